Source: an optimization exercise on an open RTL-to-GDS flow (aim: small area). Production flows keep margins and buffers that such runs may drop.
RTL that was checked went through simulation tests only; none was proved equivalent to the original.
Order is by start time. A run may have started before the one above it ended, and the first run may already hold edits.
The series may have gaps, and a smaller design here may also do less where the tests do not look.
Only the layout flow was run in runs 3 and 4; the RTL was not checked for function there.
In runs 6 to 16 the design's own scripts or RTL, not TritonCTS, make the clock network.
The flow treats the clock pin as an ideal source. Dropping or thinning the clock tree relies on that and would not hold on a real chip.

## design/flow/design.v

```verilog
module Circuit (
    input clk,
    input entry_sensor,
    input exit_sensor,
    input [1:0] switch,
    input reset,
    output [3:0] parking_slots,
    output door_open_light,
    output full_light,
    output [2:0] capacity,
    output [2:0] best_place,
    output [7:0] sev_data,
    output [4:0] sev_sel
);
  reg [4:0] c;
  reg [6:0] l;
  wire lt = (l[5:0] == 6'h2a);
  wire lfb = (l[0] ^ l[6]) & ~lt;
  always @(posedge clk or posedge reset) begin
    if (reset) begin
      c <= 5'd0;
      l <= 7'h54;
    end else begin
      c <= c + 5'd1;
      l <= {l[5:0], lfb};
    end
  end
  wire en_fast = ~c[0];
  wire lt7 = lt & (c[2:0] == 3'b111);
  wire en_2Hz = lt7 & ~c[3];
  wire en_1Hz = lt7 & c[3] & ~c[4];
  reg [1:0] ze, zx;
  reg de, dx;
  always @(posedge clk or posedge reset) begin
    if (reset) begin
      ze <= 2'd0; de <= 1'b0;
      zx <= 2'd0; dx <= 1'b0;
    end else begin
      ze <= {~entry_sensor & (ze[1] ^ ze[0]), ~entry_sensor & ~ze[0]};
      de <= &ze;
      zx <= {~exit_sensor & (zx[1] ^ zx[0]), ~exit_sensor & ~zx[0]};
      dx <= &zx;
    end
  end
  reg [3:0] state;
  reg pulse;
  wire full = &state;
  wire ent = en_fast & de & ~dx;
  wire ext = en_fast & dx & ~de;
  wire [3:0] fill = {state[3] | (&state[2:0]), state[2] | (&state[1:0]), state[1] | state[0], 1'b1};
  wire [3:0] sw_dec = 4'b0001 << switch;
  wire do_ent = ent & ~full;
  wire do_ext = ext & |(state & sw_dec);
  always @(posedge clk or posedge reset) begin
    if (reset) begin
      state <= 4'd0;
      pulse <= 1'b0;
    end else begin
      if (do_ent) state <= fill;
      else if (do_ext) state <= state & ~sw_dec;
      pulse <= do_ent | do_ext;
    end
  end
  assign parking_slots = state;
  reg [2:0] cap_v;
  assign capacity = cap_v;
  always @(*) begin
    case (state)
      4'b0000: cap_v = 3'd4;
      4'b0001, 4'b0010, 4'b0100, 4'b1000: cap_v = 3'd3;
      4'b0111, 4'b1011, 4'b1101, 4'b1110: cap_v = 3'd1;
      4'b1111: cap_v = 3'd0;
      default: cap_v = 3'd2;
    endcase
  end
  assign best_place = full ? 3'd5 :
                      ~state[0] ? 3'd0 :
                      ~state[1] ? 3'd1 :
                      ~state[2] ? 3'd2 : 3'd3;
  reg dtl, dled;
  reg [1:0] dp;
  wire didle = ~(dp[1] | dp[0]);
  always @(posedge clk or posedge reset) begin
    if (reset) begin
      dtl <= 1'b0; dled <= 1'b0; dp <= 2'b00;
    end else begin
      if (pulse) dtl <= 1'b1;
      else if (en_2Hz & didle) dtl <= 1'b0;
      if (en_2Hz) begin
        if (didle) begin
          dled <= dtl;
          dp <= {dtl, 1'b0};
        end else begin
          dled <= ~dled & ~dp[0];
          if (~dled) dp <= {1'b0, dp[1]};
        end
      end
    end
  end
  assign door_open_light = dled;
  reg ftl, fled;
  reg [1:0] fp;
  wire fidle = ~(fp[1] | fp[0]);
  always @(posedge clk or posedge reset) begin
    if (reset) begin
      ftl <= 1'b0; fled <= 1'b0; fp <= 2'b00;
    end else begin
      if (ent & full) ftl <= 1'b1;
      else if (en_1Hz & fidle) ftl <= 1'b0;
      if (en_1Hz) begin
        if (fidle) begin
          fled <= ftl;
          fp <= {ftl, ftl};
        end else begin
          fled <= ~fled & ~(fp == 2'b01);
          if (~fled) fp <= fp - 2'd1;
        end
      end
    end
  end
  assign full_light = fled;
  reg [9:0] r;
  wire tick = ((r & 10'h0ef) == 10'h026);
  wire rfb = (r[8] ^ r[9]) & ~tick;
  reg sx, sy, sz;
  reg [2:0] val;
  always @(posedge clk or posedge reset) begin
    if (reset) begin
      r <= 10'h04c;
      sx <= 1'b0; sy <= 1'b0; sz <= 1'b0;
      val <= 3'd0;
    end else begin
      r <= {r[8:0], rfb};
      if (tick) begin
        sx <= (sy & sz) | ~(sx | sy | sz);
        sy <= sx | (~sy & sz);
        sz <= sy ^ sz;
        val <= sx ? capacity : best_place;
      end
    end
  end
  assign sev_sel = {1'b0, sx, sy & ~sz, ~sy & sz, sy & sz};
  reg [7:0] seg;
  always @(*) begin
    case (val)
      3'd0: seg = 8'b00111111;
      3'd1: seg = 8'b00000110;
      3'd2: seg = 8'b01011011;
      3'd3: seg = 8'b01001111;
      3'd4: seg = 8'b01100110;
      3'd5: seg = 8'b01101101;
      default: seg = 8'b00000000;
    endcase
  end
  assign sev_data = sy ? seg : 8'b0;
endmodule
```

## design/flow/run.sh

```bash
#!/bin/bash
# synth_recipe.tcl (not shown) runs the flow's synth.tcl, then flattens the netlist and writes it again
# the make line also repeats each setting of config.mk as NAME=value (left out here)
make -C /OpenROAD-flow-scripts/flow DESIGN_CONFIG=/design/flow/config.mk WORK_HOME=/design/flow/orfs CLKGATE_MAP_FILE= SYNTH_SCRIPT=/design/flow/synth_recipe.tcl finish
```

## design/flow/config.mk

```make
export PLATFORM = sky130hd
export DESIGN_NAME = Circuit
export DESIGN_NICKNAME = Circuit
export VERILOG_FILES = /design/flow/design.v
export SDC_FILE = /design/flow/constraint.sdc
export NUM_CORES = 4
export LEC_CHECK = 0
export CAP_MARGIN = 20
export CORE_MARGIN = 2
export CORE_UTILIZATION = 40
export SLEW_MARGIN = 20
```

## design/flow/constraint.sdc

```tcl
create_clock -name core_clock -period 10.0 [get_ports {clk}]
set_input_delay 2.0000 -clock core_clock [delete_from_list [all_inputs] [get_ports {clk}]]
set_output_delay 2.0000 -clock core_clock [all_outputs]
set_load 0.01 [all_outputs]
```

==> results.yml, run 1 <==
clock_network:
  cts-root-buf: "clkbuf_8"
  worstSkewPairLatency_ns: 0.29
  cts_setup_buffers: 0
  ctsResizeCount: 0
  htreeDepth: 2
  path_clk_slew_ns: 0.08
  postCtsHoldBufs: 0
  cts_tree: "built"
  clock-sinks: 47
  cts_inserted_buffers: 5
  clockBufferDepth: 2
setup_path:
  crit_slowest_cell: "clkdlybuf4s50_1"
  arrival_ns: 2.19
  crit_required_ns: 8.00
  criticalPathCategory: "flip-flop to primary output"
  worstPathCellList: "inv_1, ha_1, nor2b_1, a211oi_1, a21o_1, clkdlybuf4s50_1"
  max_stage_delay_ns: 0.53
  worst_setup_path_end_kind: "primary output"
  cp-start-kind: "flip-flop"
  rr_startpoint: "c[0]"
  crit_start: "state[0]"
  path_buf_inv: 2
  cp_top_family: "buffers and inverters"
  critPathMaxFanout: 7
logic_synthesis:
  ys_warn_count: 1
  synth_top_area_share: 0.4913
  synthCells: 180
  yosysMostFrequentCell: "dfrtp_1"
  ys_top_cells_by_area: "dfrtp_1 49%, dfstp_2 7.5%, ha_1 6.6%"
  synth_cell_type_count: 42
  synth_area_per_cell_sq_um: 11.60
  netlist.top_cell.by_area: "dfrtp_1"
  synthArstFlopShare: 1.000
  synth_edf_count: 0
  synthTopCellsByCount: "41 x dfrtp_1, 12 x nor2_1, 11 x a21oi_1, 11 x ha_1, 11 x inv_1"
  netlist_area_sq_um: 2088
  ys_ff_latch: 47
  ys.flop_type: "dfrtp_1"
  synth_seq_area_share: 0.5668
final_layout:
  drive_gt1_frac: 0.1000
  area_delta_synth_final_pct: 19.83
  nets: 226
  num-fill-cells: 489
  antennaDiodeCount: 0
floorplan:
  dieWidth_microns: 76.26
  start_util: 0.4115
  core-area_sq_um: 5075
  die_h_microns: 76.26
  dieArea_sq_um: 5815
  row_count: 26
  pin_count: 31
global_route:
  grt_pass1_vias: 1347
  grt_usage: 0.1359
  antenna_found_initial: 0
  gr-usage-met2: 0.2177
  grt_max_degree: 48
  grt_util_met1: 0.1829
  grt_pass1_wl_microns: 6361
  grt_overflow: 0
  use_met3: 0.03673
  grt-busiest-layer: "met2"
min_path:
  min_path_type: "flip-flop to flip-flop"
  hold_path.startpoint: "r[4]"
detailed_routing:
  antenna_left: 0
  wl_microns: 3599
  vias: 1393
  viasPerCell: 4.975
  drt_iter0_drc: 147
  drt_pre_antenna_iters: 4
  drc: 0
  routedWlPerCell_microns: 12.85
placement:
  port_buffers: 28
  hpwl_microns: 2643
  gp_congestion: 0.7317
sta:
  hold_viol_final: 0
  rsz0062_at_grt: "false"
  worstMarginPinSlew_ns: 0.6005
  finalCritPeriodShare: 0.4187
  min_period_ns: 4.187
  fin_tns_setup_ns: 0
  slew_headroom: 0.5988
  setup_viol: 0
  fmax_mhz: 238.8
  maxSlewViolCount: 0
  skew_ns: 0.006115
flow_run:
  cap_viol_max_count: 0
status:
  status: "finished clean"
[metal layers]
layer  share of wire  vias to the layer above
li1                -                      675
met1            0.47                      683
met2            0.48                       31
met3           0.044                        4
met4          0.0081                        0
met5               0                        -
[sequential cells by signal, summed over array words and instances (netlist names), 2 cells and up]
signal and count:
r 10, l 7, c 5, state 4, val 3, dp 2
fp 2, ze 2, zx 2
[layout by cell type (no fill, tap or decap), types with 3 or more instances in the layout]
master	synthesis	routed
a21oi_1	11	11
inv_1	11	10
xnor2_1	6	6
clkdlybuf4s50_1	0	28
a211oi_1	3	3
nor3b_1	5	5
nand3_1	3	3
ha_1	11	11
o21ai_0	7	7
clkbuf_8	0	5
nor3_1	6	6
dfstp_2	6	6
dfrtp_1	41	41
nor2_1	12	12
a31oi_1	3	3
nand2_1	10	10
nand2b_1	4	4
nor2b_1	5	5
[cell type report]
class / instances / area, sq um / share of cell area
Tap cell: 70 / 87.58 / 0.03500
Clock inverter: 2 / 12.51 / 0.005000
Clock buffer: 6 / 72.57 / 0.02900
Timing Repair Buffer: 29 / 287.8 / 0.1150
Sequential cell: 47 / 1184 / 0.4730
Inverter: 12 / 45.04 / 0.01800
Multi-Input combinational cell: 114 / 813.3 / 0.3250
[cells by family (layout without fill, tap and decap cells)]
logic type               count (synthesis)  count (layout)  synth area share
XOR/XNOR                                 7               7           0.03655
buffers and inverters                   20              49           0.04554
AO/OA/AOI/OAI                           37              37            0.1114
other                                    1               2          0.001796
multiplexers                             3               3           0.02157
adder cells (fa/ha/maj)                 11              11           0.06591
flip-flops                              47              47            0.5668
AND/OR/NAND/NOR                         54              54            0.1504
[stage by stage]
stage	hold slack (ns)	setup WS [ns]	cells	instance area, sq um	util
final	0.3553	5.813	280	2502	0.4931
after global routing	0.3721	5.707	280	2502	0.4931
after CTS	0.3585	5.794	280	2502	0.4931
after detailed placement	0.3393	6.125	272	2417	0.4763
after global placement	0.3400	6.218	272	2417	0.4763
after floorplan	0.3312	6.735	181	2092	-
[path summary, 6_finish.rpt]
kind                                to  slack, ns  depth (start not counted)
max in group asynchronous         r[2]       7.46                          3
setup reg to reg                  fled       8.15                          5
hold reg to reg                   r[5]       0.36                          0
hold / removal                    r[5]       0.36                          0
setup / recovery           capacity[1]       5.81                          6
min in group asynchronous         r[4]       2.16                          3
Power of run 1 is not shown: the default activity estimate is doubtful for this run.
==> inputs of run 2 (changes only) <==
--- a/design/flow/config.mk
+++ b/design/flow/config.mk
@@ -10,2 +10,5 @@
 export CORE_UTILIZATION = 40
+export CTS_BUF_LIST = sky130_fd_sc_hd__clkbuf_8
+export CTS_CLUSTER_DIAMETER = 200
+export CTS_CLUSTER_SIZE = 50
 export SLEW_MARGIN = 20
==> run 2 against run 1 <==
- still clean
- cell count stayed put
- clock skew stayed put
- fmax hardly changed
- clock-buffer cell count is 1 lower
- sequential share of layout area stayed put
- die area stayed put
- utilization stayed put
- critical path type unchanged
==> results.yml, run 2 <==
status:
  status: "finished clean"
sta:
  hold_viol_final: 0
  fmax_mhz: 238.8
  min_period_ns: 4.187
  worstMarginPinSlew_ns: 0.6005
  hold_ws_ns: 0.3553
  maxSlewViolCount: 0
  fin_tns_setup_ns: 0
  setup_ws_ns: 5.813
  slew_headroom: 0.5988
  rsz0062_at_grt: "false"
  setup_viol: 0
  finalCritPeriodShare: 0.4187
  skew_ns: 0.006115
final_layout:
  area_delta_synth_final_pct: 19.83
  largest_reg_flops: 10
  final_cell_mix: "41 x dfrtp_1, 28 x clkdlybuf4s50_1, 12 x nor2_1"
  multiInputGateArea_sq_um: 813.3
  regMostFlops: "r"
  regArea_sq_um: 1184
  drive_gt1_frac: 0.1000
  final_common_cell: "dfrtp_1"
  num-fill-cells: 489
  antennaDiodeCount: 0
  finish.utilization: 0.4931
  top_regs: "r x10, l x7, c x5"
  nets: 226
clock_network:
  ctsResizeCount: 0
  path_clk_slew_ns: 0.08
  clockBufferDepth: 2
  cts_setup_buffers: 0
  cts_inserted_buffers: 5
  cts-root-buf: "clkbuf_8"
  clock-sinks: 47
  cts_tree: "built"
  worstSkewPairLatency_ns: 0.29
  htreeDepth: 2
  postCtsHoldBufs: 0
detailed_routing:
  vias: 1395
  antenna_left: 0
  drc: 0
  routedWlPerCell_microns: 12.84
  drt_pre_antenna_iters: 4
  drt_iter0_drc: 147
  wl_microns: 3596
  viasPerCell: 4.982
logic_synthesis:
  synthArstFlopShare: 1.000
  ys.flop_type: "dfrtp_1"
  synth_area_per_cell_sq_um: 11.60
  synth_seq_area_share: 0.5668
  synth_edf_count: 0
  synth_cell_type_count: 42
  synthCells: 180
  netlist.top_cell.by_area: "dfrtp_1"
  netlist_area_sq_um: 2088
  ys_ff_latch: 47
  synthTopCellsByCount: "41 x dfrtp_1, 12 x nor2_1, 11 x a21oi_1, 11 x ha_1, 11 x inv_1"
  synth_top_area_share: 0.4913
  ys_top_cells_by_area: "dfrtp_1 49%, dfstp_2 7.5%, ha_1 6.6%"
  ys_warn_count: 1
  yosysMostFrequentCell: "dfrtp_1"
setup_path:
  critPathMaxFanout: 7
  cp-start-kind: "flip-flop"
  regToRegEndpoint: "fled"
  rr_startpoint: "c[0]"
  reg2reg_slack_ns: 8.15
  crit_required_ns: 8.00
  criticalPathCategory: "flip-flop to primary output"
  worst_setup_path_end_kind: "primary output"
  r2r_cells: 5
  arrival_ns: 2.19
global_route:
  grt_pass1_wl_microns: 6361
  grt_usage: 0.1359
  grt_max_degree: 48
  grt_overflow: 0
  antenna_found_initial: 0
  grt_pass1_vias: 1347
placement:
  dpl_worst_slack_ns: 6.125
  hpwl_microns: 2643
  port_buffers: 28
  gp_congestion: 0.7317
min_path:
  min_path_cells: 0
  min_path_type: "flip-flop to flip-flop"
  holdPathEnd: "r[5]"
  hold_path.startpoint: "r[4]"
floorplan:
  row_count: 26
  dieArea_sq_um: 5815
  start_util: 0.4115
  pin_count: 31
  core-area_sq_um: 5075
  dieWidth_microns: 76.26
  die_h_microns: 76.26
flow_run:
  cap_viol_max_count: 0
run 2: cell type report:
type	instances	share of cell area
multi-input cells	114	0.3250
well taps	70	0.03500
clock inverters	3	0.006500
clock buffers	5	0.02750
flip-flops and latches	47	0.4730
repair buffers	29	0.1150
inverters	12	0.01800
run 2: cells by family after synthesis:
group	count (synthesis)	synth area share
AO/OA/AOI/OAI	37	0.1114
XOR/XNOR	7	0.03655
adder cells (fa/ha/maj)	11	0.06591
buffers and inverters	20	0.04554
flip-flops	47	0.5668
multiplexers	3	0.02157
other	1	0.001796
AND/OR/NAND/NOR	54	0.1504
run 2: routing by layer:
| metal | up-vias | part of all wire | global-route usage |
|---|---|---|---|
| met5 | - | 0 | 0 |
| li1 | 675 | - | - |
| met4 | 0 | 0.0081 | 0.03818 |
| met2 | 31 | 0.48 | 0.2177 |
| met3 | 4 | 0.044 | 0.03673 |
| met1 | 685 | 0.46 | 0.1829 |
run 2: worst max path at each step:
stage,from,end,slack [ns]
after floorplan,state[0],capacity[1],6.74
after global placement,state[0],capacity[1],6.22
after detailed placement,state[0],capacity[1],6.13
after CTS,state[0],capacity[1],5.79
after global routing,state[0],capacity[1],5.71
final,state[0],capacity[1],5.81
run 2: critical path: stages, from the launching register on:
cell,delay (ns)
dfrtp_1,0.48
inv_1,0.12
ha_1,0.20
nor2b_1,0.12
a211oi_1,0.32
a21o_1,0.12
clkdlybuf4s50_1,0.53
run 2: stage by stage:
step                      instance area [sq um]  instances
final                                      2502        280
after global routing                       2502        280
after CTS                                  2502        280
after detailed placement                   2417        272
after global placement                     2417        272
after floorplan                            2092        181
Power of run 2 is not shown: the default activity estimate is doubtful for this run.
==> inputs of run 3 (changes only) <==
==> design/flow/design.v (replaced) <==
module Circuit (
    input clk,
    input entry_sensor,
    input exit_sensor,
    input [1:0] switch,
    input reset,
    output [3:0] parking_slots,
    output door_open_light,
    output full_light,
    output [2:0] capacity,
    output [2:0] best_place,
    output [7:0] sev_data,
    output [4:0] sev_sel
);
  wire en_fast, en_2Hz, en_1Hz, de, dx, pulse, fullent, tick;
  wire [3:0] state;
  PkDiv u_div (.clk(clk), .reset(reset), .en_fast(en_fast), .en_2Hz(en_2Hz), .en_1Hz(en_1Hz));
  PkDeb u_de (.clk(clk), .reset(reset), .b(entry_sensor), .d(de));
  PkDeb u_dx (.clk(clk), .reset(reset), .b(exit_sensor), .d(dx));
  PkFsm u_fsm (.clk(clk), .reset(reset), .en_fast(en_fast), .de(de), .dx(dx), .switch(switch),
               .state(state), .pulse(pulse), .fullent(fullent));
  assign parking_slots = state;
  PkCap u_cap (.state(state), .capacity(capacity), .best_place(best_place));
  PkDoor u_door (.clk(clk), .reset(reset), .en(en_2Hz), .trig(pulse), .led(door_open_light));
  PkFull u_full (.clk(clk), .reset(reset), .en(en_1Hz), .trig(fullent), .led(full_light));
  PkDisp u_disp (.clk(clk), .reset(reset), .capacity(capacity), .best_place(best_place),
                 .sev_data(sev_data), .sev_sel(sev_sel));
endmodule
module PkDiv (input clk, input reset, output en_fast, output en_2Hz, output en_1Hz);
  reg [4:0] c;
  reg [6:0] l;
  wire lt = (l[5:0] == 6'h2a);
  wire lfb = (l[0] ^ l[6]) & ~lt;
  always @(posedge clk or posedge reset) begin
    if (reset) begin
      c <= 5'd0;
      l <= 7'h54;
    end else begin
      c <= c + 5'd1;
      l <= {l[5:0], lfb};
    end
  end
  assign en_fast = ~c[0];
  wire lt7 = lt & (c[2:0] == 3'b111);
  assign en_2Hz = lt7 & ~c[3];
  assign en_1Hz = lt7 & c[3] & ~c[4];
endmodule
module PkDeb (input clk, input reset, input b, output reg d);
  reg [1:0] z;
  always @(posedge clk or posedge reset) begin
    if (reset) begin
      z <= 2'd0; d <= 1'b0;
    end else begin
      z <= {~b & (z[1] ^ z[0]), ~b & ~z[0]};
      d <= &z;
    end
  end
endmodule
module PkFsm (input clk, input reset, input en_fast, input de, input dx, input [1:0] switch,
              output reg [3:0] state, output reg pulse, output fullent);
  wire full = &state;
  wire ent = en_fast & de & ~dx;
  wire ext = en_fast & dx & ~de;
  wire [3:0] clr = {4{ext}} & (4'b0001 << switch);
  wire [3:0] set = {ent & (&state[2:0]), ent & (&state[1:0]), ent & state[0], ent};
  assign fullent = ent & full;
  always @(posedge clk or posedge reset) begin
    if (reset) begin
      state <= 4'd0;
      pulse <= 1'b0;
    end else begin
      state <= (state | set) & ~clr;
      pulse <= (ent & ~full) | |(state & clr);
    end
  end
endmodule
module PkCap (input [3:0] state, output [2:0] capacity, output [2:0] best_place);
  assign capacity[0] = ^state;
  assign capacity[1] = ((state[0] ^ state[1]) & (state[2] ^ state[3])) |
                       ((state[0] | state[1]) ^ (state[2] | state[3]));
  assign capacity[2] = ~(|state);
  assign best_place[2] = &state;
  assign best_place[1] = state[0] & state[1] & ~(state[2] & state[3]);
  assign best_place[0] = state[0] & (~state[1] | state[2]);
endmodule
module PkDoor (input clk, input reset, input en, input trig, output reg led);
  reg tl;
  reg [1:0] p;
  wire idle = ~(p[1] | p[0]);
  always @(posedge clk or posedge reset) begin
    if (reset) begin
      tl <= 1'b0; led <= 1'b0; p <= 2'b00;
    end else begin
      if (trig) tl <= 1'b1;
      else if (en & idle) tl <= 1'b0;
      if (en) begin
        if (idle) begin
          led <= tl;
          p <= {tl, 1'b0};
        end else begin
          led <= ~led & ~p[0];
          if (~led) p <= {1'b0, p[1]};
        end
      end
    end
  end
endmodule
module PkFull (input clk, input reset, input en, input trig, output reg led);
  reg tl;
  reg [1:0] p;
  wire idle = ~(p[1] | p[0]);
  always @(posedge clk or posedge reset) begin
    if (reset) begin
      tl <= 1'b0; led <= 1'b0; p <= 2'b00;
    end else begin
      if (trig) tl <= 1'b1;
      else if (en & idle) tl <= 1'b0;
      if (en) begin
        if (idle) begin
          led <= tl;
          p <= {tl, tl};
        end else begin
          led <= ~led & ~(p == 2'b01);
          if (~led) p <= p - 2'd1;
        end
      end
    end
  end
endmodule
module PkDisp (input clk, input reset, input [2:0] capacity, input [2:0] best_place,
               output reg [7:0] sev_data, output [4:0] sev_sel);
  reg [9:0] r;
  wire tick = ((r & 10'h0ef) == 10'h026);
  wire rfb = (r[8] ^ r[9]) & ~tick;
  reg [3:0] q;
  wire blank = &q[2:0];
  always @(posedge clk or posedge reset) begin
    if (reset) begin
      r <= 10'h04c;
      q <= 4'b1110;
    end else begin
      r <= {r[8:0], rfb};
      if (tick) begin
        if (blank) q[2:0] <= q[3] ? best_place : capacity;
        else begin
          q[3] <= ~q[3];
          q[2:0] <= 3'b111;
        end
      end
    end
  end
  wire ab = q[2] & q[1];
  assign sev_sel = {1'b0, ~q[3] & ab & q[0], ~q[3] & ~ab, q[3] & ab & q[0], q[3] & ~ab};
  always @(*) begin
    case (q[2:0])
      3'd0: sev_data = 8'b00111111;
      3'd1: sev_data = 8'b00000110;
      3'd2: sev_data = 8'b01011011;
      3'd3: sev_data = 8'b01001111;
      3'd4: sev_data = 8'b01100110;
      3'd5: sev_data = 8'b01101101;
      default: sev_data = 8'b00000000;
    endcase
  end
endmodule
==> design/flow/flow/run.sh (new file) <==
#!/bin/bash
set -euo pipefail
export BUFFER_PORTS_ARGS="-buffer_cell sky130_fd_sc_hd__buf_1"
export RECOVER_POWER=100
bash standard.sh MATCH_CELL_FOOTPRINT=0 finish > standard_flow.log 2>&1
==> design/flow/standard.sh (new file) <==
#!/bin/bash
# synth_recipe.tcl (not shown) runs the flow's synth.tcl, then flattens the netlist and writes it again
# the make line also repeats each setting of config.mk as NAME=value (left out here)
make -C /OpenROAD-flow-scripts/flow DESIGN_CONFIG=/design/flow/config.mk WORK_HOME=/design/flow/orfs CLKGATE_MAP_FILE= SYNTH_SCRIPT=/design/flow/synth_recipe.tcl "${@:-finish}"
--- a/design/flow/config.mk
+++ b/design/flow/config.mk
@@ -10,5 +10,2 @@
 export CORE_UTILIZATION = 40
-export CTS_BUF_LIST = sky130_fd_sc_hd__clkbuf_8
-export CTS_CLUSTER_DIAMETER = 200
-export CTS_CLUSTER_SIZE = 50
 export SLEW_MARGIN = 20
removed: design/flow/run.sh
==> run 3 against run 2 <==
- the layout now fails its checks (capacitance limit, slew limit)
- worst setup slack improved by 0.45 ns
- via count decreased by 8.0%
- final area decreased by 13%
- fmax increased by 12%
- clock-buffer cell count increased by 2
- register-to-register slack got worse by 0.23 ns
- hold slack improved by 0.0080 ns
- first-iteration DRC count decreased by 32%
- global-route usage increased by 0.80 points
- critical path type unchanged
- highest routed layer unchanged
==> results.yml, run 3 <==
setup_path:
  worst_setup_path_end_kind: "primary output"
  regToRegEndpoint: "u_disp.q[3]"
  r2r_cells: 4
  crit_required_ns: 8.00
  cp-start-kind: "flip-flop"
  criticalPathCategory: "flip-flop to primary output"
  arrival_ns: 1.74
  rr_startpoint: "u_disp.r[2]"
  reg2reg_slack_ns: 7.92
  critPathMaxFanout: 6
min_path:
  holdPathEnd: "u_disp.r[5]"
  min_path_cells: 0
  hold_path.startpoint: "u_disp.r[4]"
  min_path_type: "flip-flop to flip-flop"
clock_network:
  path_clk_slew_ns: 0.08
  cts_tree: "built"
  ctsResizeCount: 0
  clockBufferDepth: 2
  cts-root-buf: "clkbuf_8"
  cts_inserted_buffers: 5
  worstSkewPairLatency_ns: 0.29
  clock-sinks: 45
  cts_setup_buffers: 0
  htreeDepth: 2
  postCtsHoldBufs: 0
global_route:
  grt_usage: 0.1438
  grt_overflow: 0
  antenna_found_initial: 0
  grt_pass1_wl_microns: 5906
  grt_pass1_vias: 1294
  grt_max_degree: 33
final_layout:
  drive_gt1_frac: 0.05612
  area_delta_synth_final_pct: 11.66
  final_cell_mix: "36 x dfrtp_1, 28 x buf_1, 13 x nor2_1"
  num-fill-cells: 460
  antennaDiodeCount: 0
  nets: 211
  largest_reg_flops: 10
  regMostFlops: "u_disp.r"
  final_common_cell: "dfrtp_1"
  final_cell_area_sq_um: 2181
  top_regs: "u_disp.r x10, u_div.l x7, u_div.c x5"
floorplan:
  core-area_sq_um: 4723
  pin_count: 31
  die_h_microns: 73.88
  dieWidth_microns: 73.88
  start_util: 0.4135
  row_count: 25
  dieArea_sq_um: 5458
logic_synthesis:
  synth_seq_area_share: 0.5823
  ys_top_cells_by_area: "dfrtp_1 46%, dfstp_2 12%, ha_1 6.4%"
  ys.flop_type: "dfrtp_1"
  synth_cell_type_count: 44
  netlist.top_cell.by_area: "dfrtp_1"
  synth_top_area_share: 0.4612
  synthArstFlopShare: 1.000
  ys_warn_count: 6
  synth_edf_count: 0
  netlist_area_sq_um: 1953
  yosysMostFrequentCell: "dfrtp_1"
  synthTopCellsByCount: "36 x dfrtp_1, 13 x nor2_1, 12 x inv_1"
  ys_ff_latch: 45
  synth_area_per_cell_sq_um: 11.77
  synthCells: 166
sta:
  skew_ns: 0.006016
  slew_headroom: -0.09870
  setup_viol: 0
  fmax_mhz: 267.4
  fin_tns_setup_ns: 0
  worstMarginPinSlew_ns: 1.648
  hold_viol_final: 0
  hold_ws_ns: 0.3634
  finalCritPeriodShare: 0.3740
  rsz0062_at_grt: "false"
  min_period_ns: 3.740
  maxSlewViolCount: 33
detailed_routing:
  drc: 0
  wl_microns: 3354
  drt_pre_antenna_iters: 4
  viasPerCell: 4.878
  vias: 1283
  antenna_left: 0
  drt_iter0_drc: 100
  routedWlPerCell_microns: 12.75
placement:
  place_area_sq_um: 2107
  gp_congestion: 0.8131
  port_buffers: 28
  hpwl_microns: 2480
status:
  status: "finished with violations"
  failed_checks: "capacitance limit, slew limit"
flow_run:
  cap_viol_max_count: 1
## run 3: cell types whose count changed in the layout (fill, tap and decap cells not counted), sizes merged, moves of 3 or more
| cell | delta |
|---|---|
| nor3 | -5 |
| nand2 | -3 |
| clkinv | -3 |
| nor3b | -3 |
| clkdlybuf4s50 | -28 |
| clkbuf | +3 |
| dfrtp | -5 |
| dfstp | +3 |
| a31oi | +4 |
| buf | +27 |
| a21oi | -4 |
## run 3: layout make-up
| cell class | count | area, sq um | share of cell area |
|---|---|---|---|
| clock buffers | 7 | 76.32 | 0.03500 |
| flip-flops and latches | 45 | 1137 | 0.5215 |
| clock inverters | 1 | 7.507 | 0.003442 |
| repair buffers | 29 | 108.9 | 0.04991 |
| well taps | 67 | 83.83 | 0.03844 |
| inverters | 12 | 45.04 | 0.02065 |
| multi-input cells | 102 | 721.9 | 0.3310 |
## run 3: cells by family (layout without fill, tap and decap cells)
family	count (synthesis)	count (layout)	synth area share
simple gates	49	49	0.1499
buf+inv	20	49	0.04676
mux	4	4	0.02755
other cells	1	2	0.001920
flops	45	45	0.5823
xor+xnor	7	7	0.03139
fa+ha+maj	10	10	0.06406
compound gates	30	30	0.09609
## run 3: routing by layer
| metal | global-route usage | wire (microns) | vias up |
|---|---|---|---|
| met5 | 0 | 0 | - |
| met4 | 0.06667 | 75 | 0 |
| met3 | 0.04664 | 134 | 7 |
| met2 | 0.2371 | 1692 | 21 |
| met1 | 0.1698 | 1451 | 630 |
| li1 | - | - | 625 |
## run 3: worst max-delay path, stage by stage (launching register included)
cell	delay [ns]
dfrtp_1	0.43
inv_1	0.11
ha_1	0.21
ha_1	0.28
or2_2	0.30
buf_1	0.13
## run 3: stage by stage
step | std cells | worst slack (ns) | utilization
after global routing | 263 | 5.906 | 0.4617
after global placement | 255 | 6.614 | 0.4461
after CTS | 263 | 6.241 | 0.4638
final | 263 | 6.260 | 0.4617
after floorplan | 167 | 6.686 | -
after detailed placement | 255 | 6.560 | 0.4461
## run 3: how the worst max path moves through the flow
stage	startpoint	end
floorplan	u_fsm.state[0]	capacity[1]
global placement	u_fsm.state[0]	capacity[1]
detailed placement	u_fsm.state[0]	capacity[1]
CTS	u_fsm.state[0]	capacity[1]
global route	reset	u_door.led
finish	u_fsm.state[0]	capacity[1]
Power of run 3 is not shown: the default activity estimate is doubtful for this run.
==> inputs of run 4 (changes only) <==
--- a/design/flow/flow/run.sh
+++ b/design/flow/flow/run.sh
@@ -4,2 +4,3 @@
 export RECOVER_POWER=100
+export CTS_ARGS="-sink_clustering_enable -repair_clock_nets -dont_use_dummy_load -buf_list sky130_fd_sc_hd__clkbuf_4 -sink_clustering_size 12 -sink_clustering_max_diameter 60"
 bash standard.sh MATCH_CELL_FOOTPRINT=0 finish > standard_flow.log 2>&1
==> run 4 against run 3 <==
- final area shrank 2.1%
- fmax shrank 1.7%
- cell count decreased by 1.1%
- wire length up 0.24%
- non-clock buffer count did not move
- clock-buffer cell count down 2
- the layout still fails its checks (capacitance limit, slew limit)
- global-route usage shrank 0.087 points
- utilization fell by 0.98 points
- critical path type unchanged
- die area did not move
- worst setup slack got worse by 0.066 ns
==> results.yml, run 4 <==
sta:
  slew_headroom: -0.1066
  fin_tns_setup_ns: 0
  fmax_mhz: 262.7
  setup_viol: 0
  maxSlewViolCount: 33
  hold_viol_final: 0
  min_period_ns: 3.806
  worstMarginPinSlew_ns: 1.660
  rsz0062_at_grt: "false"
  skew_ns: 0.02729
  finalCritPeriodShare: 0.3806
logic_synthesis:
  synth_edf_count: 0
  synthArstFlopShare: 1.000
  yosysMostFrequentCell: "dfrtp_1"
  ys_top_cells_by_area: "dfrtp_1 46%, dfstp_2 12%, ha_1 6.4%"
  ys_ff_latch: 45
  netlist_area_sq_um: 1953
  netlist.top_cell.by_area: "dfrtp_1"
  ys_warn_count: 6
  synthCells: 166
  synth_top_area_share: 0.4612
  synth_cell_type_count: 44
  synthTopCellsByCount: "36 x dfrtp_1, 13 x nor2_1, 12 x inv_1"
  ys.flop_type: "dfrtp_1"
  synth_seq_area_share: 0.5823
  synth_area_per_cell_sq_um: 11.77
setup_path:
  criticalPathCategory: "flip-flop to primary output"
  cpMostUsedCell: "ha_1"
  cp_top_family: "adder cells"
  max_stage_delay_ns: 0.44
  crit_required_ns: 8.00
  critPathMaxFanout: 6
  cp-start-kind: "flip-flop"
  worst_setup_path_end_kind: "primary output"
  arrival_ns: 1.81
  path_buf_inv: 2
  crit_slowest_cell: "dfrtp_1"
  worstPathCellList: "inv_1, ha_1, ha_1, or2_2, buf_1"
final_layout:
  antennaDiodeCount: 0
  regMostFlops: "u_disp.r"
  final_cell_mix: "36 x dfrtp_1, 28 x buf_1, 13 x nor2_1"
  top_regs: "u_disp.r x10, u_div.l x7, u_div.c x5"
  largest_reg_flops: 10
  nets: 211
  drive_gt1_frac: 0.05181
  final_common_cell: "dfrtp_1"
  area_delta_synth_final_pct: 9.289
status:
  status: "finished with violations"
  failed_checks: "capacitance limit, slew limit"
clock_network:
  clockBufferDepth: 2
  worstSkewPairLatency_ns: 0.35
  cts_inserted_buffers: 5
  ctsResizeCount: 0
  clock-sinks: 45
  cts-root-buf: "clkbuf_4"
  cts_setup_buffers: 0
  htreeDepth: 2
  path_clk_slew_ns: 0.12
  postCtsHoldBufs: 0
  cts_tree: "built"
detailed_routing:
  routedWlPerCell_microns: 12.93
  drt_pre_antenna_iters: 5
  viasPerCell: 4.935
  wl_microns: 3362
  drc: 0
  drt_iter0_drc: 96
  vias: 1283
  antenna_left: 0
floorplan:
  die_h_microns: 73.88
  row_count: 25
  start_util: 0.4135
  dieArea_sq_um: 5458
  dieWidth_microns: 73.88
  pin_count: 31
  core-area_sq_um: 4723
placement:
  hpwl_microns: 2480
  gp_congestion: 0.8131
  port_buffers: 28
global_route:
  grt_usage: 0.1430
  antenna_found_initial: 0
  grt_pass1_vias: 1290
  grt_pass1_wl_microns: 5851
  grt_max_degree: 33
  grt_overflow: 0
flow_run:
  cap_viol_max_count: 1
min_path:
  min_path_type: "flip-flop to flip-flop"
-- run 4: cells by family (layout without fill, tap and decap cells) --
logic type	Yosys count	in the layout	synth area share
flops	45	45	0.5823
mux	4	4	0.02755
fa+ha+maj	10	10	0.06406
other cells	1	2	0.001920
xor+xnor	7	7	0.03139
simple gates	49	49	0.1499
buf+inv	20	46	0.04676
compound gates	30	30	0.09609
-- run 4: cell type report --
cell class	instances	area, sq um
flip-flops and latches	45	1137
multi-input cells	102	721.9
clock buffers	5	37.54
repair buffers	29	108.9
well taps	67	83.83
fillers	468	2589
inverters	12	45.04
-- run 4: per-layer routing --
metal / GRT usage / up-vias / wire, microns
met5: 0 / - / 0
met4: 0.07677 / 0 / 86
met3: 0.04390 / 9 / 127
met2: 0.2321 / 25 / 1648
met1: 0.1689 / 628 / 1500
li1: - / 621 / -
-- run 4: path summary, 6_finish.rpt --
check	startpoint	end	slack [ns]	cells past startpoint
setup / recovery	u_fsm.state[0]	capacity[1]	6.19	5
hold / removal	u_disp.r[4]	u_disp.r[5]	0.34	0
hold reg to reg	u_disp.r[4]	u_disp.r[5]	0.34	0
min in group asynchronous	reset	u_disp.r[8]	1.62	2
setup reg to reg	u_disp.r[2]	u_disp.q[3]	7.91	4
max in group asynchronous	reset	u_door.led	6.45	3
-- run 4: per-stage QoR --
step / util / setup WS [ns] / instances / hold slack (ns) / instance area, sq um
after floorplan: - / 6.686 / 167 / 0.3312 / 1957
final: 0.4519 / 6.194 / 260 / 0.3371 / 2135
after global routing: 0.4519 / 5.963 / 260 / 0.3385 / 2135
after detailed placement: 0.4461 / 6.560 / 255 / 0.3490 / 2107
after global placement: 0.4461 / 6.614 / 255 / 0.3419 / 2107
after CTS: 0.4540 / 6.165 / 260 / 0.3415 / 2145
Power of run 4 is not shown: the default activity estimate is doubtful for this run.
==> inputs of run 5 (changes only) <==
--- a/design/flow/design.v
+++ b/design/flow/design.v
@@ -48,9 +48,9 @@
 module PkDeb (input clk, input reset, input b, output reg d);
-  reg [1:0] z;
+  reg [1:0] g;
   always @(posedge clk or posedge reset) begin
     if (reset) begin
-      z <= 2'd0; d <= 1'b0;
+      g <= 2'b00; d <= 1'b0;
     end else begin
-      z <= {~b & (z[1] ^ z[0]), ~b & ~z[0]};
-      d <= &z;
+      g <= {~b & g[0], ~b & ~g[1]};
+      d <= g[1] & ~g[0];
     end
@@ -139,3 +139,3 @@
       r <= 10'h04c;
-      q <= 4'b1110;
+      q <= 4'b0110;
     end else begin
@@ -143,3 +143,3 @@
       if (tick) begin
-        if (blank) q[2:0] <= q[3] ? best_place : capacity;
+        if (blank) q[2:0] <= q[3] ? capacity : best_place;
         else begin
@@ -152,3 +152,3 @@
   wire ab = q[2] & q[1];
-  assign sev_sel = {1'b0, ~q[3] & ab & q[0], ~q[3] & ~ab, q[3] & ab & q[0], q[3] & ~ab};
+  assign sev_sel = {1'b0, q[3] & ab & q[0], q[3] & ~ab, ~q[3] & ab & q[0], ~q[3] & ~ab};
   always @(*) begin
==> design/flow/flow/run.sh (replaced) <==
#!/bin/bash
# The standard layout, with three changes that only make it smaller:
#  - port buffers are buf_1 instead of the 10 um2 delay buffer buffer_ports picks;
#  - after the placement resize, every combinational cell is put at its smallest
#    drive strength and repair_design fixes any slew/cap violation (flow/downsize.tcl);
#  - the clock tree uses clkbuf_8 without dummy loads.
set -euo pipefail
export BUFFER_PORTS_ARGS="-buffer_cell sky130_fd_sc_hd__buf_1"
export POST_RESIZE_TCL="$(pwd)/flow/downsize.tcl"
export CTS_ARGS="-sink_clustering_enable -repair_clock_nets -dont_use_dummy_load -buf_list sky130_fd_sc_hd__clkbuf_8"
bash standard.sh finish > standard_flow.log 2>&1
==> design/flow/flow/downsize.tcl (new file) <==
# Post-resize hook: put every combinational cell at its smallest drive strength,
# then let repair_design fix any slew/cap violation this leaves.
set block [ord::get_db_block]
set db [ord::get_db]
set masters {}
foreach lib [$db getLibs] {
  foreach m [$lib getMasters] { dict set masters [$m getName] $m }
}
set dont_use [split $::env(DONT_USE_CELLS)]
set n 0
foreach inst [$block getInsts] {
  set name [[$inst getMaster] getName]
  if {![regexp {^(sky130_fd_sc_hd__[a-z0-9]+)_([0-9]+)$} $name -> base drv]} { continue }
  if {[regexp {__(df|dl|sdf|edf|tap|fill|decap|conb|clk|dly|buf|probe|lpflow)} $base]} { continue }
  set best $name
  set bestA [expr {[[$inst getMaster] getWidth]}]
  foreach cand [dict keys $masters ${base}_*] {
    if {![regexp "^${base}_\[0-9\]+\$" $cand]} { continue }
    if {[lsearch -exact $dont_use $cand] >= 0} { continue }
    set w [[dict get $masters $cand] getWidth]
    if {$w < $bestA || ($w == $bestA && $cand eq "${base}_1")} { set best $cand; set bestA $w }
  }
  if {$best ne $name} {
    replace_cell [$inst getName] $best
    incr n
  }
}
puts "downsize: replaced $n cells"
estimate_parasitics -placement
repair_design
==> run 5 against run 4 <==
- now clean on timing, DRC and antenna
- die area is the same
- register-to-register slack lost 0.08 ns
- sequential share of layout area up 0.16 points
- clock skew fell by 0.016 ns
- wire length decreased by 4.1%
- critical endpoint unchanged
==> results.yml, run 5 <==
final_layout:
  num-fill-cells: 474
  top_regs: "u_disp.r x10, u_div.l x7, u_div.c x5"
  nets: 208
  largest_reg_flops: 10
  final_cell_mix: "37 x dfrtp_1, 28 x buf_1, 16 x nor2_1"
  area_delta_synth_final_pct: 8.841
  antennaDiodeCount: 0
  final_common_cell: "dfrtp_1"
  finish.utilization: 0.4501
  regMostFlops: "u_disp.r"
  regArea_sq_um: 1136
  multiInputGateArea_sq_um: 671.9
  drive_gt1_frac: 0.08333
floorplan:
  dieWidth_microns: 73.88
  die_h_microns: 73.88
  start_util: 0.4135
  dieArea_sq_um: 5458
  core-area_sq_um: 4723
  pin_count: 31
  row_count: 25
clock_network:
  cts_inserted_buffers: 5
  path_clk_slew_ns: 0.08
  clockBufferDepth: 2
  postCtsHoldBufs: 0
  cts-root-buf: "clkbuf_8"
  clock-sinks: 45
  ctsResizeCount: 0
  worstSkewPairLatency_ns: 0.29
  cts_tree: "built"
  cts_setup_buffers: 0
  htreeDepth: 2
detailed_routing:
  drt_iter0_drc: 45
  wl_microns: 3223
  drc: 0
  viasPerCell: 4.792
  routedWlPerCell_microns: 12.44
  drt_pre_antenna_iters: 4
  antenna_left: 0
  vias: 1241
logic_synthesis:
  synth_seq_area_share: 0.5817
  netlist.top_cell.by_area: "dfrtp_1"
  ys_warn_count: 6
  synth_top_area_share: 0.4741
  synth_area_per_cell_sq_um: 11.84
  synth_edf_count: 0
  synthTopCellsByCount: "37 x dfrtp_1, 15 x nor2_1, 14 x inv_1"
  ys_ff_latch: 45
  synth_cell_type_count: 40
  ys_top_cells_by_area: "dfrtp_1 47%, dfstp_2 11%, ha_1 5.1%"
  ys.flop_type: "dfrtp_1"
  synthCells: 165
  yosysMostFrequentCell: "dfrtp_1"
  netlist_area_sq_um: 1953
  synthArstFlopShare: 1.000
min_path:
  min_path_type: "flip-flop to flip-flop"
sta:
  slew_headroom: 0.3438
  finalCritPeriodShare: 0.3667
  worstMarginPinSlew_ns: 0.9707
  setup_viol: 0
  skew_ns: 0.01122
  rsz0062_at_grt: "false"
  min_period_ns: 3.667
  fmax_mhz: 272.7
  fin_tns_setup_ns: 0
  hold_viol_final: 0
  maxSlewViolCount: 0
placement:
  gp_congestion: 0.8625
  hpwl_microns: 2397
  port_buffers: 28
setup_path:
  arrival_ns: 1.67
  critPathMaxFanout: 6
  criticalPathCategory: "flip-flop to primary output"
  cp-start-kind: "flip-flop"
  worst_setup_path_end_kind: "primary output"
  crit_required_ns: 8.00
global_route:
  grt_usage: 0.1330
  grt_pass1_vias: 1225
  grt_overflow: 0
  grt_max_degree: 46
  grt_pass1_wl_microns: 5437
  antenna_found_initial: 0
flow_run:
  cap_viol_max_count: 0
status:
  status: "finished clean"
-- run 5: cell types whose count changed after synthesis, sizes merged, moves of 2 or more --
| cell | delta |
|---|---|
| nor3 | +2 |
| ha | -2 |
| o41ai | +2 |
| a31oi | -2 |
| nor2 | +3 |
| o31ai | -2 |
| nand2b | -3 |
| a21oi | +3 |
| inv | +2 |
-- run 5: area by class of cell --
cell class	instances	area share
timing repair buffer	29	0.05297
sequential	45	0.5344
clock buffer	5	0.03237
multi-input combinational	99	0.3161
tap	67	0.03943
inverter	14	0.02472
-- run 5: per-layer routing --
layer / wire length [microns] / share of wire / up-vias / global-route usage
met4: 69 / 0.021 / 0 / 0.05455
met5: 0 / 0 / - / 0
met1: 1454 / 0.45 / 596 / 0.1718
li1: - / - / 613 / -
met3: 141 / 0.044 / 9 / 0.04252
met2: 1559 / 0.48 / 23 / 0.2063
-- run 5: stage by stage --
| step | hold WS [ns] | worst slack (ns) | cells | instance area [sq um] |
|---|---|---|---|---|
| detailed placement | 0.3347 | 6.640 | 254 | 2051 |
| finish | 0.3517 | 6.333 | 259 | 2126 |
| floorplan | 0.3312 | 6.685 | 166 | 1957 |
| global route | 0.3747 | 6.199 | 259 | 2126 |
| global placement | 0.3321 | 6.614 | 254 | 2107 |
| CTS | 0.3535 | 6.311 | 259 | 2120 |
-- run 5: path summary, 6_finish.rpt --
check,start,cells after the start,slack [ns],endpoint
worst min-delay path,u_disp.r[4],0,0.35,u_disp.r[5]
worst max register to register,u_div.c[0],5,7.83,u_full.led
max in group asynchronous,reset,3,7.80,u_div.l[6]
min in group asynchronous,reset,3,1.81,u_disp.r[5]
worst max-delay path,u_fsm.state[0],5,6.33,capacity[1]
worst min register to register,u_disp.r[4],0,0.35,u_disp.r[5]
-- run 5: critical path: stages (launching register included) --
cell and delay [ns]:
dfrtp_1 0.43, inv_1 0.10, ha_1 0.20, ha_1 0.27
or2_1 0.24, buf_1 0.13
-- run 5: logic make-up (layout without fill, tap and decap cells) --
logic type	after synthesis	count (layout)	synth area share
buf+inv	22	48	0.05061
xor+xnor	7	7	0.03139
fa+ha+maj	8	8	0.05125
compound gates	32	32	0.1051
other cells	1	2	0.001920
mux	4	4	0.02819
simple gates	46	46	0.1499
flops	45	45	0.5817
Power of run 5 is not shown: the default activity estimate is doubtful for this run.
==> inputs of run 6 (changes only) <==
==> design/flow/flow/run.sh (replaced) <==
#!/bin/bash
# Own layout flow: the standard flow (standard.sh) with these changes, none of
# which touches the registers, the floorplan rules or the constraints:
#  1. synthesis: the standard synthesis runs first; then the same synthesis runs
#     again with an area-oriented ABC script and without half-adder extraction.
#     Its netlist is kept only if its flip-flops (names and cell types) are
#     exactly the standard synthesis's; otherwise the standard netlist is used.
#  2. port buffers are buf_1 instead of the 10 um2 delay buffer buffer_ports picks;
#  3. after the placement resize, combinational cells go to their smallest drive
#     strength and repair_design fixes any slew/cap violation (flow/downsize.tcl);
#  4. clock tree: the clock port drives CTS1_K clkbuf_8 buffers, each driving the
#     flip-flops of one placement cluster (flow/cts1.tcl).
# Each tool's output goes to a log file in this folder.
set -euo pipefail
W=$(pwd)
R=$W/orfs/results/sky130hd/Circuit/base
export BUFFER_PORTS_ARGS="-buffer_cell sky130_fd_sc_hd__buf_1"
export POST_RESIZE_TCL="$W/flow/downsize.tcl"

bash standard.sh synth > flow_1_std_synth.log 2>&1
cp $R/1_2_yosys.v $W/std_1_2_yosys.v
cp $R/1_synth.odb $W/std_1_synth.odb 2>/dev/null || true
python3 flow/regs.py $W/std_1_2_yosys.v | sort > std_regs.txt

rm -f $R/1_2_yosys.v $R/1_synth.odb $R/1_synth.sdc $R/1_2_yosys.sdc
if bash standard.sh SYNTH_SCRIPT=$W/flow/my_synth.tcl ADDER_MAP_FILE= synth > flow_2_area_synth.log 2>&1 \
   && python3 flow/regs.py $R/1_2_yosys.v | sort > area_regs.txt \
   && cmp -s std_regs.txt area_regs.txt && [ -s area_regs.txt ]; then
  echo "using area synthesis" > synth_choice.log
else
  echo "using standard synthesis" > synth_choice.log
  rm -f $R/1_2_yosys.v $R/1_synth.odb $R/1_synth.sdc $R/1_2_yosys.sdc
  bash standard.sh synth > flow_2b_std_synth.log 2>&1
fi

bash standard.sh place > flow_3_place.log 2>&1
PLATFORM_DIR=$FLOW_HOME/platforms/sky130hd RESULTS_DIR=$R CTS1_K=${CTS1_K:-3} \
  CTS1_BUF=sky130_fd_sc_hd__clkbuf_8 DONT_USE_CELLS="sky130_fd_sc_hd__probe_p_8 sky130_fd_sc_hd__probec_p_8" \
  openroad -no_init -exit flow/cts1.tcl > flow_4_cts1.log 2>&1
cp $R/4_1_cts.odb $R/4_cts.odb
touch $R/4_cts.sdc
bash standard.sh finish > flow_5_finish.log 2>&1
==> design/flow/flow/area.abc (new file) <==
strash
ifraig
dc2
dch -f
amap
topo
==> design/flow/flow/cts1.tcl (new file) <==
# Clock tree of one buffer: the clock port drives a single clock buffer, which
# drives every flip-flop clock pin. Reads 3_place.odb, writes 4_1_cts.odb and
# 4_cts.sdc in RESULTS_DIR.
set P $::env(PLATFORM_DIR)
set R $::env(RESULTS_DIR)
read_lef $P/lef/sky130_fd_sc_hd.tlef
read_lef $P/lef/sky130_fd_sc_hd_merged.lef
read_liberty $P/lib/sky130_fd_sc_hd__tt_025C_1v80.lib
read_db $R/3_place.odb
read_sdc $R/3_place.sdc
source $P/setRC.tcl

set bufcell $::env(CTS1_BUF)
set block [ord::get_db_block]
set clknet [$block findNet clk]
set sinks {}
foreach it [$clknet getITerms] { lappend sinks $it }
set db [ord::get_db]
set k $::env(CTS1_K)
# sink locations
set pts {}
foreach it $sinks {
  set bb [[$it getInst] getBBox]
  lappend pts [list [expr {([$bb xMin] + [$bb xMax]) / 2}] [expr {([$bb yMin] + [$bb yMax]) / 2}]]
}
set n [llength $pts]
# k-means, seeded with sinks spread along the sorted order
set order [lsort -integer -index 0 [lmap p $pts {lindex $p 0}]]
set cent {}
set srt [lsort -real -index 0 $pts]
for {set c 0} {$c < $k} {incr c} { lappend cent [lindex $srt [expr {int(($c + 0.5) * $n / $k)}]] }
for {set iter 0} {$iter < 30} {incr iter} {
  set asg {}
  foreach p $pts {
    set bi 0; set bd 1e18
    for {set c 0} {$c < $k} {incr c} {
      set d [expr {abs([lindex $p 0] - [lindex $cent $c 0]) + abs([lindex $p 1] - [lindex $cent $c 1])}]
      if {$d < $bd} { set bd $d; set bi $c }
    }
    lappend asg $bi
  }
  set newc {}
  for {set c 0} {$c < $k} {incr c} {
    set x 0; set y 0; set m 0
    foreach p $pts a $asg { if {$a == $c} { set x [expr {$x + [lindex $p 0]}]; set y [expr {$y + [lindex $p 1]}]; incr m } }
    if {$m == 0} { lappend newc [lindex $cent $c] } else { lappend newc [list [expr {$x / $m}] [expr {$y / $m}]] }
  }
  set cent $newc
}
for {set c 0} {$c < $k} {incr c} {
  set net($c) [odb::dbNet_create $block clknet_leaf_$c]
  $net($c) setSigType CLOCK
  set b [odb::dbInst_create $block [$db findMaster $bufcell] clkbuf_leaf_$c]
  [$b findITerm A] connect $clknet
  [$b findITerm X] connect $net($c)
  $b setLocation [expr {int([lindex $cent $c 0])}] [expr {int([lindex $cent $c 1])}]
  $b setPlacementStatus PLACED
}
foreach it $sinks a $asg {
  $it disconnect
  $it connect $net($a)
}
puts "cts1: $n clock sinks on $k $bufcell: [lsort $asg]"
set_dont_use $::env(DONT_USE_CELLS)
detailed_placement
check_placement -verbose
set_propagated_clock [all_clocks]
estimate_parasitics -placement
set mx 0
foreach pin [all_registers -clock_pins -edge_triggered] {
  foreach edge {rise fall} { foreach an {min max} {
    set sl [get_property $pin slew_${an}_$edge]
    set mx [expr {max($mx, [sta::time_ui_sta $sl] * 1e12)}]
  } }
}
puts "cts1: worst clock pin slew $mx ps"
report_worst_slack -max
report_worst_slack -min
write_db $R/4_1_cts.odb
write_sdc $R/4_cts.sdc
==> design/flow/flow/my_synth.tcl (new file) <==
# The standard flow's synthesis script (../synth_recipe.tcl), with ABC run on an area-oriented
# script (flow/area.abc) instead of ORFS's speed script. Registers are mapped
# before ABC, so they come out the same as in the standard synthesis.
set ::my_abc_script [file join [file dirname [file normalize [info script]]] area.abc]
proc abc {args} {
  set i [lsearch -exact $args -script]
  if {$i >= 0} { lset args [expr {$i + 1}] $::my_abc_script }
  set j [lsearch -exact $args -constr]
  if {$j >= 0} { set args [lreplace $args $j [expr {$j + 1}]] }
  yosys abc {*}$args
}
source [file join [file dirname [file dirname [file normalize [info script]]]] synth_recipe.tcl]
==> design/flow/flow/regs.py (new file) <==
# Print "name celltype" for every flip-flop in a netlist (drive strength dropped).
import re, sys
t = open(sys.argv[1]).read()
for typ, name in re.findall(r'^\s*(sky130_fd_sc_hd__(?:df|sdf|edf)\w*?)_\d+\s+(\S+)\s*\(', t, re.M):
    print(name, typ)
==> run 6 against run 5 <==
- fmax rose by 6.4%
- utilization increased by 0.97 points
- register-to-register slack improved by 0.08 ns
- final area shrank 5.8%
- hold slack improved by 0.0071 ns
- die area down 7.0%
- via count up 1.0%
==> results.yml, run 6 <==
status:
  status: "finished clean"
min_path:
  min_path_type: "flip-flop to flip-flop"
final_layout:
  nets: 218
  num-fill-cells: 410
  final_common_cell: "nor2_1"
  largest_reg_flops: 10
  regMostFlops: "u_disp.r"
  drive_gt1_frac: 0.05714
  antennaDiodeCount: 0
  top_regs: "u_disp.r x10, u_div.l x7, u_div.c x5"
  multiInputGateArea_sq_um: 541.8
  final_cell_mix: "39 x nor2_1, 37 x dfrtp_1, 28 x clkinv_1, 28 x buf_1, 11 x nand2_1"
  layout.cells.non_filler: 262
  area_delta_synth_final_pct: 10.65
  regArea_sq_um: 1136
  final_cell_area_sq_um: 2002
logic_synthesis:
  synth_edf_count: 0
  ys.flop_type: "dfrtp_1"
  ys_ff_latch: 45
  yosysMostFrequentCell: "nor2_1"
  synthCells: 181
  synth_area_per_cell_sq_um: 9.996
  ys_top_cells_by_area: "dfrtp_1 51%, dfstp_2 12%, nor2_1 8.1%"
  synthArstFlopShare: 1.000
  synth_top_area_share: 0.5118
  netlist.top_cell.by_area: "dfrtp_1"
  ys_warn_count: 6
  synth_cell_type_count: 28
  synthTopCellsByCount: "39 x nor2_1, 37 x dfrtp_1, 28 x clkinv_1"
  netlist_area_sq_um: 1809
  synth_seq_area_share: 0.6279
sta:
  rsz0062_at_grt: "false"
  setup_viol: 0
  hold_viol_final: 0
  fin_tns_setup_ns: 0
  min_period_ns: 3.446
  worstMarginPinSlew_ns: 0.7693
  setup_ws_ns: 6.554
  fmax_mhz: 290.2
  slew_headroom: 0.4824
  finalCritPeriodShare: 0.3446
  maxSlewViolCount: 0
  skew_ns: 0.006393
placement:
  hpwl_microns: 2264
  place_inst: 259
  place_area_sq_um: 1961
  port_buffers: 28
  dpl_worst_slack_ns: 6.738
  gp_congestion: 0.8092
flow_run:
  cap_viol_max_count: 0
setup_path:
  worst_setup_path_end_kind: "primary output"
  cp-start-kind: "flip-flop"
  criticalPathCategory: "flip-flop to primary output"
  arrival_ns: 1.45
  critPathMaxFanout: 5
  crit_required_ns: 8.00
floorplan:
  start_util: 0.4155
  row_count: 24
  dieArea_sq_um: 5077
  die_h_microns: 71.26
  core-area_sq_um: 4354
  pin_count: 31
  dieWidth_microns: 71.26
detailed_routing:
  routedWlPerCell_microns: 11.11
  viasPerCell: 4.786
  drc: 0
  drt_iter0_drc: 77
  routed-wl-met3_microns: 127
  maxUsedRoutingLayer: "met4"
  wl_microns: 2911
  drt_pre_antenna_iters: 4
  met2_length_microns: 1255
  antenna_left: 0
  vias: 1254
  wl_met1_microns: 1501
global_route:
  grt_max_degree: 46
  antenna_found_initial: 0
  grt_usage: 0.1228
  grt_overflow: 0
  grt_pass1_wl_microns: 5333
  grt_pass1_vias: 1166
clock_network:
  path_clk_slew_ns: 0.09
  worstSkewPairLatency_ns: 0.15
[run 6: cell count changes after synthesis, sizes merged, moves of 6 or more]
| cell | previous run | this run |
|---|---|---|
| a21oi | 10 | 3 |
| clkinv | 0 | 28 |
| ha | 8 | 0 |
| inv | 14 | 0 |
| nor2 | 16 | 39 |
| o22ai | 0 | 6 |
| xnor2 | 6 | 0 |
[run 6: per-layer routing]
metal,vias to the layer above,GRT usage
met4,0,0.01048
met3,2,0.01828
met1,581,0.1961
li1,652,-
met2,19,0.1862
met5,-,0
[run 6: through the flow]
stage | hold slack [ns] | util
floorplan | 0.3312 | -
global placement | 0.3361 | 0.4503
detailed placement | 0.3459 | 0.4503
global route | 0.3654 | 0.4598
finish | 0.3588 | 0.4598
[run 6: critical path, stage by stage (launching register included)]
cell and delay [ns]:
dfstp_2 0.57, clkinv_1 0.13, nor2_1 0.17, clkinv_1 0.10, nor2_1 0.14, buf_1 0.18
[run 6: path summary, 6_finish.rpt]
path	slack, ns	endpoint	cells past startpoint	from
worst max-delay path	6.55	sev_sel[1]	5	u_disp.q[1]
worst min-delay path	0.36	u_disp.r[5]	0	u_disp.r[4]
worst max register to register	7.91	u_door.tl	6	u_div.l[0]
worst min register to register	0.36	u_disp.r[5]	0	u_disp.r[4]
max in group asynchronous	7.69	u_div.l[2]	3	reset
min in group asynchronous	1.94	u_dx.g[0]	3	reset
[run 6: final cells by class]
class,count,share of cell area
plain buffers,3,0.02063
repair buffers,29,0.05625
inverters,28,0.05250
well taps,52,0.03250
multi-input cells,105,0.2706
flip-flops and latches,45,0.5675
[run 6: cells by family (layout without fill, tap and decap cells)]
| logic type | after synthesis | in the layout | synth area share |
|---|---|---|---|
| and+or+nand+nor | 72 | 72 | 0.1784 |
| AOI/OAI and AO/OA | 31 | 31 | 0.1169 |
| buffers and inverters | 32 | 60 | 0.07469 |
| other | 1 | 2 | 0.002073 |
| DFF | 45 | 45 | 0.6279 |
Power of run 6 is not shown: the default activity estimate is doubtful for this run.
==> inputs of run 7 (changes only) <==
--- a/design/flow/design.v
+++ b/design/flow/design.v
@@ -132,4 +132,4 @@
   reg [9:0] r;
-  wire tick = ((r & 10'h0ef) == 10'h026);
-  wire rfb = (r[8] ^ r[9]) & ~tick;
+  wire tick = ((r & 10'h1ee) == 10'h0c8);
+  wire rfb = (r[0] ^ r[9]) | tick;
   reg [3:0] q;
@@ -138,3 +138,3 @@
     if (reset) begin
-      r <= 10'h04c;
+      r <= 10'h191;
       q <= 4'b0110;
==> design/flow/flow/area.abc (replaced) <==
strash
ifraig
dc2
dch -f
amap -m -F 4 -A 8
strash
dch -f
amap -m -F 4 -A 8
topo
==> run 7 against run 6 <==
- still clean on timing, DRC and antenna
- wire length up 9.6%
- die area is 0.46% lower
- first-iteration DRC count fell by 19%
- highest routed layer unchanged
==> results.yml, run 7 <==
detailed_routing:
  antenna_left: 0
  viasPerCell: 4.977
  drt_iter0_drc: 62
  routedWlPerCell_microns: 11.99
  drc: 0
  wl_microns: 3190
  vias: 1324
  drt_pre_antenna_iters: 4
final_layout:
  drive_gt1_frac: 0.06542
  layout.cells.non_filler: 266
  regMostFlops: "u_disp.r"
  final_common_cell: "nor2_1"
  top_regs: "u_disp.r x10, u_div.l x7, u_div.c x5"
  final_cell_mix: "39 x nor2_1, 36 x dfrtp_1, 28 x buf_1"
  largest_reg_flops: 10
  nets: 222
  area_delta_synth_final_pct: 11.12
  antennaDiodeCount: 0
sta:
  fin_tns_setup_ns: 0
  worstMarginPinSlew_ns: 0.6522
  min_period_ns: 3.581
  slew_headroom: 0.5612
  hold_ws_ns: 0.3735
  setup_viol: 0
  fmax_mhz: 279.2
  finalCritPeriodShare: 0.3581
  skew_ns: 0.008534
  rsz0062_at_grt: "false"
  hold_viol_final: 0
  maxSlewViolCount: 0
logic_synthesis:
  synth_top_area_share: 0.5003
  synthCells: 184
  ys_ff_latch: 45
  ys_top_cells_by_area: "dfrtp_1 50%, dfstp_2 13%, nor2_1 8.1%"
  ys.flop_type: "dfrtp_1"
  ys_warn_count: 6
  synth_seq_area_share: 0.6317
  netlist.top_cell.by_area: "dfrtp_1"
  yosysMostFrequentCell: "nor2_1"
  synth_edf_count: 0
  synth_cell_type_count: 25
  synthTopCellsByCount: "39 x nor2_1, 36 x dfrtp_1, 26 x clkinv_1"
  netlist_area_sq_um: 1800
  synth_area_per_cell_sq_um: 9.785
  synthArstFlopShare: 1.000
global_route:
  antenna_found_initial: 0
  grt_pass1_vias: 1228
  grt_pass1_wl_microns: 5540
  grt_usage: 0.1300
  grt_max_degree: 46
  grt_overflow: 0
setup_path:
  criticalPathCategory: "flip-flop to primary output"
  cp-start-kind: "flip-flop"
  max_stage_delay_ns: 0.62
  worstPathCellList: "nor4_1, o21ai_1, buf_1"
  arrival_ns: 1.58
  worst_setup_path_end_kind: "primary output"
  critPathMaxFanout: 6
  crit_slowest_cell: "nor4_1"
  crit_required_ns: 8.00
clock_network:
  worstSkewPairLatency_ns: 0.15
  path_clk_slew_ns: 0.10
flow_run:
  cap_viol_max_count: 0
placement:
  port_buffers: 28
  place_inst: 263
  gp_congestion: 0.8575
  hpwl_microns: 2353
status:
  status: "finished clean"
floorplan:
  dieWidth_microns: 71.09
  start_util: 0.4135
  die_h_microns: 71.09
  core-area_sq_um: 4354
  dieArea_sq_um: 5054
  pin_count: 31
  row_count: 24
min_path:
  min_path_type: "flip-flop to flip-flop"
[run 7: changes by cell type after synthesis, moves of 3 or more]
cell and delta:
o21ai_0 +6, nand2_1 +4, o22ai_1 -3, or2_0 -3
[run 7: kinds of logic (layout without fill, tap and decap cells)]
logic type,after synthesis,count (layout),share of synthesized area
simple gates,75,75,0.1807
flops,45,45,0.6317
compound gates,33,33,0.1147
buf+inv,30,59,0.07088
other cells,1,2,0.002083
[run 7: per-stage QoR]
step	utilization	setup WS, ns	instance area (sq um)
floorplan	-	6.650	1804
global route	0.4595	6.326	2001
finish	0.4595	6.419	2001
detailed placement	0.4500	6.645	1959
global placement	0.4500	6.657	1959
[run 7: worst max-delay path, delay by kind of cell, from the launching register on]
family                 cells  cell delay [ns]
AO/OA/AOI/OAI              1             0.19
AND/OR/NAND/NOR            1             0.62
flip-flops                 1             0.45
buffers and inverters      1             0.17
[run 7: path summary, 6_finish.rpt]
kind | start | endpoint | slack (ns) | cells past startpoint
hold reg to reg | u_disp.r[7] | u_disp.r[8] | 0.37 | 0
min in group asynchronous | reset | u_de.g[1] | 1.94 | 3
setup reg to reg | u_div.c[0] | u_full.p[0] | 7.91 | 9
hold / removal | u_disp.r[7] | u_disp.r[8] | 0.37 | 0
setup / recovery | u_fsm.state[3] | capacity[1] | 6.42 | 3
max in group asynchronous | reset | u_div.l[2] | 7.68 | 3
[run 7: metal layers]
layer	wire, microns	global-route usage	up-vias
li1	-	-	666
met5	0	0	-
met2	1378	0.1963	27
met1	1618	0.2024	628
met3	161	0.01994	3
met4	33	0.02306	0
[run 7: layout make-up]
type	instances	area [sq um]
Buffer	3	41.29
Tap cell	52	65.06
Inverter	26	97.59
Sequential cell	45	1137
Multi-Input combinational cell	110	539.3
Fill cell	416	2354
Timing Repair Buffer	30	120.1
Power of run 7 is not shown: the default activity estimate is doubtful for this run.
==> inputs of run 8 (changes only) <==
--- a/design/flow/design.v
+++ b/design/flow/design.v
@@ -132,4 +132,4 @@
   reg [9:0] r;
-  wire tick = ((r & 10'h1ee) == 10'h0c8);
-  wire rfb = (r[0] ^ r[9]) | tick;
+  wire tick = ((r & 10'h0ef) == 10'h026);
+  wire rfb = (r[8] ^ r[9]) & ~tick;
   reg [3:0] q;
@@ -138,3 +138,3 @@
     if (reset) begin
-      r <= 10'h191;
+      r <= 10'h04c;
       q <= 4'b0110;
--- a/design/flow/flow/run.sh
+++ b/design/flow/flow/run.sh
@@ -10,3 +10,3 @@
 #     strength and repair_design fixes any slew/cap violation (flow/downsize.tcl);
-#  4. clock tree: the clock port drives CTS1_K clkbuf_8 buffers, each driving the
+#  4. clock tree: the clock port drives CTS1_K CTS1_BUF buffers, each driving the
 #     flip-flops of one placement cluster (flow/cts1.tcl).
@@ -18,2 +18,4 @@
 export POST_RESIZE_TCL="$W/flow/downsize.tcl"
+CTS1_K=3
+CTS1_BUF=sky130_fd_sc_hd__clkbuf_8
 
@@ -36,4 +38,4 @@
 bash standard.sh place > flow_3_place.log 2>&1
-PLATFORM_DIR=$FLOW_HOME/platforms/sky130hd RESULTS_DIR=$R CTS1_K=${CTS1_K:-3} \
-  CTS1_BUF=sky130_fd_sc_hd__clkbuf_8 DONT_USE_CELLS="sky130_fd_sc_hd__probe_p_8 sky130_fd_sc_hd__probec_p_8" \
+PLATFORM_DIR=$FLOW_HOME/platforms/sky130hd RESULTS_DIR=$R CTS1_K=$CTS1_K CTS1_BUF=$CTS1_BUF \
+  DONT_USE_CELLS="sky130_fd_sc_hd__probe_p_8 sky130_fd_sc_hd__probec_p_8" \
   openroad -no_init -exit flow/cts1.tcl > flow_4_cts1.log 2>&1
--- a/design/flow/config.mk
+++ b/design/flow/config.mk
@@ -9,3 +9,4 @@
 export CORE_MARGIN = 2
-export CORE_UTILIZATION = 40
+export CORE_UTILIZATION = 70
+export PLACE_DENSITY = 0.85
 export SLEW_MARGIN = 20
==> run 8 against run 7 <==
- flip-flop and latch count is the same
- fmax is essentially flat
- global-route usage grew 9.3 points
- sequential share of layout area grew 1.3 points
- synthesized cell count shrank 3.3%
- first-iteration DRC count shrank 45%
- final area shrank 2.3%
- register-to-register slack is essentially flat
- clock skew grew 0.019 ns
- utilization grew 34 points
- wire length shrank 2.0%
- critical path type unchanged
==> results.yml, run 8 <==
status:
  status: "finished clean"
logic_synthesis:
  synthTopCellsByCount: "38 x nor2_1, 37 x dfrtp_1, 23 x clkinv_1"
  yosysMostFrequentCell: "nor2_1"
  ys.flop_type: "dfrtp_1"
  ys_ff_latch: 45
  synth_area_per_cell_sq_um: 10.01
  synthArstFlopShare: 1.000
  ys_top_cells_by_area: "dfrtp_1 52%, dfstp_2 12%, nor2_1 8.0%"
  synth_edf_count: 0
  synthCells: 178
  synth_top_area_share: 0.5197
  netlist.top_cell.by_area: "dfrtp_1"
  netlist_area_sq_um: 1782
  synth_seq_area_share: 0.6376
  synth_cell_type_count: 25
  ys_warn_count: 6
final_layout:
  regMostFlops: "u_disp.r"
  area_delta_synth_final_pct: 9.691
  drive_gt1_frac: 0.06250
  num-fill-cells: 167
  largest_reg_flops: 10
  nets: 216
  antennaDiodeCount: 0
  multiInputGateArea_sq_um: 533.0
  top_regs: "u_disp.r x10, u_div.l x7, u_div.c x5"
  final_common_cell: "nor2_1"
  regArea_sq_um: 1136
  final_cell_mix: "38 x nor2_1, 37 x dfrtp_1, 28 x buf_1"
sta:
  skew_ns: 0.02714
  rsz0062_at_grt: "false"
  hold_viol_final: 0
  maxSlewViolCount: 0
  fmax_mhz: 279.4
  slew_headroom: 0.6471
  finalCritPeriodShare: 0.3580
  min_period_ns: 3.580
  setup_ws_ns: 6.420
  worstMarginPinSlew_ns: 0.5293
  fin_tns_setup_ns: 0
  setup_viol: 0
setup_path:
  critPathMaxFanout: 7
  crit_start: "u_disp.q[2]"
  worst_setup_path_end_kind: "primary output"
  criticalPathCategory: "flip-flop to primary output"
  arrival_ns: 1.58
  reg2reg_slack_ns: 7.91
  crit_required_ns: 8.00
  rr_startpoint: "u_div.c[0]"
  cp-start-kind: "flip-flop"
floorplan:
  row_count: 18
  dieArea_sq_um: 2965
  dieWidth_microns: 54.45
  start_util: 0.7258
  pin_count: 31
  core-area_sq_um: 2455
  die_h_microns: 54.45
detailed_routing:
  drt_pre_antenna_iters: 4
  routedWlPerCell_microns: 13.13
  drc: 0
  viasPerCell: 5.668
  antenna_left: 0
  vias: 1349
  wl_microns: 3125
  drt_iter0_drc: 34
placement:
  dpl_worst_slack_ns: 6.596
  port_buffers: 28
  hpwl_microns: 2368
  gp_congestion: 0.8060
global_route:
  grt_pass1_wl_microns: 4816
  grt_max_degree: 46
  grt_overflow: 0
  antenna_found_initial: 0
  grt_usage: 0.2231
  grt_pass1_vias: 1173
flow_run:
  cap_viol_max_count: 0
clock_network:
  path_clk_slew_ns: 0.10
  worstSkewPairLatency_ns: 0.15
min_path:
  hold_path.startpoint: "u_disp.r[0]"
  min_path_type: "flip-flop to flip-flop"
## run 8: cell types whose count changed after synthesis, sizes merged
cell    previous run  this run
nand2             15        12
a211oi             1         2
or2                0         1
clkinv            26        23
o211ai             1         0
nor3               7         5
o21ai             13        11
o22ai              3         5
dfrtp             36        37
dfstp              9         8
nor2              39        38
a21oi              5         7
## run 8: cell families (layout without fill, tap and decap cells)
logic type	after synthesis	in the layout	share of synthesized area
simple gates	70	70	0.1721
flops	45	45	0.6376
compound gates	35	35	0.1229
buf+inv	27	56	0.06531
other cells	1	2	0.002105
## run 8: path summary, 6_finish.rpt
check,cells after the start,to
setup / recovery,5,sev_sel[3]
hold / removal,0,u_disp.r[1]
setup reg to reg,9,u_full.p[0]
hold reg to reg,0,u_disp.r[1]
max in group asynchronous,3,u_disp.q[1]
min in group asynchronous,3,u_dx.g[0]
## run 8: metrics by stage
step	utilization	area (sq um)	instances	hold slack, ns
2_1_floorplan	-	1785	179	0.3312
3_3_place_gp	0.7793	1913	235	0.3403
3_5_place_dp	0.7793	1913	235	0.3451
5_1_grt	0.7961	1954	238	0.3720
6_report	0.7961	1954	238	0.3558
## run 8: worst max-delay path, stage by stage, from the launching register on
cell      delay [ns]
dfstp_2         0.59
clkinv_1        0.14
nor2_1          0.22
nand2_1         0.15
nor2_1          0.18
buf_1           0.17
## run 8: layout make-up
type,count,share of cell area
multi-input combinational,107,0.2727
timing repair buffer,30,0.06146
tap,30,0.01921
inverter,23,0.04417
buffer,3,0.02113
sequential,45,0.5813
## run 8: metal layers
layer,global-route usage,vias up,part of all wire
li1,-,656,-
met1,0.3038,651,0.44
met2,0.4016,34,0.50
met3,0.01366,8,0.042
met4,0.04167,0,0.018
met5,0,-,0
Power of run 8 is not shown: the default activity estimate is doubtful for this run.
==> inputs of run 9 (changes only) <==
--- a/design/flow/design.v
+++ b/design/flow/design.v
@@ -135,3 +135,3 @@
   reg [3:0] q;
-  wire blank = &q[2:0];
+  wire blank = (q[2:0] == (3'd4));
   always @(posedge clk or posedge reset) begin
@@ -139,3 +139,3 @@
       r <= 10'h04c;
-      q <= 4'b0110;
+      q <= {1'b0, 3'd5};
     end else begin
@@ -143,6 +143,6 @@
       if (tick) begin
-        if (blank) q[2:0] <= q[3] ? capacity : best_place;
+        if (blank) q[2:0] <= (q[3] ? capacity : best_place) ^ 3'd3;
         else begin
           q[3] <= ~q[3];
-          q[2:0] <= 3'b111;
+          q[2:0] <= 3'd4;
         end
@@ -151,13 +151,15 @@
   end
-  wire ab = q[2] & q[1];
-  assign sev_sel = {1'b0, q[3] & ab & q[0], q[3] & ~ab, ~q[3] & ab & q[0], ~q[3] & ~ab};
+  wire [2:0] v = q[2:0] ^ 3'd3;
+  wire ab = v[2] & v[1];
+  assign sev_sel = {1'b0, q[3] & ab & v[0], q[3] & ~ab, ~q[3] & ab & v[0], ~q[3] & ~ab};
   always @(*) begin
     case (q[2:0])
-      3'd0: sev_data = 8'b00111111;
-      3'd1: sev_data = 8'b00000110;
-      3'd2: sev_data = 8'b01011011;
-      3'd3: sev_data = 8'b01001111;
-      3'd4: sev_data = 8'b01100110;
-      3'd5: sev_data = 8'b01101101;
-      default: sev_data = 8'b00000000;
+      3'd3: sev_data = 8'b00111111;
+      3'd2: sev_data = 8'b00000110;
+      3'd1: sev_data = 8'b01011011;
+      3'd0: sev_data = 8'b01001111;
+      3'd7: sev_data = 8'b01100110;
+      3'd6: sev_data = 8'b01101101;
+      3'd5: sev_data = 8'b00000000;
+      3'd4: sev_data = 8'b00000000;
     endcase
--- a/design/flow/flow/run.sh
+++ b/design/flow/flow/run.sh
@@ -10,4 +10,5 @@
 #     strength and repair_design fixes any slew/cap violation (flow/downsize.tcl);
-#  4. clock tree: the clock port drives CTS1_K CTS1_BUF buffers, each driving the
-#     flip-flops of one placement cluster (flow/cts1.tcl).
+#  4. clock tree: the clock port drives a few buffers, each driving the
+#     flip-flops of one placement cluster (flow/cts1.tcl); the smallest buffer
+#     set whose clock-pin slew estimate is under CTS1_MAX_SLEW_PS is kept.
 # Each tool's output goes to a log file in this folder.
@@ -18,4 +19,3 @@
 export POST_RESIZE_TCL="$W/flow/downsize.tcl"
-CTS1_K=3
-CTS1_BUF=sky130_fd_sc_hd__clkbuf_8
+CTS1_MAX_SLEW_PS=112
 
@@ -38,5 +38,12 @@
 bash standard.sh place > flow_3_place.log 2>&1
-PLATFORM_DIR=$FLOW_HOME/platforms/sky130hd RESULTS_DIR=$R CTS1_K=$CTS1_K CTS1_BUF=$CTS1_BUF \
-  DONT_USE_CELLS="sky130_fd_sc_hd__probe_p_8 sky130_fd_sc_hd__probec_p_8" \
-  openroad -no_init -exit flow/cts1.tcl > flow_4_cts1.log 2>&1
+# Try clock buffer sets from the smallest area up; keep the first whose worst
+# flip-flop clock-pin slew (placement estimate) is at most CTS1_MAX_SLEW_PS.
+for cfg in buf_4:4 buf_6:3 buf_4:5 clkbuf_8:3 buf_6:4 clkbuf_8:4 clkbuf_8:5 clkbuf_16:4; do
+  b=${cfg%:*}; k=${cfg#*:}
+  PLATFORM_DIR=$FLOW_HOME/platforms/sky130hd RESULTS_DIR=$R CTS1_K=$k CTS1_BUF=sky130_fd_sc_hd__$b \
+    CTS1_MAX_SLEW_PS=$CTS1_MAX_SLEW_PS CTS1_RESULT=$W/cts1_result.txt \
+    DONT_USE_CELLS="sky130_fd_sc_hd__probe_p_8 sky130_fd_sc_hd__probec_p_8" \
+    openroad -no_init -exit flow/cts1.tcl > flow_4_cts1_${b}_$k.log 2>&1
+  if [ "$(cat $W/cts1_result.txt)" = ok ]; then echo "$b x$k" > cts1_choice.log; break; fi
+done
 cp $R/4_1_cts.odb $R/4_cts.odb
--- a/design/flow/flow/cts1.tcl
+++ b/design/flow/flow/cts1.tcl
@@ -31,11 +31,20 @@
 for {set c 0} {$c < $k} {incr c} { lappend cent [lindex $srt [expr {int(($c + 0.5) * $n / $k)}]] }
+# balanced k-means: each cluster takes at most ceil(n/k) sinks
+set cap [expr {($n + $k - 1) / $k}]
 for {set iter 0} {$iter < 30} {incr iter} {
-  set asg {}
+  set pairs {}
+  set i 0
   foreach p $pts {
-    set bi 0; set bd 1e18
     for {set c 0} {$c < $k} {incr c} {
-      set d [expr {abs([lindex $p 0] - [lindex $cent $c 0]) + abs([lindex $p 1] - [lindex $cent $c 1])}]
-      if {$d < $bd} { set bd $d; set bi $c }
+      lappend pairs [list [expr {abs([lindex $p 0] - [lindex $cent $c 0]) + abs([lindex $p 1] - [lindex $cent $c 1])}] $i $c]
     }
-    lappend asg $bi
+    incr i
+  }
+  set asg [lrepeat $n -1]
+  set size [lrepeat $k 0]
+  foreach pr [lsort -real -index 0 $pairs] {
+    lassign $pr d i c
+    if {[lindex $asg $i] >= 0 || [lindex $size $c] >= $cap} { continue }
+    lset asg $i $c
+    lset size $c [expr {[lindex $size $c] + 1}]
   }
@@ -76,2 +85,5 @@
 puts "cts1: worst clock pin slew $mx ps"
+set f [open $::env(CTS1_RESULT) w]
+puts $f [expr {$mx <= $::env(CTS1_MAX_SLEW_PS) ? "ok" : "fail"}]
+close $f
 report_worst_slack -max
--- a/design/flow/flow/downsize.tcl
+++ b/design/flow/flow/downsize.tcl
@@ -13,3 +13,3 @@
   if {![regexp {^(sky130_fd_sc_hd__[a-z0-9]+)_([0-9]+)$} $name -> base drv]} { continue }
-  if {[regexp {__(df|dl|sdf|edf|tap|fill|decap|conb|clk|dly|buf|probe|lpflow)} $base]} { continue }
+  if {[regexp {__(df|dl|sdf|edf|tap|fill|decap|conb|clk|dly|probe|lpflow|bufbuf)} $base]} { continue }
   set best $name
--- a/design/flow/config.mk
+++ b/design/flow/config.mk
@@ -9,4 +9,3 @@
 export CORE_MARGIN = 2
-export CORE_UTILIZATION = 70
-export PLACE_DENSITY = 0.85
+export CORE_UTILIZATION = 40
 export SLEW_MARGIN = 20
==> run 9 against run 8 <==
- fmax down 0.29%
- sequential share of layout area down 0.74 points
- cell count up 8.8%
- synthesized cell count down 0.56%
- still clean
- hold slack better by 0.0070 ns
- final area up 1.3%
==> results.yml, run 9 <==
sta:
  fmax_mhz: 278.5
  fin_tns_setup_ns: 0
  maxSlewViolCount: 0
  finalCritPeriodShare: 0.3590
  slew_headroom: 0.2911
  hold_viol_final: 0
  rsz0062_at_grt: "false"
  min_period_ns: 3.590
  worstMarginPinSlew_ns: 1.054
  skew_ns: 0.008308
  setup_viol: 0
placement:
  place_inst: 256
  gp_congestion: 0.7666
  port_buffers: 28
  hpwl_microns: 2225
global_route:
  grt_pass1_wl_microns: 5133
  grt_max_degree: 26
  grt_usage: 0.1198
  antenna_found_initial: 0
  grt_pass1_vias: 1154
  grt_overflow: 0
final_layout:
  antennaDiodeCount: 0
  multiInputGateArea_sq_um: 524.3
  final_common_cell: "dfrtp_1"
  final_cell_mix: "37 x dfrtp_1, 33 x nor2_1, 28 x buf_1"
  regArea_sq_um: 1136
  area_delta_synth_final_pct: 11.41
  drive_gt1_frac: 0.06280
  regMostFlops: "u_disp.r"
  layout.cells.non_filler: 259
  nets: 215
  top_regs: "u_disp.r x10, u_div.l x7, u_div.c x5"
  largest_reg_flops: 10
  num-fill-cells: 435
logic_synthesis:
  synth_cell_type_count: 24
  ys_top_cells_by_area: "dfrtp_1 52%, dfstp_2 12%, nor2_1 7.0%"
  synthCells: 177
  synthTopCellsByCount: "37 x dfrtp_1, 33 x nor2_1, 24 x clkinv_1"
  synth_area_per_cell_sq_um: 10.04
  netlist.top_cell.by_area: "dfrtp_1"
  ys_ff_latch: 45
  ys_warn_count: 6
  yosysMostFrequentCell: "dfrtp_1"
  ys.flop_type: "dfrtp_1"
  netlist_area_sq_um: 1777
  synth_top_area_share: 0.5211
  synth_seq_area_share: 0.6394
  synth_edf_count: 0
  synthArstFlopShare: 1.000
detailed_routing:
  antenna_left: 0
  routedWlPerCell_microns: 11.26
  wl_microns: 2917
  vias: 1248
  wl_met1_microns: 1444
  routed-wl-met3_microns: 105
  met2_length_microns: 1325
  maxUsedRoutingLayer: "met4"
  drt_iter0_drc: 57
  viasPerCell: 4.819
  drc: 0
  drt_pre_antenna_iters: 4
setup_path:
  r2r_cells: 5
  crit_required_ns: 8.00
  arrival_ns: 1.59
  criticalPathCategory: "flip-flop to primary output"
  critPathMaxFanout: 6
  worst_setup_path_end_kind: "primary output"
  cp-start-kind: "flip-flop"
floorplan:
  dieWidth_microns: 70.65
  die_h_microns: 70.65
  dieArea_sq_um: 4991
  core-area_sq_um: 4324
  row_count: 24
  pin_count: 31
  start_util: 0.4109
min_path:
  min_path_cells: 0
  min_path_type: "flip-flop to flip-flop"
status:
  status: "finished clean"
clock_network:
  worstSkewPairLatency_ns: 0.13
  path_clk_slew_ns: 0.10
flow_run:
  cap_viol_max_count: 0
[run 9: cell families after synthesis]
kind of cell	share of synthesized area
simple gates	0.1718
flops	0.6394
compound gates	0.1190
buf+inv	0.06761
other cells	0.002111
[run 9: critical path: stages (launching register included)]
cell	delay, ns
dfstp_2	0.55
clkinv_1	0.12
nor2_1	0.31
nand2_1	0.16
nor2_1	0.15
buf_1	0.17
[run 9: final timing paths]
check                            endpoint   startpoint  slack (ns)
min reg2reg                   u_disp.r[5]  u_disp.r[4]        0.36
min in group asynchronous  u_fsm.state[0]        reset        1.94
max reg2reg                   u_disp.q[2]  u_disp.r[2]        7.89
max in group asynchronous     u_disp.q[2]        reset        7.49
max                            sev_sel[1]  u_disp.q[2]        6.41
min                           u_disp.r[5]  u_disp.r[4]        0.36
[run 9: layer usage]
layer / global-route usage / vias up
met5: 0 / -
met4: 0.01258 / 0
met3: 0.01567 / 5
li1: - / 651
met1: 0.1812 / 577
met2: 0.1939 / 15
[run 9: cell type report]
cell class                 count  area share
sequential                    45      0.5740
multi-input combinational    105      0.2649
timing repair buffer          30     0.06574
inverter                      24     0.04551
tap                           52     0.03287
buffer                         3     0.01707
[run 9: metrics by stage]
| stage | setup slack [ns] | instance area [sq um] | hold slack (ns) | util |
|---|---|---|---|---|
| after floorplan | 6.652 | 1780 | 0.3312 | - |
| after global placement | 6.649 | 1928 | 0.3424 | 0.4459 |
| after detailed placement | 6.577 | 1946 | 0.3433 | 0.4499 |
| after global routing | 6.217 | 1979 | 0.3773 | 0.4578 |
| final | 6.410 | 1979 | 0.3628 | 0.4578 |
Power of run 9 is not shown: the default activity estimate is doubtful for this run.
==> inputs of run 10 (changes only) <==
--- a/design/flow/flow/downsize.tcl
+++ b/design/flow/flow/downsize.tcl
@@ -13,3 +13,3 @@
   if {![regexp {^(sky130_fd_sc_hd__[a-z0-9]+)_([0-9]+)$} $name -> base drv]} { continue }
-  if {[regexp {__(df|dl|sdf|edf|tap|fill|decap|conb|clk|dly|probe|lpflow|bufbuf)} $base]} { continue }
+  if {[regexp {__(df|dl|sdf|edf|tap|fill|decap|conb|clk|dly|buf|probe|lpflow)} $base]} { continue }
   set best $name
==> run 10 against run 9 <==
- still clean
- flip-flop and latch count did not move
- utilization fell by 0.087 points
- wire length increased by 0.58%
- die area unchanged
- hold slack worse by 0.0027 ns
- sequential share of layout area increased by 0.11 points
- critical path depth unchanged
- register-to-register slack improved by 0.04 ns
- fmax is essentially flat
- highest routed layer unchanged
==> results.yml, run 10 <==
setup_path:
  critPathMaxFanout: 6
  r2r_cells: 6
  worst_setup_path_end_kind: "primary output"
  crit_required_ns: 8.00
  regToRegEndpoint: "u_full.p[0]"
  crit_start: "u_disp.q[2]"
  cp-start-kind: "flip-flop"
  reg2reg_slack_ns: 7.93
  crit_path_end: "sev_sel[3]"
  arrival_ns: 1.59
  rr_startpoint: "u_div.l[0]"
  criticalPathCategory: "flip-flop to primary output"
logic_synthesis:
  ys_warn_count: 6
  yosysMostFrequentCell: "dfrtp_1"
  synth_seq_area_share: 0.6394
  ys_top_cells_by_area: "dfrtp_1 52%, dfstp_2 12%, nor2_1 7.0%"
  ys.flop_type: "dfrtp_1"
  synth_area_per_cell_sq_um: 10.04
  synthCells: 177
  synth_top_area_share: 0.5211
  ys_ff_latch: 45
  synth_edf_count: 0
  synthArstFlopShare: 1.000
  synthTopCellsByCount: "37 x dfrtp_1, 33 x nor2_1, 24 x clkinv_1"
  netlist.top_cell.by_area: "dfrtp_1"
  synth_cell_type_count: 24
  netlist_area_sq_um: 1777
sta:
  fin_tns_setup_ns: 0
  min_period_ns: 3.594
  slew_headroom: 0.5657
  skew_ns: 0.006229
  setup_viol: 0
  finalCritPeriodShare: 0.3594
  rsz0062_at_grt: "false"
  fmax_mhz: 278.3
  maxSlewViolCount: 0
  worstMarginPinSlew_ns: 0.6461
  hold_viol_final: 0
final_layout:
  largest_reg_flops: 10
  drive_gt1_frac: 0.06311
  final_cell_area_sq_um: 1976
  antennaDiodeCount: 0
  final_cell_mix: "37 x dfrtp_1, 33 x nor2_1, 28 x buf_1"
  top_regs: "u_disp.r x10, u_div.l x7, u_div.c x5"
  num-fill-cells: 427
  area_delta_synth_final_pct: 11.20
  final_common_cell: "dfrtp_1"
  nets: 214
  regMostFlops: "u_disp.r"
floorplan:
  die_h_microns: 70.65
  start_util: 0.4109
  dieArea_sq_um: 4991
  row_count: 24
  dieWidth_microns: 70.65
  pin_count: 31
  core-area_sq_um: 4324
detailed_routing:
  drt_pre_antenna_iters: 4
  viasPerCell: 4.876
  wl_microns: 2934
  drc: 0
  drt_iter0_drc: 46
  vias: 1258
  routedWlPerCell_microns: 11.37
  antenna_left: 0
status:
  status: "finished clean"
flow_run:
  cap_viol_max_count: 0
clock_network:
  path_clk_slew_ns: 0.09
  worstSkewPairLatency_ns: 0.15
global_route:
  grt_usage: 0.1206
  grt_pass1_vias: 1178
  grt_pass1_wl_microns: 5112
  grt_max_degree: 46
  antenna_found_initial: 0
  grt_overflow: 0
placement:
  place_area_sq_um: 1928
  port_buffers: 28
  gp_congestion: 0.7666
  hpwl_microns: 2157
min_path:
  min_path_type: "flip-flop to flip-flop"
==> run 10: worst min path at each step <==
stage                start     endpoint  slack, ns  depth (start not counted)
2_1_floorplan  u_disp.r[4]  u_disp.r[5]       0.33                          0
3_3_place_gp   u_disp.r[4]  u_disp.r[5]       0.34                          0
3_5_place_dp   u_disp.r[4]  u_disp.r[5]       0.34                          0
5_1_grt        u_disp.r[4]  u_disp.r[5]       0.38                          0
6_report       u_disp.r[4]  u_disp.r[5]       0.36                          0
==> run 10: critical path, stage by stage, from the launching register on <==
cell      delay, ns
dfstp_2        0.55
clkinv_1       0.12
nor2_1         0.30
nand2_1        0.15
nor2_1         0.15
buf_1          0.17
==> run 10: cell type report <==
class,instances,area (sq um),share of cell area
tap,52,65.06,0.03293
multi-input combinational,105,530.5,0.2685
buffer,3,41.29,0.02090
inverter,24,90.09,0.04560
timing repair buffer,29,112.6,0.05700
sequential,45,1136,0.5750
==> run 10: layer usage <==
| metal | share of wire | routed length [microns] | global-route usage | vias up |
|---|---|---|---|---|
| li1 | - | - | - | 641 |
| met1 | 0.48 | 1415 | 0.1799 | 590 |
| met2 | 0.46 | 1350 | 0.2002 | 23 |
| met3 | 0.043 | 127 | 0.01282 | 4 |
| met4 | 0.014 | 41 | 0.01258 | 0 |
| met5 | 0 | 0 | 0 | - |
==> run 10: cells by family (layout without fill, tap and decap cells) <==
family | after synthesis | in the layout | synth area share
simple gates | 69 | 69 | 0.1718
other cells | 1 | 2 | 0.002111
buf+inv | 28 | 56 | 0.06761
compound gates | 34 | 34 | 0.1190
flops | 45 | 45 | 0.6394
==> run 10: through the flow <==
step | hold slack [ns] | setup WS [ns] | util | std cells
5_1_grt | 0.3751 | 6.145 | 0.4569 | 258
3_3_place_gp | 0.3424 | 6.649 | 0.4459 | 255
2_1_floorplan | 0.3312 | 6.652 | - | 178
3_5_place_dp | 0.3433 | 6.604 | 0.4459 | 255
6_report | 0.3602 | 6.406 | 0.4569 | 258
Power of run 10 is not shown: the default activity estimate is doubtful for this run.
==> inputs of run 11 (changes only) <==
--- a/design/flow/flow/run.sh
+++ b/design/flow/flow/run.sh
@@ -19,3 +19,3 @@
 export POST_RESIZE_TCL="$W/flow/downsize.tcl"
-CTS1_MAX_SLEW_PS=112
+CTS1_MAX_SLEW_PS=115
 
==> run 11 against run 10 <==
- die area stayed put
- critical endpoint unchanged
- still clean on timing, DRC and antenna
- flip-flop and latch count unchanged
- cell count unchanged
- clock skew grew 0.0015 ns
- first-iteration DRC count rose by 22%
- largest cell class unchanged
==> results.yml, run 11 <==
sta:
  setup_ws_ns: 6.415
  slew_headroom: 0.3265
  worstMarginPinSlew_ns: 1.001
  setup_viol: 0
  fin_tns_setup_ns: 0
  min_period_ns: 3.585
  maxSlewViolCount: 0
  skew_ns: 0.007752
  hold_viol_final: 0
  rsz0062_at_grt: "false"
  finalCritPeriodShare: 0.3585
  fmax_mhz: 279.0
min_path:
  min_path_type: "flip-flop to flip-flop"
  min_path_cells: 0
detailed_routing:
  wl_microns: 2880
  drc: 0
  drt_pre_antenna_iters: 4
  vias: 1265
  viasPerCell: 4.903
  drt_iter0_drc: 56
  antenna_left: 0
  routedWlPerCell_microns: 11.16
logic_synthesis:
  yosysMostFrequentCell: "dfrtp_1"
  synth_edf_count: 0
  ys_top_cells_by_area: "dfrtp_1 52%, dfstp_2 12%, nor2_1 7.0%"
  netlist_area_sq_um: 1777
  ys_ff_latch: 45
  synthTopCellsByCount: "37 x dfrtp_1, 33 x nor2_1, 24 x clkinv_1"
  synth_seq_area_share: 0.6394
  synth_top_area_share: 0.5211
  synthArstFlopShare: 1.000
  ys_warn_count: 6
  synth_cell_type_count: 24
  synthCells: 177
  ys.flop_type: "dfrtp_1"
  synth_area_per_cell_sq_um: 10.04
  netlist.top_cell.by_area: "dfrtp_1"
final_layout:
  area_delta_synth_final_pct: 10.42
  num-fill-cells: 429
  final_common_cell: "dfrtp_1"
  finish.utilization: 0.4537
  largest_reg_flops: 10
  nets: 214
  regMostFlops: "u_disp.r"
  antennaDiodeCount: 0
  drive_gt1_frac: 0.05825
  top_regs: "u_disp.r x10, u_div.l x7, u_div.c x5"
  final_cell_mix: "37 x dfrtp_1, 33 x nor2_1, 28 x buf_1"
  regArea_sq_um: 1136
  multiInputGateArea_sq_um: 524.3
setup_path:
  crit_required_ns: 8.00
  r2r_cells: 5
  cp-start-kind: "flip-flop"
  worst_setup_path_end_kind: "primary output"
  cp_top_family: "simple AND/OR/NAND/NOR gates"
  crit_cells: 5
  cpMostUsedCell: "nor2_1"
  path_buf_inv: 2
  critPathMaxFanout: 6
  worstPathCellList: "clkinv_1, nor2_1, nand2_1, nor2_1, buf_1"
  max_stage_delay_ns: 0.56
  reg2reg_slack_ns: 7.94
  crit_slowest_cell: "dfstp_2"
  criticalPathCategory: "flip-flop to primary output"
  arrival_ns: 1.58
global_route:
  antenna_found_initial: 0
  grt_pass1_wl_microns: 5092
  grt_max_degree: 46
  grt_pass1_vias: 1197
  grt_overflow: 0
  grt_usage: 0.1191
floorplan:
  pin_count: 31
  dieArea_sq_um: 4991
  row_count: 24
  core-area_sq_um: 4324
  die_h_microns: 70.65
  start_util: 0.4109
  dieWidth_microns: 70.65
status:
  status: "finished clean"
clock_network:
  worstSkewPairLatency_ns: 0.13
  path_clk_slew_ns: 0.10
flow_run:
  cap_viol_max_count: 0
placement:
  dpl_worst_slack_ns: 6.604
  gp_congestion: 0.7666
  hpwl_microns: 2157
  port_buffers: 28
run 11: cell counts after synthesis:
No cell type changed its count.
run 11: final cells by class:
class                           instances  area share
Sequential cell                        45      0.5791
Tap cell                               52     0.03316
Multi-Input combinational cell        105      0.2672
Buffer                                  3     0.01722
Inverter                               24     0.04592
Timing Repair Buffer                   29     0.05740
run 11: stage by stage:
stage               instances  hold slack (ns)  instance area [sq um]
floorplan                 178           0.3312                   1780
global placement          255           0.3424                   1928
detailed placement        255           0.3433                   1928
global route              258           0.3774                   1962
finish                    258           0.3628                   1962
run 11: metal layers:
metal	wire length, microns	GRT usage	share of wire	vias up
met4	41	0.01258	0.014	0
met2	1362	0.2044	0.47	19
met3	114	0.01282	0.040	4
li1	-	-	-	643
met1	1362	0.1715	0.47	599
met5	0	0	0	-
run 11: worst register-to-register path: cells and delay by family, from the launching register on:
family,cells,cell delay (ns)
and+or+nand+nor,2,0.85
DFF,1,0.54
AOI/OAI and AO/OA,2,0.39
buffers and inverters,1,0.23
run 11: path summary, 6_finish.rpt:
check,start,end
max in group asynchronous,reset,u_disp.r[3]
hold reg to reg,u_disp.r[4],u_disp.r[5]
setup reg to reg,u_disp.r[2],u_disp.q[2]
hold / removal,u_disp.r[4],u_disp.r[5]
min in group asynchronous,reset,u_dx.g[1]
setup / recovery,u_disp.q[2],sev_sel[3]
run 11: cell families (layout without fill, tap and decap cells):
kind of cell,Yosys count,after routing,share of synthesized area
AND/OR/NAND/NOR,69,69,0.1718
flip-flops,45,45,0.6394
AO/OA/AOI/OAI,34,34,0.1190
buffers and inverters,28,56,0.06761
other,1,2,0.002111
Power of run 11 is not shown: the default activity estimate is doubtful for this run.
==> inputs of run 12 (changes only) <==
--- a/design/flow/design.v
+++ b/design/flow/design.v
@@ -14,8 +14,9 @@
 );
-  wire en_fast, en_2Hz, en_1Hz, de, dx, pulse, fullent, tick;
+  wire odd, ent, ext, fe, fx, en_2Hz, en_1Hz, pulse, fullent;
   wire [3:0] state;
-  PkDiv u_div (.clk(clk), .reset(reset), .en_fast(en_fast), .en_2Hz(en_2Hz), .en_1Hz(en_1Hz));
-  PkDeb u_de (.clk(clk), .reset(reset), .b(entry_sensor), .d(de));
-  PkDeb u_dx (.clk(clk), .reset(reset), .b(exit_sensor), .d(dx));
-  PkFsm u_fsm (.clk(clk), .reset(reset), .en_fast(en_fast), .de(de), .dx(dx), .switch(switch),
+  PkDeb u_de (.clk(clk), .reset(reset), .b(entry_sensor), .fire(fe));
+  PkDeb u_dx (.clk(clk), .reset(reset), .b(exit_sensor), .fire(fx));
+  PkPhase u_ph (.clk(clk), .reset(reset), .fe(fe), .fx(fx), .odd(odd), .ent(ent), .ext(ext));
+  PkDiv u_div (.clk(clk), .reset(reset), .c0(odd), .en_2Hz(en_2Hz), .en_1Hz(en_1Hz));
+  PkFsm u_fsm (.clk(clk), .reset(reset), .ent(ent), .ext(ext), .switch(switch),
                .state(state), .pulse(pulse), .fullent(fullent));
@@ -28,4 +29,4 @@
 endmodule
-module PkDiv (input clk, input reset, output en_fast, output en_2Hz, output en_1Hz);
-  reg [4:0] c;
+module PkDiv (input clk, input reset, input c0, output en_2Hz, output en_1Hz);
+  reg [4:1] c;
   reg [6:0] l;
@@ -35,6 +36,6 @@
     if (reset) begin
-      c <= 5'd0;
+      c <= 4'd0;
       l <= 7'h54;
     end else begin
-      c <= c + 5'd1;
+      c <= c + {3'd0, c0};
       l <= {l[5:0], lfb};
@@ -42,4 +43,3 @@
   end
-  assign en_fast = ~c[0];
-  wire lt7 = lt & (c[2:0] == 3'b111);
+  wire lt7 = lt & c0 & c[1] & c[2];
   assign en_2Hz = lt7 & ~c[3];
@@ -47,10 +47,13 @@
 endmodule
-module PkDeb (input clk, input reset, input b, output reg d);
-  reg [1:0] g;
+module PkPhase (input clk, input reset, input fe, input fx, output odd, output ent, output ext);
+  reg u, v;
+  assign odd = u & v;
+  assign ent = u & ~v;
+  assign ext = ~u & v;
   always @(posedge clk or posedge reset) begin
     if (reset) begin
-      g <= 2'b00; d <= 1'b0;
+      u <= 1'b0; v <= 1'b0;
     end else begin
-      g <= {~b & g[0], ~b & ~g[1]};
-      d <= g[1] & ~g[0];
+      u <= ~odd | (fe & ~fx);
+      v <= ~odd | (fx & ~fe);
     end
@@ -58,7 +61,13 @@
 endmodule
-module PkFsm (input clk, input reset, input en_fast, input de, input dx, input [1:0] switch,
+module PkDeb (input clk, input reset, input b, output fire);
+  reg [1:0] g;
+  assign fire = g[1] & ~g[0];
+  always @(posedge clk or posedge reset) begin
+    if (reset) g <= 2'b00;
+    else g <= {~b & g[0], ~b & ~g[1]};
+  end
+endmodule
+module PkFsm (input clk, input reset, input ent, input ext, input [1:0] switch,
               output reg [3:0] state, output reg pulse, output fullent);
   wire full = &state;
-  wire ent = en_fast & de & ~dx;
-  wire ext = en_fast & dx & ~de;
   wire [3:0] clr = {4{ext}} & (4'b0001 << switch);
==> run 12 against run 11 <==
- die area down 0.27%
- synthesized area shrank 0.28%
- hold slack worse by 0.0044 ns
- flip-flop and latch count decreased by 1
- critical path type unchanged
- highest routed layer unchanged
==> results.yml, run 12 <==
global_route:
  grt-busiest-layer: "met2"
  grt_overflow: 0
  use_met3: 0.01140
  gr-usage-met2: 0.1929
  grt_usage: 0.1208
  grt_max_degree: 45
  antenna_found_initial: 0
  grt_pass1_vias: 1171
  grt_util_met1: 0.1898
  grt_pass1_wl_microns: 5126
flow_run:
  cap_viol_max_count: 0
clock_network:
  worstSkewPairLatency_ns: 0.13
  path_clk_slew_ns: 0.09
detailed_routing:
  antenna_left: 0
  vias: 1305
  routedWlPerCell_microns: 11.20
  viasPerCell: 4.925
  drt_pre_antenna_iters: 6
  drt_iter0_drc: 62
  drc: 0
  wl_microns: 2968
logic_synthesis:
  ys_top_cells_by_area: "dfrtp_1 51%, dfstp_2 12%, nor2_1 9.5%"
  synth_area_per_cell_sq_um: 9.629
  synthCells: 184
  synth_edf_count: 0
  synth_seq_area_share: 0.6271
  ys_ff_latch: 44
  synth-simple-area-share: 0.1730
  synthTopCellsByCount: "45 x nor2_1, 36 x dfrtp_1, 30 x clkinv_1"
  synth_top_family_by_area: "simple AND/OR/NAND/NOR gates"
  ys_warn_count: 7
  synth_cell_type_count: 24
  yosys.area_share.adder: 0
  synth_xor_area_frac: 0
  yosysMostFrequentCell: "nor2_1"
  synthArstFlopShare: 1.000
  synth_top_area_share: 0.5085
  synth_mux_area_frac: 0
  ys.flop_type: "dfrtp_1"
  netlist_area_sq_um: 1772
  synth_compound_area_frac: 0.1172
  netlist.top_cell.by_area: "dfrtp_1"
final_layout:
  final_cell_mix: "45 x nor2_1, 36 x dfrtp_1, 30 x clkinv_1"
  final_common_cell: "nor2_1"
  layout.cells.non_filler: 265
  num-fill-cells: 420
  regMostFlops: "u_disp.r"
  area_delta_synth_final_pct: 10.45
  largest_reg_flops: 10
  drive_gt1_frac: 0.05634
  antennaDiodeCount: 0
  nets: 221
  top_regs: "u_disp.r x10, u_div.l x7"
setup_path:
  arrival_ns: 1.59
  crit_start: "u_disp.q[2]"
  reg2reg_slack_ns: 8.02
  rr_startpoint: "u_disp.r[2]"
  criticalPathCategory: "flip-flop to primary output"
  worst_setup_path_end_kind: "primary output"
  crit_required_ns: 8.00
  cp-start-kind: "flip-flop"
  r2r_cells: 4
  regToRegEndpoint: "u_disp.q[2]"
  critPathMaxFanout: 7
min_path:
  min_path_cells: 0
  min_path_type: "flip-flop to flip-flop"
  holdPathEnd: "u_disp.r[5]"
  hold_path.startpoint: "u_disp.r[4]"
placement:
  port_buffers: 28
  place_inst: 262
  gp_congestion: 0.8230
  hpwl_microns: 2200
floorplan:
  core-area_sq_um: 4324
  pin_count: 31
  row_count: 24
  dieWidth_microns: 70.55
  dieArea_sq_um: 4977
  die_h_microns: 70.55
  start_util: 0.4097
sta:
  fin_tns_setup_ns: 0
  hold_viol_final: 0
  min_period_ns: 3.587
  finalCritPeriodShare: 0.3587
  setup_viol: 0
  worstMarginPinSlew_ns: 0.7762
  hold_ws_ns: 0.3583
  skew_ns: 0.009340
  slew_headroom: 0.4778
  rsz0062_at_grt: "false"
  maxSlewViolCount: 0
  fmax_mhz: 278.8
status:
  status: "finished clean"
==> run 12: critical path, stage by stage (launching register included) <==
cell      delay (ns)
dfstp_2         0.55
clkinv_1        0.12
nor2_1          0.35
nand2_1         0.13
nor2_1          0.16
buf_1           0.17
==> run 12: kinds of logic after synthesis <==
logic type,after synthesis
buf+inv,34
flops,44
compound gates,32
other cells,1
simple gates,73
==> run 12: final cells by class <==
| class | count | area, sq um | share of cell area |
|---|---|---|---|
| buffer | 3 | 33.78 | 0.01726 |
| inverter | 30 | 112.6 | 0.05754 |
| multi-input combinational | 107 | 521.8 | 0.2666 |
| sequential | 44 | 1111 | 0.5678 |
| tap | 52 | 65.06 | 0.03325 |
| timing repair buffer | 29 | 112.6 | 0.05754 |
==> run 12: layer usage <==
layer  up-vias  wire length [microns]
li1        660                      -
met1       619                   1498
met2        24                   1318
met3         2                    124
met4         0                     26
met5         -                      0
==> run 12: how the worst max path moves through the flow <==
stage | to | depth (start not counted)
floorplan | sev_data[3] | 5
global placement | sev_sel[3] | 5
detailed placement | sev_sel[3] | 5
global route | sev_sel[3] | 5
finish | sev_sel[3] | 5
==> run 12: stage by stage <==
step | utilization | area [sq um] | worst slack [ns]
floorplan | - | 1775 | 6.631
global placement | 0.4447 | 1923 | 6.643
detailed placement | 0.4447 | 1923 | 6.575
global route | 0.4525 | 1957 | 6.238
finish | 0.4525 | 1957 | 6.413
Power of run 12 is not shown: the default activity estimate is doubtful for this run.
==> inputs of run 13 (changes only) <==
--- a/design/flow/flow/downsize.tcl
+++ b/design/flow/flow/downsize.tcl
@@ -28,2 +28,37 @@
 puts "downsize: replaced $n cells"
+
+# A buffer that only feeds flip-flop asynchronous set/reset pins from an
+# inverter (the reset tree repair_design builds) is removed; the inverter,
+# as inv_2 (same area as inv_1), drives those pins itself.
+set todo {}
+foreach inst [$block getInsts] {
+  if {![string match sky130_fd_sc_hd__buf_* [[$inst getMaster] getName]]} { continue }
+  set in [[$inst findITerm A] getNet]
+  set out [[$inst findITerm X] getNet]
+  if {$in eq "NULL" || $out eq "NULL" || [llength [$out getBTerms]] > 0} { continue }
+  set ok 1
+  foreach it [$out getITerms] {
+    if {[$it getInst] eq $inst} { continue }
+    if {[lsearch -exact {RESET_B SET_B} [[$it getMTerm] getName]] < 0} { set ok 0 }
+  }
+  set drv ""
+  foreach it [$in getITerms] { if {[$it isOutputSignal]} { set drv [$it getInst] } }
+  if {$ok && $drv ne "" && [llength [$in getITerms]] == 2 &&
+      [regexp {__(clk)?inv_[0-9]+$} [[$drv getMaster] getName]]} {
+    lappend todo [list $inst $drv $in $out]
+  }
+}
+foreach t $todo {
+  lassign $t inst drv in out
+  foreach it [$out getITerms] {
+    if {[$it getInst] eq $inst} { continue }
+    $it disconnect
+    $it connect $in
+  }
+  set bname [$inst getName]
+  odb::dbInst_destroy $inst
+  odb::dbNet_destroy $out
+  replace_cell [$drv getName] sky130_fd_sc_hd__inv_2
+  puts "downsize: removed reset buffer $bname; [$drv getName] is now inv_2"
+}
 estimate_parasitics -placement
==> run 13 against run 12 <==
- fmax increased by 0.13%
- synthesized cell count unchanged
- via count decreased by 2.1%
- global-route usage decreased by 0.10 points
- critical path type unchanged
- critical endpoint unchanged
- largest cell class unchanged
- highest routed layer unchanged
==> results.yml, run 13 <==
logic_synthesis:
  synth-simple-area-share: 0.1730
  ys.flop_type: "dfrtp_1"
  yosys.area_share.adder: 0
  synth_top_area_share: 0.5085
  netlist.top_cell.by_area: "dfrtp_1"
  synth_compound_area_frac: 0.1172
  synthTopCellsByCount: "45 x nor2_1, 36 x dfrtp_1, 30 x clkinv_1"
  synth_seq_area_share: 0.6271
  synth_area_per_cell_sq_um: 9.629
  synth_edf_count: 0
  synth_top_family_by_area: "simple AND/OR/NAND/NOR gates"
  synthCells: 184
  synthArstFlopShare: 1.000
  ys_ff_latch: 44
  ys_top_cells_by_area: "dfrtp_1 51%, dfstp_2 12%, nor2_1 9.5%"
  synth_cell_type_count: 24
  yosysMostFrequentCell: "nor2_1"
  netlist_area_sq_um: 1772
  synth_mux_area_frac: 0
  synth_xor_area_frac: 0
  ys_warn_count: 7
final_layout:
  nets: 220
  drive_gt1_frac: 0.05660
  top_regs: "u_disp.r x10, u_div.l x7"
  final_common_cell: "nor2_1"
  largest_reg_flops: 10
  regMostFlops: "u_disp.r"
  final_cell_mix: "45 x nor2_1, 36 x dfrtp_1, 29 x clkinv_1"
  area_delta_synth_final_pct: 10.03
  final_cell_area_sq_um: 1949
  antennaDiodeCount: 0
setup_path:
  cp-start-kind: "flip-flop"
  worst_setup_path_end_kind: "primary output"
  crit_required_ns: 8.00
  crit_slowest_cell: "dfstp_2"
  worstPathCellList: "clkinv_1, nor2_1, nand2_1, nor2_1, buf_1"
  arrival_ns: 1.58
  max_stage_delay_ns: 0.55
  criticalPathCategory: "flip-flop to primary output"
  cpMostUsedCell: "nor2_1"
  critPathMaxFanout: 7
sta:
  setup_viol: 0
  rsz0062_at_grt: "false"
  slew_headroom: 0.4115
  skew_ns: 0.01125
  worstMarginPinSlew_ns: 0.8814
  hold_viol_final: 0
  maxSlewViolCount: 0
  min_period_ns: 3.583
  fin_tns_setup_ns: 0
  fmax_mhz: 279.1
  finalCritPeriodShare: 0.3583
floorplan:
  core-area_sq_um: 4324
  start_util: 0.4097
  dieWidth_microns: 70.55
  row_count: 24
  die_h_microns: 70.55
  pin_count: 31
  dieArea_sq_um: 4977
global_route:
  grt_pass1_vias: 1167
  grt_overflow: 0
  antenna_found_initial: 0
  grt_pass1_wl_microns: 5064
  grt_max_degree: 45
  grt_usage: 0.1197
status:
  status: "finished clean"
placement:
  gp_congestion: 0.8230
  hpwl_microns: 2193
  port_buffers: 28
  place_area_sq_um: 1916
detailed_routing:
  drc: 0
  wl_microns: 2964
  viasPerCell: 4.837
  drt_pre_antenna_iters: 4
  antenna_left: 0
  vias: 1277
  drt_iter0_drc: 59
  routedWlPerCell_microns: 11.23
clock_network:
  path_clk_slew_ns: 0.09
  worstSkewPairLatency_ns: 0.13
flow_run:
  cap_viol_max_count: 0
min_path:
  min_path_type: "flip-flop to flip-flop"
[run 13: logic make-up (layout without fill, tap and decap cells)]
kind of cell,after synthesis,in the layout
compound gates,32,32
flops,44,44
simple gates,73,73
buf+inv,34,61
other cells,1,2
[run 13: stage by stage]
stage          setup WS (ns)  hold WS, ns  cells    util
6_report               6.417       0.3587    264  0.4508
5_1_grt                6.218       0.3653    264  0.4508
3_5_place_dp           6.585       0.3451    261  0.4430
3_3_place_gp           6.643       0.3357    262  0.4447
2_1_floorplan          6.631       0.3312    185       -
[run 13: path summary, 6_finish.rpt]
path,slack [ns],cells past startpoint,startpoint,to
worst max-delay path,6.42,5,u_disp.q[2],sev_sel[3]
worst min-delay path,0.36,0,u_disp.r[4],u_disp.r[5]
worst max register to register,8.00,4,u_disp.r[2],u_disp.q[2]
worst min register to register,0.36,0,u_disp.r[4],u_disp.r[5]
max in group asynchronous,7.41,2,reset,u_disp.r[0]
min in group asynchronous,2.03,2,reset,u_full.led
[run 13: final cells by class]
class / count / area, sq um
Multi-Input combinational cell: 107 / 521.8
Inverter: 30 / 112.6
Fill cell: 419 / 2375
Sequential cell: 44 / 1111
Buffer: 3 / 33.78
Tap cell: 52 / 65.06
Timing Repair Buffer: 28 / 105.1
[run 13: critical path, delay by kind of cell (launching register included)]
kind / cells / cell delay (ns)
AND/OR/NAND/NOR: 3 / 0.61
flip-flops: 1 / 0.55
buffers and inverters: 2 / 0.29
[run 13: layer usage]
layer  GRT usage  wire (microns)
met5           0               0
met2      0.1950            1302
met3     0.01994             152
met4     0.01468              29
met1      0.1762            1478
Power of run 13 is not shown: the default activity estimate is doubtful for this run.
==> inputs of run 14 (changes only) <==
--- a/design/flow/flow/run.sh
+++ b/design/flow/flow/run.sh
@@ -19,3 +19,3 @@
 export POST_RESIZE_TCL="$W/flow/downsize.tcl"
-CTS1_MAX_SLEW_PS=115
+CTS1_MAX_SLEW_PS=118
 
==> run 14 against run 13 <==
- final area unchanged
- fmax unchanged
- synthesized cell count unchanged
- wire length unchanged
- worst setup slack unchanged
- synthesized area unchanged
- critical path depth unchanged
- clock skew unchanged
- first-iteration DRC count unchanged
==> results.yml, run 14 <==
status:
  status: "finished clean"
final_layout:
  multiInputGateArea_sq_um: 521.8
  largest_reg_flops: 10
  regArea_sq_um: 1111
  area_delta_synth_final_pct: 10.03
  top_regs: "u_disp.r x10, u_div.l x7"
  num-fill-cells: 419
  regMostFlops: "u_disp.r"
  final_cell_mix: "45 x nor2_1, 36 x dfrtp_1, 29 x clkinv_1"
  antennaDiodeCount: 0
  drive_gt1_frac: 0.05660
  final_common_cell: "nor2_1"
  nets: 220
logic_synthesis:
  ys.flop_type: "dfrtp_1"
  ys_ff_latch: 44
  synth_top_area_share: 0.5085
  netlist_area_sq_um: 1772
  synth_compound_area_frac: 0.1172
  synthCells: 184
  synthArstFlopShare: 1.000
  synthTopCellsByCount: "45 x nor2_1, 36 x dfrtp_1, 30 x clkinv_1"
  synth_edf_count: 0
  synth_mux_area_frac: 0
  yosys.area_share.adder: 0
  yosysMostFrequentCell: "nor2_1"
  synth_xor_area_frac: 0
  synth_cell_type_count: 24
  ys_warn_count: 7
  synth_area_per_cell_sq_um: 9.629
  synth_top_family_by_area: "simple AND/OR/NAND/NOR gates"
  netlist.top_cell.by_area: "dfrtp_1"
  synth-simple-area-share: 0.1730
  synth_seq_area_share: 0.6271
  ys_top_cells_by_area: "dfrtp_1 51%, dfstp_2 12%, nor2_1 9.5%"
setup_path:
  crit_required_ns: 8.00
  cpMostUsedCell: "nor2_1"
  max_stage_delay_ns: 0.55
  criticalPathCategory: "flip-flop to primary output"
  critPathMaxFanout: 7
  worst_setup_path_end_kind: "primary output"
  crit_slowest_cell: "dfstp_2"
  arrival_ns: 1.58
  cp-start-kind: "flip-flop"
  worstPathCellList: "clkinv_1, nor2_1, nand2_1, nor2_1, buf_1"
placement:
  gp_congestion: 0.8230
  port_buffers: 28
  hpwl_microns: 2193
sta:
  hold_viol_final: 0
  finalCritPeriodShare: 0.3583
  skew_ns: 0.01125
  slew_headroom: 0.4115
  fin_tns_setup_ns: 0
  min_period_ns: 3.583
  rsz0062_at_grt: "false"
  worstMarginPinSlew_ns: 0.8814
  setup_viol: 0
  maxSlewViolCount: 0
  fmax_mhz: 279.1
detailed_routing:
  routedWlPerCell_microns: 11.23
  drc: 0
  drt_iter0_drc: 59
  antenna_left: 0
  vias: 1277
  drt_pre_antenna_iters: 4
  viasPerCell: 4.837
  wl_microns: 2964
floorplan:
  dieWidth_microns: 70.55
  pin_count: 31
  dieArea_sq_um: 4977
  start_util: 0.4097
  row_count: 24
  core-area_sq_um: 4324
  die_h_microns: 70.55
global_route:
  grt_max_degree: 45
  grt_pass1_vias: 1167
  grt_overflow: 0
  antenna_found_initial: 0
  grt_usage: 0.1197
  grt_pass1_wl_microns: 5064
clock_network:
  path_clk_slew_ns: 0.09
  worstSkewPairLatency_ns: 0.13
flow_run:
  cap_viol_max_count: 0
min_path:
  min_path_type: "flip-flop to flip-flop"
[run 14: cell counts in the layout (fill, tap and decap cells not counted)]
No cell type changed its count.
[run 14: worst max-delay path, delay by kind of cell, from the launching register on]
| family | cells | cell delay, ns |
|---|---|---|
| DFF | 1 | 0.55 |
| buffers and inverters | 2 | 0.29 |
| and+or+nand+nor | 3 | 0.61 |
[run 14: layout make-up]
type / count / area share
sequential: 44 / 0.5700
multi-input combinational: 107 / 0.2677
inverter: 30 / 0.05777
timing repair buffer: 28 / 0.05392
tap: 52 / 0.03338
buffer: 3 / 0.01733
[run 14: logic make-up (layout without fill, tap and decap cells)]
family	after synthesis	after routing
buf+inv	34	61
flops	44	44
other cells	1	2
compound gates	32	32
simple gates	73	73
[run 14: path summary, 6_finish.rpt]
| kind | startpoint | cells past startpoint | slack (ns) | endpoint |
|---|---|---|---|---|
| max in group asynchronous | reset | 2 | 7.41 | u_disp.r[0] |
| max | u_disp.q[2] | 5 | 6.42 | sev_sel[3] |
| min reg2reg | u_disp.r[4] | 0 | 0.36 | u_disp.r[5] |
| max reg2reg | u_disp.r[2] | 4 | 8.00 | u_disp.q[2] |
| min | u_disp.r[4] | 0 | 0.36 | u_disp.r[5] |
| min in group asynchronous | reset | 2 | 2.03 | u_full.led |
[run 14: metrics by stage]
stage / std cells / hold slack [ns] / worst slack [ns] / instance area (sq um) / util
after global routing: 264 / 0.3653 / 6.218 / 1949 / 0.4508
final: 264 / 0.3587 / 6.417 / 1949 / 0.4508
after global placement: 262 / 0.3357 / 6.643 / 1923 / 0.4447
after detailed placement: 261 / 0.3451 / 6.585 / 1916 / 0.4430
after floorplan: 185 / 0.3312 / 6.631 / 1775 / -
[run 14: layer usage]
layer / GRT usage / up-vias / wire length (microns)
met1: 0.1762 / 592 / 1478
met2: 0.1950 / 20 / 1302
met4: 0.01468 / 0 / 29
met3: 0.01994 / 4 / 152
li1: - / 661 / -
met5: 0 / - / 0
Power of run 14 is not shown: the default activity estimate is doubtful for this run.
==> inputs of run 15 (changes only) <==
==> design/flow/flow/area1.abc (new file) <==
strash
ifraig
dc2
dch -f
amap -m -F 4 -A 8
strash
dch -f
amap -m -F 4 -A 8
topo
==> design/flow/flow/area2.abc (new file) <==
strash
ifraig
dc2
dch -f
if -K 4
mfs2 -W 4
strash
dch -f
amap -m -F 4 -A 8
strash
dch -f
amap -m -F 4 -A 8
topo
==> design/flow/flow/area3.abc (new file) <==
strash
ifraig
dc2
dch -f
amap -m -F 4 -A 8 -E 0.01
topo
==> design/flow/flow/area4.abc (new file) <==
strash
dc2
dch -f
amap -m -F 4 -A 8
strash
dch -f
amap -m -F 4 -A 8
strash
dch -f
amap -m -F 4 -A 8
topo
==> design/flow/flow/area8.abc (new file) <==
strash
dc2
dch
amap -m -F 2 -A 4
strash
dch -f
amap -m -F 8 -A 16
topo
==> design/flow/flow/my_synth.tcl (replaced) <==
# The standard flow's synthesis script (../synth_recipe.tcl), with ABC run on area-oriented
# scripts (flow/area*.abc) instead of ORFS's speed script: each script maps the
# logic and the smallest result is kept. Registers are mapped before ABC, so they
# come out the same as in the standard synthesis.
set ::my_flow_dir [file dirname [file normalize [info script]]]
proc abc {args} {
  set lib ""
  set i [lsearch -exact $args -liberty]
  if {$i >= 0} { set lib [lindex $args [expr {$i + 1}]] }
  set j [lsearch -exact $args -constr]
  if {$j >= 0} { set args [lreplace $args $j [expr {$j + 1}]] }
  set k [lsearch -exact $args -script]
  yosys design -save my_pre_abc
  set best ""
  set bestA 1e18
  foreach s [lsort [glob -directory $::my_flow_dir area*.abc]] {
    yosys design -load my_pre_abc
    set a $args
    if {$k >= 0} { lset a [expr {$k + 1}] $s }
    yosys abc {*}$a
    set rpt [file join $::env(OBJECTS_DIR) my_abc_stat.txt]
    yosys tee -q -o $rpt stat -liberty $lib
    set f [open $rpt r]; set txt [read $f]; close $f
    set area 1e18
    regexp {Chip area for module[^:]*:\s*([0-9.]+)} $txt -> area
    puts "my_synth: [file tail $s] area $area"
    if {$area < $bestA} { set bestA $area; set best $s; yosys design -save my_best_abc }
  }
  puts "my_synth: kept [file tail $best] ($bestA)"
  yosys design -load my_best_abc
}
source [file join [file dirname $::my_flow_dir] synth_recipe.tcl]
removed: design/flow/flow/area.abc
==> run 15 against run 14 <==
- via count decreased by 0.16%
- synthesized cell count down 2.7%
- highest routed layer unchanged
- fmax rose by 2.3%
==> results.yml, run 15 <==
status:
  status: "finished clean"
logic_synthesis:
  synthCells: 179
  ys.flop_type: "dfrtp_1"
  netlist.top_cell.by_area: "dfrtp_1"
  synth_cell_type_count: 28
  synth_area_per_cell_sq_um: 9.856
  synth_edf_count: 0
  synth_top_area_share: 0.5106
  yosysMostFrequentCell: "dfrtp_1"
  synth_seq_area_share: 0.6298
  synthTopCellsByCount: "36 x dfrtp_1, 33 x nor2_1, 31 x clkinv_1"
  ys_warn_count: 7
  netlist_area_sq_um: 1764
  ys_ff_latch: 44
  synthArstFlopShare: 1.000
  ys_top_cells_by_area: "dfrtp_1 51%, dfstp_2 12%, nor2_1 7.0%"
final_layout:
  regMostFlops: "u_disp.r"
  regArea_sq_um: 1111
  area_delta_synth_final_pct: 10.50
  drive_gt1_frac: 0.06250
  final_common_cell: "dfrtp_1"
  antennaDiodeCount: 0
  final_cell_mix: "36 x dfrtp_1, 33 x nor2_1, 30 x clkinv_1"
  top_regs: "u_disp.r x10, u_div.l x7"
  nets: 216
  multiInputGateArea_sq_um: 510.5
  final_cell_area_sq_um: 1949
  num-fill-cells: 424
  largest_reg_flops: 10
detailed_routing:
  drt_iter0_drc: 53
  drt_pre_antenna_iters: 4
  routedWlPerCell_microns: 11.15
  antenna_left: 0
  vias: 1275
  viasPerCell: 4.904
  drc: 0
  wl_microns: 2899
floorplan:
  core-area_sq_um: 4294
  row_count: 24
  dieWidth_microns: 70.41
  start_util: 0.4108
  dieArea_sq_um: 4958
  pin_count: 31
  die_h_microns: 70.41
sta:
  hold_viol_final: 0
  min_period_ns: 3.501
  setup_ws_ns: 6.499
  finalCritPeriodShare: 0.3501
  fin_tns_setup_ns: 0
  maxSlewViolCount: 0
  rsz0062_at_grt: "false"
  setup_viol: 0
  skew_ns: 0.01608
  slew_headroom: 0.4291
  worstMarginPinSlew_ns: 0.8551
  fmax_mhz: 285.7
global_route:
  antenna_found_initial: 0
  grt_pass1_vias: 1218
  grt_util_met1: 0.1883
  grt_pass1_wl_microns: 5278
  grt_max_degree: 45
  grt_usage: 0.1240
  use_met3: 0.01299
  gr-usage-met2: 0.1950
  grt_overflow: 0
  grt-busiest-layer: "met2"
setup_path:
  cp-start-kind: "flip-flop"
  arrival_ns: 1.50
  reg2reg_slack_ns: 8.15
  crit_required_ns: 8.00
  regToRegEndpoint: "u_door.p[1]"
  r2r_cells: 7
  worst_setup_path_end_kind: "primary output"
  criticalPathCategory: "flip-flop to primary output"
  rr_startpoint: "u_div.l[0]"
  critPathMaxFanout: 7
placement:
  dpl_worst_slack_ns: 6.674
  port_buffers: 28
  place_area_sq_um: 1916
  hpwl_microns: 2146
  gp_congestion: 0.7492
min_path:
  min_path_type: "flip-flop to flip-flop"
  hold_path.startpoint: "u_disp.r[4]"
  holdPathEnd: "u_disp.r[5]"
  min_path_cells: 0
clock_network:
  path_clk_slew_ns: 0.09
  worstSkewPairLatency_ns: 0.13
flow_run:
  cap_viol_max_count: 0
==> run 15: changes by cell type in the layout (fill, tap and decap cells not counted), sizes merged, moves of 2 or more <==
cell   delta
nor2     -12
nand2     +2
a21oi     +3
nor3      -3
a31oi     +3
o21a      -2
==> run 15: critical path, stage by stage (launching register included) <==
cell and delay, ns:
dfstp_2 0.60, clkinv_1 0.13, nor2_1 0.18, nand2_1 0.13
nor2_1 0.16, buf_1 0.17
==> run 15: final cells by class <==
class / instances / area share
sequential: 44 / 0.5700
multi-input combinational: 101 / 0.2619
inverter: 31 / 0.05969
timing repair buffer: 29 / 0.05777
tap: 52 / 0.03338
buffer: 3 / 0.01733
==> run 15: routing by layer <==
metal	up-vias	wire (microns)
met5	-	0
li1	661	-
met2	17	1238
met1	591	1504
met4	0	52
met3	6	103
==> run 15: metrics by stage <==
| step | hold slack, ns | instances | util |
|---|---|---|---|
| global route | 0.3704 | 260 | 0.4540 |
| floorplan | 0.3312 | 180 | - |
| global placement | 0.3372 | 258 | 0.4478 |
| detailed placement | 0.3404 | 257 | 0.4461 |
| finish | 0.3602 | 260 | 0.4540 |
==> run 15: worst max path at each step <==
stage | to | slack, ns | depth (start not counted) | start
floorplan | sev_data[3] | 6.65 | 5 | u_disp.q[0]
global placement | sev_sel[3] | 6.74 | 5 | u_disp.q[2]
detailed placement | sev_sel[3] | 6.67 | 5 | u_disp.q[2]
global route | sev_sel[1] | 6.36 | 5 | u_disp.q[2]
finish | sev_sel[3] | 6.50 | 5 | u_disp.q[2]
==> run 15: kinds of logic (layout without fill, tap and decap cells) <==
group | count (synthesis) | in the layout | share of synthesized area
buffers and inverters | 35 | 63 | 0.08298
AO/OA/AOI/OAI | 38 | 38 | 0.1369
other | 1 | 2 | 0.002126
AND/OR/NAND/NOR | 61 | 61 | 0.1482
flip-flops | 44 | 44 | 0.6298
Power of run 15 is not shown: the default activity estimate is doubtful for this run.
==> inputs of run 16 (changes only) <==
--- a/design/flow/design.v
+++ b/design/flow/design.v
@@ -16,4 +16,4 @@
   wire [3:0] state;
-  PkDeb u_de (.clk(clk), .reset(reset), .b(entry_sensor), .fire(fe));
-  PkDeb u_dx (.clk(clk), .reset(reset), .b(exit_sensor), .fire(fx));
+  PkDeb #(.M(2'h0)) u_de (.clk(clk), .reset(reset), .b(entry_sensor), .fire(fe));
+  PkDeb #(.M(2'h0)) u_dx (.clk(clk), .reset(reset), .b(exit_sensor), .fire(fx));
   PkPhase u_ph (.clk(clk), .reset(reset), .fe(fe), .fx(fx), .odd(odd), .ent(ent), .ext(ext));
@@ -30,4 +30,8 @@
 module PkDiv (input clk, input reset, input c0, output en_2Hz, output en_1Hz);
-  reg [4:1] c;
-  reg [6:0] l;
+  localparam [4:1] MC = 4'h0;
+  localparam [6:0] ML = 7'h0;
+  reg [4:1] c_q;
+  reg [6:0] l_q;
+  wire [4:1] c = c_q ^ MC;
+  wire [6:0] l = l_q ^ ML;
   wire lt = (l[5:0] == 6'h2a);
@@ -36,7 +40,7 @@
     if (reset) begin
-      c <= 4'd0;
-      l <= 7'h54;
+      c_q <= 4'd0 ^ MC;
+      l_q <= 7'h54 ^ ML;
     end else begin
-      c <= c + {3'd0, c0};
-      l <= {l[5:0], lfb};
+      c_q <= (c + {3'd0, c0}) ^ MC;
+      l_q <= {l[5:0], lfb} ^ ML;
     end
@@ -48,3 +52,7 @@
 module PkPhase (input clk, input reset, input fe, input fx, output odd, output ent, output ext);
-  reg u, v;
+  localparam MU = 1'b0;
+  localparam MV = 1'b0;
+  reg u_q, v_q;
+  wire u = u_q ^ MU;
+  wire v = v_q ^ MV;
   assign odd = u & v;
@@ -54,6 +62,6 @@
     if (reset) begin
-      u <= 1'b0; v <= 1'b0;
+      u_q <= MU; v_q <= MV;
     end else begin
-      u <= ~odd | (fe & ~fx);
-      v <= ~odd | (fx & ~fe);
+      u_q <= (~odd | (fe & ~fx)) ^ MU;
+      v_q <= (~odd | (fx & ~fe)) ^ MV;
     end
@@ -61,8 +69,9 @@
 endmodule
-module PkDeb (input clk, input reset, input b, output fire);
-  reg [1:0] g;
+module PkDeb #(parameter [1:0] M = 2'b00) (input clk, input reset, input b, output fire);
+  reg [1:0] g_q;
+  wire [1:0] g = g_q ^ M;
   assign fire = g[1] & ~g[0];
   always @(posedge clk or posedge reset) begin
-    if (reset) g <= 2'b00;
-    else g <= {~b & g[0], ~b & ~g[1]};
+    if (reset) g_q <= M;
+    else g_q <= {~b & g[0], ~b & ~g[1]} ^ M;
   end
@@ -70,3 +79,9 @@
 module PkFsm (input clk, input reset, input ent, input ext, input [1:0] switch,
-              output reg [3:0] state, output reg pulse, output fullent);
+              output [3:0] state, output pulse, output fullent);
+  localparam [3:0] MS = 4'h0;
+  localparam MP = 1'b0;
+  reg [3:0] state_q;
+  reg pulse_q;
+  assign state = state_q ^ MS;
+  assign pulse = pulse_q ^ MP;
   wire full = &state;
@@ -77,7 +92,7 @@
     if (reset) begin
-      state <= 4'd0;
-      pulse <= 1'b0;
+      state_q <= MS;
+      pulse_q <= MP;
     end else begin
-      state <= (state | set) & ~clr;
-      pulse <= (ent & ~full) | |(state & clr);
+      state_q <= ((state | set) & ~clr) ^ MS;
+      pulse_q <= ((ent & ~full) | |(state & clr)) ^ MP;
     end
@@ -94,21 +109,20 @@
 endmodule
-module PkDoor (input clk, input reset, input en, input trig, output reg led);
-  reg tl;
-  reg [1:0] p;
+module PkDoor (input clk, input reset, input en, input trig, output led);
+  localparam MT = 1'b1;
+  localparam ME = 1'b0;
+  localparam [1:0] MP = 2'h2;
+  reg tl_q, led_q;
+  reg [1:0] p_q;
+  wire tl = tl_q ^ MT;
+  assign led = led_q ^ ME;
+  wire [1:0] p = p_q ^ MP;
   wire idle = ~(p[1] | p[0]);
+  wire tl_n = trig | (tl & ~(en & idle));
+  wire led_n = en ? (idle ? tl : (~led & ~p[0])) : led;
+  wire [1:0] p_n = en ? (idle ? {tl, 1'b0} : (led ? p : {1'b0, p[1]})) : p;
   always @(posedge clk or posedge reset) begin
     if (reset) begin
-      tl <= 1'b0; led <= 1'b0; p <= 2'b00;
+      tl_q <= MT; led_q <= ME; p_q <= MP;
     end else begin
-      if (trig) tl <= 1'b1;
-      else if (en & idle) tl <= 1'b0;
-      if (en) begin
-        if (idle) begin
-          led <= tl;
-          p <= {tl, 1'b0};
-        end else begin
-          led <= ~led & ~p[0];
-          if (~led) p <= {1'b0, p[1]};
-        end
-      end
+      tl_q <= tl_n ^ MT; led_q <= led_n ^ ME; p_q <= p_n ^ MP;
     end
@@ -116,21 +130,20 @@
 endmodule
-module PkFull (input clk, input reset, input en, input trig, output reg led);
-  reg tl;
-  reg [1:0] p;
+module PkFull (input clk, input reset, input en, input trig, output led);
+  localparam MT = 1'b0;
+  localparam ME = 1'b0;
+  localparam [1:0] MP = 2'h0;
+  reg tl_q, led_q;
+  reg [1:0] p_q;
+  wire tl = tl_q ^ MT;
+  assign led = led_q ^ ME;
+  wire [1:0] p = p_q ^ MP;
   wire idle = ~(p[1] | p[0]);
+  wire tl_n = trig | (tl & ~(en & idle));
+  wire led_n = en ? (idle ? tl : (~led & ~(p == 2'b01))) : led;
+  wire [1:0] p_n = en ? (idle ? {tl, tl} : (led ? p : p - 2'd1)) : p;
   always @(posedge clk or posedge reset) begin
     if (reset) begin
-      tl <= 1'b0; led <= 1'b0; p <= 2'b00;
+      tl_q <= MT; led_q <= ME; p_q <= MP;
     end else begin
-      if (trig) tl <= 1'b1;
-      else if (en & idle) tl <= 1'b0;
-      if (en) begin
-        if (idle) begin
-          led <= tl;
-          p <= {tl, tl};
-        end else begin
-          led <= ~led & ~(p == 2'b01);
-          if (~led) p <= p - 2'd1;
-        end
-      end
+      tl_q <= tl_n ^ MT; led_q <= led_n ^ ME; p_q <= p_n ^ MP;
     end
@@ -140,20 +153,19 @@
                output reg [7:0] sev_data, output [4:0] sev_sel);
-  reg [9:0] r;
+  localparam [9:0] MR = 10'h0;
+  localparam [3:0] MQ = 4'h5;
+  reg [9:0] r_q;
+  reg [3:0] q_q;
+  wire [9:0] r = r_q ^ MR;
+  wire [3:0] q = q_q ^ MQ;
   wire tick = ((r & 10'h0ef) == 10'h026);
   wire rfb = (r[8] ^ r[9]) & ~tick;
-  reg [3:0] q;
-  wire blank = (q[2:0] == (3'd4));
+  wire blank = (q[2:0] == 3'd4);
+  wire [3:0] q_n = ~tick ? q : blank ? {q[3], (q[3] ? capacity : best_place) ^ 3'd3} : {~q[3], 3'd4};
   always @(posedge clk or posedge reset) begin
     if (reset) begin
-      r <= 10'h04c;
-      q <= {1'b0, 3'd5};
+      r_q <= 10'h04c ^ MR;
+      q_q <= 4'b0101 ^ MQ;
     end else begin
-      r <= {r[8:0], rfb};
-      if (tick) begin
-        if (blank) q[2:0] <= (q[3] ? capacity : best_place) ^ 3'd3;
-        else begin
-          q[3] <= ~q[3];
-          q[2:0] <= 3'd4;
-        end
-      end
+      r_q <= {r[8:0], rfb} ^ MR;
+      q_q <= q_n ^ MQ;
     end
@@ -171,4 +183,3 @@
       3'd6: sev_data = 8'b01101101;
-      3'd5: sev_data = 8'b00000000;
-      3'd4: sev_data = 8'b00000000;
+      default: sev_data = 8'b00000000;
     endcase
--- a/design/flow/flow/run.sh
+++ b/design/flow/flow/run.sh
@@ -4,3 +4,4 @@
 #  1. synthesis: the standard synthesis runs first; then the same synthesis runs
-#     again with an area-oriented ABC script and without half-adder extraction.
+#     again without half-adder extraction, with ABC trying the area-oriented
+#     scripts flow/area*.abc and keeping the smallest result (flow/my_synth.tcl).
 #     Its netlist is kept only if its flip-flops (names and cell types) are
@@ -9,3 +10,5 @@
 #  3. after the placement resize, combinational cells go to their smallest drive
-#     strength and repair_design fixes any slew/cap violation (flow/downsize.tcl);
+#     strength, the reset inverter (as inv_2) drives the flip-flops' reset pins
+#     without the buffer repair_design put after it, and repair_design then
+#     fixes any slew/cap violation (flow/downsize.tcl);
 #  4. clock tree: the clock port drives a few buffers, each driving the
==> run 16 against run 15 <==
- still clean
- clock skew decreased by 0.0027 ns
- first-iteration DRC count rose by 74%
- wire length rose by 19%
- critical path depth did not move
- fmax down 1.5%
- global-route usage fell by 0.60 points
- register-to-register slack improved by 0.14 ns
- cell count rose by 4.2%
- utilization is 1.5 points lower
- final area increased by 14%
- critical endpoint is now capacity[1]
- highest routed layer unchanged
==> results.yml, run 16 <==
sta:
  worstMarginPinSlew_ns: 0.8956
  rsz0062_at_grt: "false"
  fin_tns_setup_ns: 0
  min_period_ns: 3.555
  finalCritPeriodShare: 0.3555
  slew_headroom: 0.4021
  fmax_mhz: 281.3
  maxSlewViolCount: 0
  hold_viol_final: 0
  setup_viol: 0
  skew_ns: 0.01337
logic_synthesis:
  synth_top_area_share: 0.4353
  ys_warn_count: 7
  synthTopCellsByCount: "36 x dfrtp_1, 11 x inv_1, 11 x nor2_1"
  netlist.top_cell.by_area: "dfrtp_1"
  yosysMostFrequentCell: "dfrtp_1"
  synthCells: 179
  yosys.area_share.adder: 0.04837
  ys_top_cells_by_area: "dfrtp_1 44%, dfstp_2 10%, ha_1 4.8%"
  synth_xor_area_frac: 0.02963
  ys_ff_latch: 44
  netlist_area_sq_um: 2069
  synth_area_per_cell_sq_um: 11.56
  synth_mux_area_frac: 0.03628
  synthArstFlopShare: 1.000
  synth-simple-area-share: 0.1886
  synth_cell_type_count: 45
  synth_compound_area_frac: 0.1100
  synth_edf_count: 0
  synth_top_family_by_area: "simple AND/OR/NAND/NOR gates"
  ys.flop_type: "dfrtp_1"
  synth_seq_area_share: 0.5369
setup_path:
  max_stage_delay_ns: 0.46
  crit_required_ns: 8.00
  worst_setup_path_end_kind: "primary output"
  path_buf_inv: 2
  cpMostUsedCell: "ha_1"
  crit_slowest_cell: "dfrtp_1"
  arrival_ns: 1.55
  cp-start-kind: "flip-flop"
  critPathMaxFanout: 7
  cp_top_family: "adder cells"
  worstPathCellList: "inv_1, ha_1, ha_1, or2_1, buf_1"
  criticalPathCategory: "flip-flop to primary output"
detailed_routing:
  antenna_left: 0
  vias: 1390
  drt_pre_antenna_iters: 4
  drt_iter0_drc: 92
  drc: 0
  routedWlPerCell_microns: 12.74
  viasPerCell: 5.129
  wl_microns: 3452
placement:
  place_area_sq_um: 2181
  gp_congestion: 0.7124
  port_buffers: 28
  hpwl_microns: 2502
floorplan:
  core-area_sq_um: 5042
  row_count: 26
  dieWidth_microns: 75.93
  dieArea_sq_um: 5765
  start_util: 0.4104
  pin_count: 31
  die_h_microns: 75.93
final_layout:
  final_cell_mix: "36 x dfrtp_1, 28 x buf_1, 11 x nor2_1"
  top_regs: "u_disp.r_q x10, u_div.l_q x7"
  regMostFlops: "u_disp.r_q"
  largest_reg_flops: 10
  nets: 217
  area_delta_synth_final_pct: 7.013
  final_cell_area_sq_um: 2215
  final_common_cell: "dfrtp_1"
  num-fill-cells: 494
  antennaDiodeCount: 0
  drive_gt1_frac: 0.06468
global_route:
  grt_overflow: 0
  grt_pass1_vias: 1263
  antenna_found_initial: 0
  grt_pass1_wl_microns: 5871
  grt_usage: 0.1180
  grt_max_degree: 45
min_path:
  min_path_type: "flip-flop to flip-flop"
clock_network:
  worstSkewPairLatency_ns: 0.13
  path_clk_slew_ns: 0.09
flow_run:
  cap_viol_max_count: 0
status:
  status: "finished clean"
run 16: final cells by class:
type / instances / area, sq um / share of cell area
buffer: 3 / 33.78 / 0.01525
timing repair buffer: 28 / 105.1 / 0.04746
multi-input combinational: 115 / 835.8 / 0.3774
inverter: 11 / 41.29 / 0.01864
tap: 70 / 87.58 / 0.03955
sequential: 44 / 1111 / 0.5017
run 16: cell families after synthesis:
kind of cell             Yosys count
multiplexers                       6
buffers and inverters             21
XOR/XNOR                           7
adder cells (fa/ha/maj)            8
AND/OR/NAND/NOR                   59
other                              1
AO/OA/AOI/OAI                     33
flip-flops                        44
run 16: per-stage QoR:
step | utilization | cells | setup slack [ns] | hold WS [ns]
global route | 0.4392 | 271 | 6.336 | 0.3799
finish | 0.4392 | 271 | 6.446 | 0.3624
detailed placement | 0.4325 | 268 | 6.602 | 0.3370
global placement | 0.4392 | 269 | 6.572 | 0.3329
floorplan | - | 180 | 6.664 | 0.3312
run 16: path summary, 6_finish.rpt:
check                                 startpoint             to  slack (ns)  cells after the start
worst max-delay path            u_fsm.state_q[0]    capacity[1]        6.45                      5
worst min-delay path               u_disp.r_q[4]  u_disp.r_q[5]        0.36                      0
worst max register to register  u_fsm.state_q[0]  u_disp.q_q[1]        8.29                      6
worst min register to register     u_disp.r_q[4]  u_disp.r_q[5]        0.36                      0
max in group asynchronous                  reset   u_div.c_q[3]        7.41                      2
min in group asynchronous                  reset   u_div.l_q[3]        2.03                      2
run 16: routing by layer:
layer / vias up / GRT usage / routed length [microns]
li1: 676 / - / -
met1: 692 / 0.1806 / 1752
met2: 18 / 0.1920 / 1564
met3: 4 / 0.007143 / 90
met4: 0 / 0.01455 / 44
met5: - / 0 / 0
Power of run 16 is not shown: the default activity estimate is doubtful for this run.

afterwards: timing with drivers on the ports:
The results above use ideal ports. As a check the final layouts listed here were re-extracted and re-timed, cells and wires unchanged.
Step 1 (the two cells are an assumption about what drives the block):
set clk [get_ports {clk}]
set_driving_cell -lib_cell sky130_fd_sc_hd__clkbuf_16 $clk
set_driving_cell -lib_cell sky130_fd_sc_hd__buf_2 [delete_from_list [all_inputs] $clk]
Step 2 adds t to the input delays and takes it off the output delays; t is the mean of the earliest and latest rising clock arrival at the registers after step 1. Input paths then give back, and output paths get back, about the clock's delay inside the block.
Three values: no drivers, after step 1, after step 2; two values: the first two.
| run | shift t [ns] | setup WS [ns] | hold slack, ns | pins driven straight from the clock port |
|---|---|---|---|---|
| run 1 | 0.314 | 5.813 / 5.787 / 6.101 | 0.355 / 0.355 / 0.355 | 1 |
| run 2 | 0.314 | 5.813 / 5.788 / 6.101 | 0.355 / 0.355 / 0.355 | 1 |
| run 3 | 0.313 | 6.260 / 6.233 / 6.110 | 0.363 / 0.363 / 0.363 | 1 |
| run 4 | 0.358 | 6.194 / 6.170 / 6.095 | 0.337 / 0.337 / 0.337 | 1 |
| run 5 | 0.311 | 6.333 / 6.307 / 6.618 | 0.352 / 0.352 / 0.352 | 1 |
| run 6 | 0.186 | 6.554 / 6.513 / 6.699 | 0.359 / 0.359 / 0.359 | 3 |
| run 7 | 0.193 | 6.419 / 6.374 / 6.567 | 0.374 / 0.374 / 0.374 | 3 |
| run 8 | 0.183 | 6.420 / 6.378 / 6.562 | 0.356 / 0.356 / 0.356 | 3 |
| run 9 | 0.169 | 6.410 / 6.364 / 6.533 | 0.363 / 0.363 / 0.363 | 3 |
| run 10 | 0.193 | 6.406 / 6.360 / 6.553 | 0.360 / 0.360 / 0.360 | 3 |
| run 11 | 0.171 | 6.415 / 6.368 / 6.539 | 0.363 / 0.363 / 0.363 | 3 |
| run 12 | 0.166 | 6.413 / 6.368 / 6.534 | 0.358 / 0.358 / 0.358 | 3 |
| run 13 | 0.171 | 6.417 / 6.370 / 6.541 | 0.359 / 0.359 / 0.359 | 3 |
| run 14 | 0.171 | 6.417 / 6.370 / 6.541 | 0.359 / 0.359 / 0.359 | 3 |
| run 15 | 0.171 | 6.499 / 6.450 / 6.621 | 0.360 / 0.360 / 0.360 | 3 |
| run 16 | 0.175 | 6.446 / 6.397 / 6.572 | 0.362 / 0.362 / 0.362 | 3 |
The setup slack of run 3, which loses most, moves by -0.027 ns with the drivers and by -0.150 ns with both steps. Setup slack includes reset recovery checks.
